What follows belongs to an exercise in optimizing a design on an open flow for small area and a short achievable clock period; a production flow would make more cautious choices.
At most, simulation tests tie the RTL to the original design; equivalence was not proved.
Order is by start time. A run may have started before the one above it ended, and the first run may already hold edits.
Not every run is shown, and edits may drop behaviour that the tests do not exercise.
Function not checked in runs 2 and 5: the RTL went through the layout flow alone.
The clock port is modelled as an ideal driver; clocking choices that lean on that would not hold on a real chip.
Power figures rest on the tool's default switching activity, not on a simulated workload.

**flow/run.sh**
```bash
#!/bin/bash
# synth_recipe.tcl (not shown) runs the flow's synth.tcl, then flattens the netlist and writes it again
# the make line also repeats each setting of config.mk as NAME=value (left out here)
make -C /OpenROAD-flow-scripts/flow DESIGN_CONFIG=/design/flow/config.mk WORK_HOME=/design/flow/orfs CLKGATE_MAP_FILE= SYNTH_SCRIPT=/design/flow/synth_recipe.tcl finish
```
**flow/config.mk**
```make
export PLATFORM = sky130hd
export DESIGN_NAME = multiplier
export DESIGN_NICKNAME = multiplier
export VERILOG_FILES = /design/flow/design.v
export SDC_FILE = /design/flow/constraint.sdc
export NUM_CORES = 4
export LEC_CHECK = 0
export CAP_MARGIN = 20
export CORE_MARGIN = 2
export CORE_UTILIZATION = 40
export SLEW_MARGIN = 20
```
**flow/constraint.sdc**
```tcl
create_clock -name core_clock -period 6.0 [get_ports {clock}]
set_input_delay 1.2000 -clock core_clock [delete_from_list [all_inputs] [get_ports {clock}]]
set_output_delay 1.2000 -clock core_clock [all_outputs]
set_load 0.01 [all_outputs]
```
**flow/design.v**
```verilog
typedef union packed {
    logic [7:0][7:0] byte_level;
    logic [3:0][15:0] half_level;
    logic [1:0][31:0] word_level;
} EXAMPLE_CACHE_BLOCK;
typedef enum logic [3:0] {
	INST_ADDR_MISALIGN  = 4'h0,
	INST_ACCESS_FAULT   = 4'h1,
	ILLEGAL_INST        = 4'h2,
	BREAKPOINT          = 4'h3,
	LOAD_ADDR_MISALIGN  = 4'h4,
	LOAD_ACCESS_FAULT   = 4'h5,
	STORE_ADDR_MISALIGN = 4'h6,
	STORE_ACCESS_FAULT  = 4'h7,
	ECALL_U_MODE        = 4'h8,
	ECALL_S_MODE        = 4'h9,
	NO_ERROR            = 4'ha,  
	ECALL_M_MODE        = 4'hb,
	INST_PAGE_FAULT     = 4'hc,
	LOAD_PAGE_FAULT     = 4'hd,
	HALTED_ON_WFI       = 4'he,  
	STORE_PAGE_FAULT    = 4'hf
} EXCEPTION_CODE;
typedef enum logic [5:0] {
	ALU_ADD     = 6'h00,
	ALU_SUB     = 6'h01,
	ALU_SLT     = 6'h02,
	ALU_SLTU    = 6'h03,
	ALU_AND     = 6'h04,
	ALU_OR      = 6'h05,
	ALU_XOR     = 6'h06,
	ALU_SLL     = 6'h07,
	ALU_SRL     = 6'h08,
	ALU_SRA     = 6'h09,
	MULT_MUL     = 6'h0a,
	MULT_MULH    = 6'h0b,
	MULT_MULHSU  = 6'h0c,
	MULT_MULHU   = 6'h0d,
	BTU_BEQ		= 6'h0e,
	BTU_BNE 	= 6'h0f,
	BTU_BLT		= 6'h10,
	BTU_BGE		= 6'h11,
	BTU_BLTU	= 6'h12,
	BTU_BGEU	= 6'h13,
	BTU_JAL		= 6'h14,
	BTU_JALR	= 6'h15,
	LS_LOAD         = 6'h16,
	LS_LOADU        = 6'h17,
	LS_STORE        = 6'h18
} INSN_FUNC;
typedef enum logic [1:0] {
	FU_LSU    		= 2'b00,  
	FU_MULT     	= 2'b01,  
	FU_BTU     		= 2'b10,  
	FU_ALU     		= 2'b11  
} FUNC_UNIT;
typedef struct packed {
    logic unsigned [5-1:0] src1;
    logic unsigned [5-1:0] src2;
    logic unsigned [5-1:0] dest;
} ARCH_REG;
typedef union packed {
	logic [31:0] inst;
	struct packed {
		logic [6:0] funct7;
		logic [4:0] rs2;
		logic [4:0] rs1;
		logic [2:0] funct3;
		logic [4:0] rd;
		logic [6:0] opcode;
	} r;  
	struct packed {
		logic [11:0] imm;
		logic [4:0]  rs1;  
		logic [2:0]  funct3;
		logic [4:0]  rd;   
		logic [6:0]  opcode;
	} i;  
	struct packed {
		logic [6:0] off;  
		logic [4:0] rs2;  
		logic [4:0] rs1;  
		logic [2:0] funct3;
		logic [4:0] set;  
		logic [6:0] opcode;
	} s;  
	struct packed {
		logic       of;  
		logic [5:0] s;    
		logic [4:0] rs2; 
		logic [4:0] rs1; 
		logic [2:0] funct3;
		logic [3:0] et;  
		logic       f;   
		logic [6:0] opcode;
	} b;  
	struct packed {
		logic [19:0] imm;
		logic [4:0]  rd;
		logic [6:0]  opcode;
	} u;  
	struct packed {
		logic       of;  
		logic [9:0] et;  
		logic       s;   
		logic [7:0] f;	 
		logic [4:0] rd;  
		logic [6:0] opcode;
	} j;   
} INST;  
typedef enum logic [1:0] {
	BUS_NONE     = 2'h0,
	BUS_LOAD     = 2'h1,
	BUS_STORE    = 2'h2
} BUS_COMMAND;
`timescale 1ns/100ps
module multiplier #(
	parameter N = 8
) (
				input clock, reset,
				input unsigned [63:0] mcand, mplier,
				input [6-1:0] insn_tag_in,
				input [6-1:0] result_tag_in,
				input start,
				output [63:0] product,
				output [6-1:0] insn_tag,
				output [6-1:0] result_tag,
				output done
			);
  logic [63:0] mcand_out, mplier_out;
  logic [((N-1)*64)-1:0] internal_products, internal_mcands, internal_mpliers; 
  logic [((N-1)*6)-1:0] internal_insn_tags, internal_result_tags;
  logic [(N-2):0] internal_dones;
	mult_stage #(N) mstage [(N-1):0]  (
		.clock(clock),
		.reset(reset),
		.product_in({internal_products,64'h0}),
		.mplier_in({internal_mpliers,mplier}),
		.mcand_in({internal_mcands,mcand}),
		.insn_tag_in({internal_insn_tags, insn_tag_in}),
		.result_tag_in({internal_result_tags, result_tag_in}),
		.start({internal_dones,start}),
		.product_out({product,internal_products}),
		.mplier_out({mplier_out,internal_mpliers}),
		.mcand_out({mcand_out,internal_mcands}),
		.insn_tag_out({insn_tag, internal_insn_tags}),
		.result_tag_out({result_tag, internal_result_tags}),
		.done({done,internal_dones})
	);
endmodule
module mult_stage #(
	parameter N = 8
) (
					input clock, reset, start,
					input [63:0] product_in, mplier_in, mcand_in,
					input [6-1:0] insn_tag_in,
					input [6-1:0] result_tag_in,
					output logic done,
					output logic [63:0] product_out, mplier_out, mcand_out,
					output logic [6-1:0] insn_tag_out,
					output logic [6-1:0] result_tag_out
				);
	localparam M = 64 / N;
	logic [63:0] prod_in_reg, partial_prod_reg;
	logic [63:0] partial_product, next_mplier, next_mcand;
	assign product_out = prod_in_reg + partial_prod_reg;
	assign partial_product = mplier_in[M-1:0] * mcand_in;
	assign next_mplier = mplier_in >> M;
	assign next_mcand = mcand_in << M;
	always_ff @(posedge clock) begin
		prod_in_reg      <= product_in;
		partial_prod_reg <= partial_product;
		mplier_out       <= next_mplier;
		mcand_out        <= next_mcand;
		insn_tag_out	 <= insn_tag_in;
		result_tag_out	 <= result_tag_in;
	end
	always_ff @(posedge clock) begin
		if(reset)
			done <= 1'b0;
		else
			done <= start;
	end
endmodule
```
==> results of run 1 <==
synth_stat cells (65+ instances only):
cell	count	area share, %
a21o_1	248	1.9
o21a_1	73	0.57
nand2b_1	65	0.42
dfxtp_1	1288	27
fa_1	1447	30
nand2_1	801	3.1
o21ai_0	202	1.0
inv_1	1258	4.9
nor2_1	251	0.97
nand3_1	89	0.46
xor2_1	132	1.2
a21oi_1	384	2.0
and2_1	1506	9.7
nor3_1	80	0.41
xnor2_1	382	3.5
clkbuf_1	258	1.0
ha_1	569	7.3
worst max-delay path: stages:
cell       delay, ns
buf_6           0.12
buf_12          0.14
buf_6           0.14
and2_4          0.14
fa_1            0.51
fa_1            0.54
fa_1            0.53
inv_1           0.05
fa_1            0.50
inv_2           0.05
ha_4            0.26
buf_4           0.11
a21o_1          0.15
o21ai_2         0.07
a211oi_2        0.29
o31ai_4         0.16
a2111oi_4       0.35
buf_4           0.19
o31ai_4         0.06
buf_6           0.14
a211oi_4        0.25
o22ai_2         0.13
o211ai_1        0.20
o211ai_1        0.13
xnor2_1         0.14
cells by family after synthesis:
kind of cell             Yosys count  synth area share, %
buffers and inverters           1579                 6.34
adder cells (fa/ha/maj)         2016                 37.3
XOR/XNOR                         514                 4.65
AO/OA/AOI/OAI                   1247                 8.40
multiplexers                       5               0.0517
flip-flops                      1288                 26.6
AND/OR/NAND/NOR                 3024                 16.7
power breakdown:
| group | internal (mW) | switching [mW] | total [mW] |
|---|---|---|---|
| logic | 19.3 | 22.2 | 41.5 |
| clock network | 6.07 | 3.88 | 9.94 |
| registers | 11.9 | 1.41 | 13.3 |
| total | 37.2 | 27.5 | 64.7 |
metal layers:
metal / wire length (um) / global-route usage, %
met2: 117000 / 34.2
met4: 6750 / 5.69
met3: 10900 / 2.90
met5: 35 / 0
met1: 105000 / 25.5
per-stage QoR:
step / util, % / setup WS [ns] / hold slack, ns / cell area, sq um
after floorplan: - / -0.0136 / 0.310 / 96900
after global placement: 44.1 / -1.04 / 0.310 / 106000
after detailed placement: 44.1 / -1.19 / 0.312 / 106000
after CTS: 46.5 / -0.0245 / 0.289 / 112000
after global routing: 46.7 / -0.0547 / 0.309 / 112000
final: 46.7 / 0.106 / 0.301 / 112000
final cells by class:
class / count / share of cell area, %
clock inverters: 83 / 1.16
clock buffers: 193 / 3.72
well taps: 3185 / 3.55
repair buffers: 805 / 6.31
inverters: 1258 / 4.20
diodes: 7 / 0.0156
flip-flops and latches: 1288 / 22.9
multi-input cells: 6806 / 58.1
worst paths after layout:
check                            startpoint                              to  cells past startpoint
hold / removal    mstage[4].prod_in_reg[20]       mstage[5].prod_in_reg[20]                      0
setup reg to reg    mstage[1].mplier_out[2]  mstage[2].partial_prod_reg[62]                     21
hold reg to reg   mstage[4].prod_in_reg[20]       mstage[5].prod_in_reg[20]                      0
setup / recovery                  mplier[5]  mstage[0].partial_prod_reg[61]                     25
what timing repair did:
action,CTS,global route
gates cloned,6,1
gates resized for setup,51,119
setup endpoints to repair,16,30
buffers inserted,8,18
pin swaps,14,42
hold endpoints to repair,0,0
==> results.yml, run 1 <==
global_route:
  grt_pass1_vias: 73232
  grt_antenna_before_repair: 9
  overflow: 0
  grt_start_max_net_pins: 47
  grt_pass1_wl_mm: 389
  gr-usage-all-layers_pct: 19.7
clock_network:
  clk_latency_ns: 0.81
  root_buffer: "clkbuf_16"
  cts_tree: "yes"
  clock-sinks: 1288
  cts_buffers: 150
  path_clk_slew_ns: 0.06
  cts_hold_buf: 0
  clockBufferDepth: 3
  h-tree-depth: 4
floorplan:
  die_x_um: 496
  die_h_um: 496
  ios: 220
  dieArea_sq_mm: 0.246
  core_area_sq_mm: 0.241
  rows: 180
  initial_core_util_pct: 40.2
detailed_routing:
  wl_per_cell_um: 17.6
  num_vias: 67355
  drtAntennaViolNets: 0
  drc: 0
  totalWireLength_mm: 240
  via_per_inst: 4.94
  drt-initial-drc-count: 3331
  drt-pass1-iter-count: 5
sta:
  fin_setup_tns_ns: 0
  finalHoldViolations: 0
  slew_headroom_pct: 34.0
  setup_viol: 0
  rsz0062_at_grt: "true"
  fin_crit_sh_pct: 98.2
  fin_skew_ns: 0.0541
  post-route-min-period_ns: 5.89
  worst_pin_slew_ns: 0.965
  finalMaxSlewViolations: 0
  fmax_ghz: 0.170
power_and_ir_drop:
  p_total_mw: 64.7
  powerDensity_mw_per_mm2: 576
  leakage_nw: 52.4
  peakVddDrop_uv: 346
critical_path:
  path_class: "primary input to flop"
  r2r_slack_ns: 0.22
  worst_ep_required_time_ns: 6.68
  crit_fanout: 7
  critPathLaunchType: "primary input"
  cp_data_arrival_time_ns: 6.57
  end_kind: "flop"
synth:
  syn_area_per_cell_sq_um: 10.0
  ys_ff_latch: 1288
  synth_seq_area_share_pct: 26.6
  synthesis.area_sq_mm: 0.0969
  ys.flop_type: "dfxtp_1"
  synth_cell_types: 92
  ys_async_sr_fraction_pct: 0
  synthCells: 9673
  yosys_warnings: 1
  synth_enable_flop_cells: 0
layout:
  area_growth_pct: 16.0
  multiInputGateArea_sq_mm: 0.0653
  final_common_cell: "and2_1"
  finalNonFillerCells: 13625
  drive_gt1_share_pct: 9.31
  area.sequential_sq_mm: 0.0258
  fillCellCount: 22323
  layout.cells.most_common_list: "and2_1, fa_1, dfxtp_1"
  largest_reg_flops: 448
  final_nets: 12468
place:
  hpwlAfterDp_mm: 190
  io_buffers: 219
  place_inst: 13309
  routabilityCongestion: 0.914
run:
  max_cap_viol_count: 0
worst_hold_path:
  hold_path_class: "flop to flop"
outcome:
  status: "finished clean"
## Run 2: large edit since run 1, in outline
flow/design.v: 184 -> 7203 lines; modules unchanged: 0
  multiplier: edited, 34 -> 7087 lines, shown in part
  removed: mult_stage
==> module multiplier, changes in run 2, first 59 of 7121 lines <==
@@ -1,34 +1,7087 @@
-module multiplier #(
-	parameter N = 8
-) (
-				input clock, reset,
-				input unsigned [63:0] mcand, mplier,
-				input [6-1:0] insn_tag_in,
-				input [6-1:0] result_tag_in,
-				input start,
-				output [63:0] product,
-				output [6-1:0] insn_tag,
-				output [6-1:0] result_tag,
-				output done
-			);
-  logic [63:0] mcand_out, mplier_out;
-  logic [((N-1)*64)-1:0] internal_products, internal_mcands, internal_mpliers; 
-  logic [((N-1)*6)-1:0] internal_insn_tags, internal_result_tags;
-  logic [(N-2):0] internal_dones;
-	mult_stage #(N) mstage [(N-1):0]  (
-		.clock(clock),
-		.reset(reset),
-		.product_in({internal_products,64'h0}),
-		.mplier_in({internal_mpliers,mplier}),
-		.mcand_in({internal_mcands,mcand}),
-		.insn_tag_in({internal_insn_tags, insn_tag_in}),
-		.result_tag_in({internal_result_tags, result_tag_in}),
-		.start({internal_dones,start}),
-		.product_out({product,internal_products}),
-		.mplier_out({mplier_out,internal_mpliers}),
-		.mcand_out({mcand_out,internal_mcands}),
-		.insn_tag_out({insn_tag, internal_insn_tags}),
-		.result_tag_out({result_tag, internal_result_tags}),
-		.done({done,internal_dones})
-	);
+module multiplier (
+  input clock, reset,
+  input unsigned [63:0] mcand, mplier,
+  input [6-1:0] insn_tag_in,
+  input [6-1:0] result_tag_in,
+  input start,
+  output [63:0] product,
+  output [6-1:0] insn_tag,
+  output [6-1:0] result_tag,
+  output done
+);
+  reg [6-1:0] it_r [0:7];
+  reg [6-1:0] rt_r [0:7];
+  reg [7:0] dn_r;
+  integer k;
+  always @(posedge clock) begin
+    it_r[0] <= insn_tag_in;
+    rt_r[0] <= result_tag_in;
+    for (k = 1; k < 8; k = k + 1) begin
+      it_r[k] <= it_r[k-1];
+      rt_r[k] <= rt_r[k-1];
+    end
+  end
+  always @(posedge clock) begin
+    if (reset) dn_r <= 8'b0;
==> run 2 against run 1 <==
Effect of this change: global-route usage up 8.0 points; clock-buffer cell count fell by 57; worst setup slack improved by 1.6 ns; maximum frequency grew 37%; clock power down 24%; wire length down 1.8%; synthesized cell count shrank 37%; worst hold slack got worse by 0.0049 ns; largest power group unchanged.
==> results.yml, run 2 <==
layout:
  fillCellCount: 15313
  area_growth_pct: 11.9
  layout.cells.most_common_list: "a22oi_1, dfxtp_1, fa_1"
  final_nets: 7092
  postLayoutCellArea_sq_mm: 0.0742
  final_common_cell: "a22oi_1"
  multiInputGateArea_sq_mm: 0.0404
  drive_gt1_share_pct: 6.69
  largest_reg_flops: 320
  final_util_pct: 45.0
  area.sequential_sq_mm: 0.0214
sta:
  fin_setup_tns_ns: 0
  fin_skew_ns: 0.108
  finalHoldViolations: 0
  post-route-min-period_ns: 4.31
  slew_headroom_pct: 12.8
  worst_pin_slew_ns: 1.31
  finalMaxSlewViolations: 0
  rsz0062_at_grt: "false"
  setup_viol: 0
  fin_crit_sh_pct: 71.8
  fmax_ghz: 0.232
critical_path:
  path_cells: "ha_1 > ha_1 > nand3_2 > nor4_1 > o41ai_2 > buf_4 > o211ai_1 > nand3_1 > a211oi_2 > nor4_1 > a2111oi_0"
  crit_fanout: 5
  path_class: "flop to flop"
  slowest_stage: "o211ai_1"
  critPathLaunchType: "flop"
  end_kind: "flop"
  cp_data_arrival_time_ns: 4.98
  worst_ep_required_time_ns: 6.67
  critPathMaxStageDelay_ns: 0.70
synth:
  synth_top_area_share_pct: 31.9
  synthCells: 6094
  synth_seq_area_share_pct: 31.9
  yosys_warnings: 4
  syn_area_per_cell_sq_um: 10.9
  yosysMostFrequentCell: "dfxtp_1"
  ys_async_sr_fraction_pct: 0
  yosysTopAreaCell: "dfxtp_1"
  synthTopCellsByArea: "dfxtp_1, fa_1, a22oi_1"
  ys_ff_latch: 1059
  synth_enable_flop_cells: 0
  ys.flop_type: "dfxtp_1"
  ys_top_cells_by_count: "dfxtp_1, a22oi_1, fa_1"
  synth_cell_types: 73
  synthesis.area_sq_mm: 0.0664
outcome:
  status: "finished clean"
floorplan:
  dieArea_sq_mm: 0.169
  initial_core_util_pct: 40.3
  core_area_sq_mm: 0.165
  die_x_um: 411
  die_h_um: 411
  ios: 220
  rows: 149
global_route:
  grt_antenna_before_repair: 16
  overflow: 0
  grt_pass1_vias: 51188
  grt_start_max_net_pins: 63
  gr-usage-all-layers_pct: 27.7
  grt_pass1_wl_mm: 344
detailed_routing:
  wl_met2_mm: 101
  wl_per_cell_um: 28.6
  num_vias: 48313
  via_per_inst: 5.86
  drt-initial-drc-count: 6173
  drt-pass1-iter-count: 7
  totalWireLength_mm: 236
  wl_met3_mm: 30.6
  top_layer: "met5"
  drtAntennaViolNets: 0
  drc: 0
  met1_length_mm: 87.8
power_and_ir_drop:
  powerDensity_mw_per_mm2: 643
  peakVddDrop_uv: 761
  leakage_nw: 30.4
run:
  max_cap_viol_count: 0
place:
  placed_cell_area_sq_mm: 0.0701
  routabilityCongestion: 0.915
  io_buffers: 219
  hpwlAfterDp_mm: 148
clock_network:
  clockBufferDepth: 3
  cts_resized: 0
  cts_buffers: 115
  h-tree-depth: 3
  clock-sinks: 1059
  path_clk_slew_ns: 0.06
  clk_latency_ns: 0.83
  cts_setup_buffers: 0
  cts_hold_buf: 0
  cts_tree: "yes"
  root_buffer: "clkbuf_16"
worst_hold_path:
  hold_path_class: "flop to flop"
## run 2: cell count changes after synthesis, sizes merged, moves of 333 or more
cell / previous run / this run
inv: 1258 / 692
and2: 1506 / 3
a21oi: 384 / 51
fa: 1447 / 890
ha: 569 / 108
xor2: 132 / 510
a22oi: 1 / 1024
nand2: 801 / 146
## run 2: final timing paths
kind	from	end	slack [ns]	depth (start not counted)
min	p_r[1][35]	p_r[2][35]	0.30	0
max reg2reg	r2_2248	p_r[0][53]	1.69	11
max	r2_2248	p_r[0][53]	1.69	11
min reg2reg	p_r[1][35]	p_r[2][35]	0.30	0
## run 2: report_power, final
group / switching (mW) / internal, mW / total (mW)
Clock: 3.20 / 4.36 / 7.56
Combinational: 16.0 / 11.7 / 27.7
Sequential: 1.84 / 10.6 / 12.5
Total: 21.0 / 26.7 / 47.7
## run 2: area by class of cell
| cell class | instances | area share [%] |
|---|---|---|
| diodes | 4 | 0.0135 |
| clock buffers | 136 | 4.12 |
| clock inverters | 81 | 1.39 |
| inverters | 693 | 3.51 |
| multi-input cells | 3763 | 54.4 |
| flip-flops and latches | 1059 | 28.8 |
| well taps | 2189 | 3.69 |
| repair buffers | 319 | 4.06 |
## run 2: kinds of logic after synthesis
logic type,after synthesis,share of synthesized area (%)
AO/OA/AOI/OAI,1244,13.8
multiplexers,15,0.247
XOR/XNOR,1203,15.9
buffers and inverters,1272,7.20
adder cells (fa/ha/maj),998,28.9
flip-flops,1059,31.9
AND/OR/NAND/NOR,303,2.06
## run 2: worst max-delay path: cells and delay by family (launching register included)
family | cells | cell delay, ns
compound gates | 4 | 1.74
buf+inv | 1 | 0.20
simple gates | 4 | 1.27
fa+ha+maj | 2 | 0.65
flops | 1 | 0.30
## run 2: metal layers
metal  global-route usage [%]  vias to the layer above
li1                         -                    19476
met1                     34.5                    24022
met2                     41.5                     3706
met3                     9.52                     1091
met4                     16.3                       18
met5                     1.13                        -
## run 2: per-stage QoR
step | power, mW | instances | setup WS, ns | hold WS, ns
2_1_floorplan | 29.1 | 6094 | 2.74 | 0.310
4_1_cts | 47.9 | 8239 | 1.59 | 0.300
5_1_grt | 51.7 | 8242 | 1.26 | 0.309
3_5_place_dp | 40.2 | 8022 | 1.62 | 0.312
3_3_place_gp | 39.5 | 8022 | 1.61 | 0.310
6_report | 47.7 | 8244 | 1.69 | 0.297
## Run 3: large edit since run 2, in outline
flow/design.v: 7203 -> 6865 lines; modules unchanged: 0
  multiplier: edited, 7087 -> 6718 lines, shown in part
  bsel8: new, 3 lines
  mfa: new, 4 lines
  cpa_gp_a: new, 4 lines
  cpa_gp_o: new, 4 lines
  cpa_g_a: new, 3 lines
  cpa_g_o: new, 3 lines
  cpa_p_a: new, 3 lines
  cpa_p_o: new, 3 lines
  mha: new, 4 lines
==> module multiplier, changes in run 3, first 105 of 11495 lines <==
@@ -28,41 +28,8 @@
   assign insn_tag = it_r[7];
   assign result_tag = rt_r[7];
   assign done = dn_r[7];
-  reg [31:0] s_one, s_two, s_neg;
-  reg [63:0] s_a;
-  reg r1_1423;
-  reg r1_1424;
-  reg r1_1425;
-  reg r1_1426;
-  reg r1_1427;
-  reg r1_1428;
-  reg r1_1429;
-  reg r1_1430;
-  reg r1_1431;
-  reg r1_1432;
-  reg r1_1433;
-  reg r1_1434;
-  reg r1_1435;
-  reg r1_1436;
-  reg r1_1437;
-  reg r1_1438;
-  reg r1_1439;
-  reg r1_1440;
-  reg r1_1441;
-  reg r1_1442;
-  reg r1_1443;
-  reg r1_1444;
-  reg r1_1445;
-  reg r1_1446;
-  reg r1_1447;
-  reg r1_1448;
-  reg r1_1449;
-  reg r1_1450;
-  reg r1_1451;
-  reg r1_1452;
-  reg r1_1453;
-  reg r1_1454;
-  reg r1_1455;
+  reg [21:0] s_one, s_two, s_three, s_four, s_neg;
+  reg [63:0] s_a, s_a3;
   reg r1_1456;
   reg r1_1457;
   reg r1_1458;
@@ -385,37 +352,39 @@
   reg r1_1775;
   reg r1_1776;
   reg r1_1777;
-  reg r2_2232;
-  reg r2_2233;
-  reg r2_2234;
-  reg r2_2235;
-  reg r2_2236;
-  reg r2_2237;
-  reg r2_2238;
-  reg r2_2239;
-  reg r2_2240;
-  reg r2_2241;
-  reg r2_2242;
-  reg r2_2243;
-  reg r2_2244;
-  reg r2_2245;
-  reg r2_2246;
-  reg r2_2247;
-  reg r2_2248;
-  reg r2_2249;
-  reg r2_2250;
-  reg r2_2251;
-  reg r2_2252;
-  reg r2_2253;
-  reg r2_2254;
-  reg r2_2255;
-  reg r2_2256;
-  reg r2_2257;
-  reg r2_2258;
-  reg r2_2259;
-  reg r2_2260;
-  reg r2_2261;
-  reg r2_2262;
+  reg r1_1778;
+  reg r1_1779;
+  reg r1_1780;
+  reg r1_1781;
+  reg r1_1782;
+  reg r1_1783;
+  reg r1_1784;
+  reg r1_1785;
+  reg r1_1786;
+  reg r1_1787;
+  reg r1_1788;
+  reg r1_1789;
+  reg r1_1790;
+  reg r1_1791;
+  reg r1_1792;
+  reg r1_1793;
+  reg r1_1794;
+  reg r1_1795;
+  reg r1_1796;
+  reg r1_1797;
+  reg r1_1798;
+  reg r1_1799;
+  reg r1_1800;
+  reg r1_1801;
+  reg r1_1802;
+  reg r1_1803;
==> module bsel8 as of run 3 <==
module bsel8 (input one, two, three, four, neg, a1, a2, a3, a4, output pp);
  assign pp = ((one & a1) | (two & a2) | (three & a3) | (four & a4)) ^ neg;
endmodule
==> module mfa as of run 3 <==
module mfa (input a, b, c, output s, co);
  assign s = a ^ b ^ c;
  assign co = (a & b) | (a & c) | (b & c);
endmodule
==> module cpa_gp_a as of run 3 <==
module cpa_gp_a (input gh, ph, gl, pl, output g, p);
  assign g = ~(gh | (ph & gl));
  assign p = ~(ph & pl);
endmodule
==> module cpa_gp_o as of run 3 <==
module cpa_gp_o (input gh, ph, gl, pl, output g, p);
  assign g = ~(gh & (ph | gl));
  assign p = ~(ph | pl);
endmodule
==> module cpa_g_a as of run 3 <==
module cpa_g_a (input gh, ph, gl, output g);
  assign g = ~(gh | (ph & gl));
endmodule
==> module cpa_g_o as of run 3 <==
module cpa_g_o (input gh, ph, gl, output g);
  assign g = ~(gh & (ph | gl));
endmodule
==> module cpa_p_a as of run 3 <==
module cpa_p_a (input ph, pl, output p);
  assign p = ~(ph & pl);
endmodule
==> module cpa_p_o as of run 3 <==
module cpa_p_o (input ph, pl, output p);
  assign p = ~(ph | pl);
endmodule
==> module mha as of run 3 <==
module mha (input a, b, output s, co);
  assign s = a ^ b;
  assign co = a & b;
endmodule
--- a/flow/config.mk
+++ b/flow/config.mk
@@ -7,5 +7,7 @@
 export LEC_CHECK = 0
 export CAP_MARGIN = 20
 export CORE_MARGIN = 2
-export CORE_UTILIZATION = 40
+export CORE_UTILIZATION = 35
+export SETUP_SLACK_MARGIN = 3.4
 export SLEW_MARGIN = 20
+export SYNTH_HIERARCHICAL = 1
==> run 3 against run 2 <==
Effect of this change: still clean; flip-flop and latch count is 79 higher; largest cell class unchanged; critical endpoint is now r2_2348; clock skew decreased by 0.0089 ns; register-to-register slack better by 1.6 ns; first-iteration DRC count is 17% higher.
==> results.yml, run 3 <==
synth:
  syn_area_per_cell_sq_um: 12.6
  synthesis.area_sq_mm: 0.0696
  synthCells: 5532
  yosys_warnings: 10
detailed_routing:
  num_vias: 57273
  drt-pass1-iter-count: 6
  wl_met2_mm: 136
  wl_per_cell_um: 36.1
  totalWireLength_mm: 327
  met1_length_mm: 117
  wl_met3_mm: 44.6
  drc: 0
  via_per_inst: 6.32
  drt-initial-drc-count: 7197
  drtAntennaViolNets: 0
  top_layer: "met5"
clock_network:
  clockBufferDepth: 3
  cts_tree: "yes"
  root_buffer: "clkbuf_16"
  cts_buffers: 119
  path_clk_slew_ns: 0.07
  h-tree-depth: 3
  clk_latency_ns: 0.86
  clock-sinks: 1138
global_route:
  grt_pass1_wl_mm: 445
  gr-usage-all-layers_pct: 30.8
  overflow: 0
  grt_start_max_net_pins: 55
  grt_antenna_before_repair: 22
  grt_pass1_vias: 57424
floorplan:
  die_h_um: 450
  dieArea_sq_mm: 0.202
  initial_core_util_pct: 35.3
  ios: 220
  core_area_sq_mm: 0.197
  die_x_um: 450
  rows: 163
layout:
  multiInputGateArea_sq_mm: 0.0498
  layout.cells.most_common_list: "dfxtp_1, xnor2_1, a22o_1, a221oi_2, fa_1"
  area_growth_pct: 25.7
  drive_gt1_share_pct: 37.6
  final_nets: 7205
  fillCellCount: 18130
  area.sequential_sq_mm: 0.0233
  final_common_cell: "dfxtp_1"
  largest_reg_flops: 320
power_and_ir_drop:
  powerDensity_mw_per_mm2: 610
  p_total_mw: 53.4
  peakVddDrop_uv: 611
  leakage_nw: 31.4
place:
  io_buffers: 219
  routabilityCongestion: 1.00
  hpwlAfterDp_mm: 201
critical_path:
  end_kind: "flop"
  critPathMaxStageDelay_ns: 0.65
  crit_top_cell: "fa_2"
  worst_ep_required_time_ns: 6.73
  path_cells: "fa_2 > fa_2 > fa_2 > fa_2"
  rr_worst_depth: 4
  slowest_stage: "fa_2"
  critPathLaunchType: "flop"
  path_class: "flop to flop"
  cp_data_arrival_time_ns: 3.43
  crit_fanout: 2
run:
  max_cap_viol_count: 0
sta:
  worst_pin_slew_ns: 1.08
  slew_headroom_pct: 28.3
  rsz0062_at_grt: "true"
  fin_setup_tns_ns: 0
  fin_crit_sh_pct: 45.0
  setup_viol: 0
  finalHoldViolations: 0
  fmax_ghz: 0.370
  finalMaxSlewViolations: 0
  fin_skew_ns: 0.0992
  post-route-min-period_ns: 2.70
worst_hold_path:
  worstHoldPathCells: 0
  hold_path_class: "flop to flop"
outcome:
  status: "finished clean"
[run 3: power by group]
part           switching, mW  total [mW]  internal (mW)
registers               2.38        13.5           11.2
clock network           3.47        8.26           4.79
logic                   18.8        31.6           12.8
total                   24.6        53.4           28.8
[run 3: worst paths after layout]
kind / slack [ns] / end / from
worst min-delay path: 0.32 / p_r[1][18] / p_r[0][18]
worst max-delay path: 3.30 / r2_2348 / r1_1656
worst max register to register: 3.30 / r2_2348 / r1_1656
worst min register to register: 0.32 / p_r[1][18] / p_r[0][18]
[run 3: area by class of cell]
type	instances	share of cell area, %
antenna	21	0.0600
sequential	1138	26.6
inverter	39	0.167
multi-input combinational	4430	56.8
clock inverter	82	1.32
timing repair buffer	567	7.53
tap	2640	3.77
clock buffer	146	3.72
[run 3: stage by stage]
step           utilization [%]  std cells  instance area [sq um]  worst slack [ns]  hold slack [ns]
3_3_place_gp              39.0       8594                  77100              2.05            0.310
6_report                  44.3       9063                  87500              3.30            0.319
2_1_floorplan                -       5607                  70500              3.40            0.310
4_1_cts                   43.2       8946                  85200              3.27            0.323
5_1_grt                   44.3       9046                  87500              3.32            0.327
3_5_place_dp              39.0       8594                  77100              2.00            0.312
[run 3: metal layers]
metal | global-route usage, % | vias to the layer above
met1 | 35.0 | 28342
met3 | 14.5 | 1515
met2 | 45.4 | 4533
met5 | 1.52 | -
li1 | - | 22855
met4 | 21.5 | 28
[run 3: repair_timing]
action	in CTS	in global routing
gates resized for setup	665	353
hold buffers	0	0
setup buffers	124	96
pin swaps	34	75
endpoints found under the setup margin	459	191
gates cloned	0	0
[run 3: worst max-delay path, delay by kind of cell, from the launching register on]
kind	cells	cell delay, ns
adders and majority gates	4	2.25
DFF	1	0.32
==> run 4: changes to the inputs <==
==> flow/flow/run.sh (new file) <==
#!/bin/bash
# Standard layout, with one extra step after global placement: cells that synthesis sized up
# but that are off the critical paths are sized back down (OpenROAD power recovery, which
# keeps every path within the same setup margin the flow repairs to).
set -uo pipefail
R=orfs/results/$FLOW_PLATFORM/multiplier/base
bash standard.sh synth > log_synth.txt 2>&1 || exit 1
bash standard.sh place > log_place.txt 2>&1 || exit 1
openroad -no_init -exit flow/downsize.tcl > log_downsize.txt 2>&1 || exit 1
bash standard.sh > log_rest.txt 2>&1 || exit 1
==> flow/flow/downsize.tcl (new file) <==
# Size every combinational cell that synthesis sized up back to its smallest (_1) variant.
# The later repair steps of the standard flow size up again only what timing needs.
set R orfs/results/$::env(FLOW_PLATFORM)/multiplier/base
set P $::env(FLOW_HOME)/platforms/$::env(FLOW_PLATFORM)
read_db $R/3_place.odb
read_liberty $P/lib/sky130_fd_sc_hd__tt_025C_1v80.lib
read_sdc $R/3_place.sdc
source $P/setRC.tcl
estimate_parasitics -placement
puts "before: area [rsz::design_area] ws [worst_slack -max]"
set n 0
foreach inst [get_cells *] {
  set name [get_property $inst full_name]
  if {[string match input* $name] || [string match output* $name]} { continue }
  set lc [get_property $inst ref_name]
  if {[regexp {^(sky130_fd_sc_hd__[a-z0-9]+)_([0-9]+)$} $lc -> base drive] && $drive > 1} {
    if {[regexp {df|dl|sdf|edf|clk|conb|tap|fill|decap|diode|probe|lpflow} $base]} { continue }
    set new [get_lib_cells -quiet ${base}_1]
    if {[llength $new]} { replace_cell $inst $new; incr n }
  }
}
puts "downsized $n"
detailed_placement
estimate_parasitics -placement
puts "after: area [rsz::design_area] ws [worst_slack -max]"
write_db $R/3_place.odb
==> flow/standard.sh (new file) <==
#!/bin/bash
# synth_recipe.tcl (not shown) runs the flow's synth.tcl, then flattens the netlist and writes it again
# the make line also repeats each setting of config.mk as NAME=value (left out here)
make -C /OpenROAD-flow-scripts/flow DESIGN_CONFIG=/design/flow/config.mk WORK_HOME=/design/flow/orfs CLKGATE_MAP_FILE= SYNTH_SCRIPT=/design/flow/synth_recipe.tcl "${@:-finish}"
removed: flow/run.sh
==> run 4 against run 3 <==
Effect of this change: critical path depth did not move; non-clock buffer count fell by 32; global-route usage fell by 0.21 points; sequential share of layout area rose by 2.1 points; area after synthesis did not move; clock skew fell by 0.035 ns; largest power group unchanged; critical endpoint unchanged; combinational power fell by 6.3%; worst hold slack improved by 0.0041 ns; wire length fell by 0.88%; final cell count fell by 0.29%.
==> results.yml, run 4 <==
critical_path:
  critPathLaunchType: "flop"
  r2r_slack_ns: 3.33
  rr_worst_depth: 4
  worst_ep_required_time_ns: 6.74
  r2r_start: "r1_1650"
  end_kind: "flop"
  path_cells: "fa_1 > fa_2 > fa_1 > fa_2"
  cp_data_arrival_time_ns: 3.41
  critPathMaxStageDelay_ns: 0.62
  path_class: "flop to flop"
  slowest_stage: "fa_2"
  crit_fanout: 1
  rr_endpoint: "r2_2348"
place:
  hpwlAfterDp_mm: 201
  routabilityCongestion: 1.00
  placed_cell_area_sq_mm: 0.0771
  io_buffers: 219
  place_inst: 8594
clock_network:
  cts_tree: "yes"
  root_buffer: "clkbuf_16"
  cts_hold_buf: 0
  h-tree-depth: 3
  cts_buffers: 121
  clk_latency_ns: 0.85
  clock-sinks: 1138
  path_clk_slew_ns: 0.07
  clockBufferDepth: 3
sta:
  finalHoldViolations: 0
  fin_setup_tns_ns: 0
  finalMaxSlewViolations: 0
  fin_crit_sh_pct: 44.5
  setup_viol: 0
  fmax_ghz: 0.374
  slew_headroom_pct: 30.6
  post-route-min-period_ns: 2.67
  fin_skew_ns: 0.0642
  rsz0062_at_grt: "true"
  worst_pin_slew_ns: 1.04
floorplan:
  dieArea_sq_mm: 0.202
  rows: 163
  die_x_um: 450
  initial_core_util_pct: 35.3
  die_h_um: 450
  core_area_sq_mm: 0.197
  ios: 220
worst_hold_path:
  min_from: "p_r[0][56]"
  hold_path_class: "flop to flop"
  worstHoldPathCells: 0
  holdPathEnd: "p_r[1][56]"
detailed_routing:
  via_per_inst: 6.31
  num_vias: 57043
  wl_per_cell_um: 35.9
  drtAntennaViolNets: 0
  totalWireLength_mm: 324
  drc: 0
  drt-initial-drc-count: 7269
  drt-pass1-iter-count: 7
power_and_ir_drop:
  p_total_mw: 51.3
  powerDensity_mw_per_mm2: 632
  leakage_nw: 29.2
  peakVddDrop_uv: 572
layout:
  finalNonFillerCells: 9037
  final_nets: 7175
  area_growth_pct: 16.5
  largest_reg_flops: 320
  layout.cells.most_common_list: "dfxtp_1, xnor2_1, a22o_1"
  postLayoutCellArea_sq_mm: 0.0811
  final_util_pct: 41.1
  drive_gt1_share_pct: 21.4
  final_common_cell: "dfxtp_1"
global_route:
  grt_start_max_net_pins: 55
  grt_pass1_vias: 57176
  gr-usage-all-layers_pct: 30.6
  overflow: 0
  grt_antenna_before_repair: 25
  grt_pass1_wl_mm: 444
synth:
  syn_area_per_cell_sq_um: 12.6
  yosys_warnings: 10
  synthesis.area_sq_mm: 0.0696
  synthCells: 5532
outcome:
  status: "finished clean"
run:
  max_cap_viol_count: 0
==> run 4: worst max-delay path by stage <==
stage	start	slack, ns	endpoint	cells past startpoint
6_report	r1_1650	3.33	r2_2348	4
5_1_grt	mcand[60]	3.29	s_a3[63]	10
4_1_cts	mcand[12]	3.29	s_a3[63]	10
3_5_place_dp	mcand[27]	2.00	s_a3[53]	9
3_3_place_gp	mcand[7]	2.05	s_a3[30]	8
2_1_floorplan	mcand[35]	3.40	s_a3[63]	9
==> run 4: layout make-up <==
class / count / area (sq um)
Multi-Input combinational cell: 4430 / 43900
Sequential cell: 1138 / 23300
Fill cell: 19214 / 116000
Clock buffer: 160 / 3440
Clock inverter: 70 / 1000
Antenna cell: 25 / 62.6
Timing Repair Buffer: 535 / 6010
Inverter: 39 / 146
Tap cell: 2640 / 3300
==> run 4: critical path, delay by kind of cell (launching register included) <==
kind	cells	cell delay (ns)
adders and majority gates	4	2.15
DFF	1	0.41
==> run 4: where the power goes <==
| part | internal, mW | switching (mW) | total (mW) |
|---|---|---|---|
| Combinational | 12.0 | 17.6 | 29.6 |
| Clock | 4.75 | 3.47 | 8.21 |
| Sequential | 11.2 | 2.33 | 13.5 |
| Total | 27.9 | 23.4 | 51.3 |
==> run 4: timing repair <==
item / in CTS / in global routing
cloned: 1 / 0
gates resized for setup: 1457 / 500
setup buffers: 106 / 81
endpoints found under the setup margin: 539 / 276
pin swaps: 49 / 89
==> run 4: stage by stage <==
stage	hold slack, ns	setup slack, ns
after CTS	0.318	3.29
after global placement	0.310	2.05
after detailed placement	0.312	2.00
final	0.324	3.33
after floorplan	0.310	3.40
after global routing	0.328	3.29
==> run 4: layer usage <==
metal,GRT usage [%],up-vias,share of wire (%)
met4,20.6,32,8.6
met2,45.5,4590,42
met5,0.568,-,0.21
met1,35.3,28195,36
li1,-,22667,-
met3,13.6,1559,14
==> run 5: too many edits to list; what changed since run 4 <==
flow/design.v: 6865 -> 6488 lines; modules unchanged: 9
  multiplier: edited, 6718 -> 6341 lines, shown in part
==> module multiplier, changes in run 5, first 108 of 8968 lines <==
@@ -30,6 +30,259 @@
   assign done = dn_r[7];
   reg [21:0] s_one, s_two, s_three, s_four, s_neg;
   reg [63:0] s_a, s_a3;
+  reg r1_1203;
+  reg r1_1204;
+  reg r1_1205;
+  reg r1_1206;
+  reg r1_1207;
+  reg r1_1208;
+  reg r1_1209;
+  reg r1_1210;
+  reg r1_1211;
+  reg r1_1212;
+  reg r1_1213;
+  reg r1_1214;
+  reg r1_1215;
+  reg r1_1216;
+  reg r1_1217;
+  reg r1_1218;
+  reg r1_1219;
+  reg r1_1220;
+  reg r1_1221;
+  reg r1_1222;
+  reg r1_1223;
+  reg r1_1224;
+  reg r1_1225;
+  reg r1_1226;
+  reg r1_1227;
+  reg r1_1228;
+  reg r1_1229;
+  reg r1_1230;
+  reg r1_1231;
+  reg r1_1232;
+  reg r1_1233;
+  reg r1_1234;
+  reg r1_1235;
+  reg r1_1236;
+  reg r1_1237;
+  reg r1_1238;
+  reg r1_1239;
+  reg r1_1240;
+  reg r1_1241;
+  reg r1_1242;
+  reg r1_1243;
+  reg r1_1244;
+  reg r1_1245;
+  reg r1_1246;
+  reg r1_1247;
+  reg r1_1248;
+  reg r1_1249;
+  reg r1_1250;
+  reg r1_1251;
+  reg r1_1252;
+  reg r1_1253;
+  reg r1_1254;
+  reg r1_1255;
+  reg r1_1256;
+  reg r1_1257;
+  reg r1_1258;
+  reg r1_1259;
+  reg r1_1260;
+  reg r1_1261;
+  reg r1_1262;
+  reg r1_1263;
+  reg r1_1264;
+  reg r1_1265;
+  reg r1_1266;
+  reg r1_1267;
+  reg r1_1268;
+  reg r1_1269;
+  reg r1_1270;
+  reg r1_1271;
+  reg r1_1272;
+  reg r1_1273;
+  reg r1_1274;
+  reg r1_1275;
+  reg r1_1276;
+  reg r1_1277;
+  reg r1_1278;
+  reg r1_1279;
+  reg r1_1280;
+  reg r1_1281;
+  reg r1_1282;
+  reg r1_1283;
+  reg r1_1284;
+  reg r1_1285;
+  reg r1_1286;
+  reg r1_1287;
+  reg r1_1288;
+  reg r1_1289;
+  reg r1_1290;
+  reg r1_1291;
+  reg r1_1292;
+  reg r1_1293;
+  reg r1_1294;
+  reg r1_1295;
+  reg r1_1296;
+  reg r1_1297;
+  reg r1_1298;
+  reg r1_1299;
+  reg r1_1300;
+  reg r1_1301;
+  reg r1_1302;
+  reg r1_1303;
+  reg r1_1304;
+  reg r1_1305;
+  reg r1_1306;
==> flow/flow/run.sh (replaced) <==
#!/bin/bash
# Standard layout with two changes, both after synthesis:
#  - after global placement, combinational cells that synthesis sized up are set back to their
#    smallest size and the port buffers to plain buffers (flow/downsize.tcl); the flow's own
#    timing repair then sizes up only what the setup margin needs;
#  - clock tree synthesis without dummy loads, with larger sink clusters (fewer leaf buffers).
# Each tool's output goes to a log file of its own in this folder.
set -uo pipefail
export CTS_ARGS="-sink_clustering_enable -repair_clock_nets -dont_use_dummy_load -sink_clustering_size 20 -sink_clustering_max_diameter 150"
bash standard.sh synth > log_1_synth.txt 2>&1 || exit 1
bash standard.sh place > log_2_floorplan_place.txt 2>&1 || exit 1
openroad -no_init -exit flow/downsize.tcl > log_3_downsize.txt 2>&1 || exit 1
bash standard.sh > log_4_cts_route_finish.txt 2>&1 || exit 1
==> flow/flow/downsize.tcl (replaced) <==
# Set every combinational cell that synthesis sized up back to its smallest (_1) variant, and
# the port buffers to plain buffers. The later repair steps of the standard flow size up again
# only what the setup margin needs.
set R orfs/results/$::env(FLOW_PLATFORM)/multiplier/base
set P $::env(FLOW_HOME)/platforms/$::env(FLOW_PLATFORM)
read_db $R/3_place.odb
read_liberty $P/lib/sky130_fd_sc_hd__tt_025C_1v80.lib
read_sdc $R/3_place.sdc
source $P/setRC.tcl
estimate_parasitics -placement
puts "before: area [rsz::design_area] ws [worst_slack -max]"
set n 0
set nport 0
set ibuf [get_lib_cells sky130_fd_sc_hd__buf_1]
set obuf [get_lib_cells sky130_fd_sc_hd__buf_2]
foreach inst [get_cells *] {
  set name [get_property $inst full_name]
  set lc [get_property $inst ref_name]
  if {[string match input* $name]} {
    if {[string match *clkdlybuf* $lc]} { replace_cell $inst $ibuf; incr nport }
    continue
  }
  if {[string match output* $name]} {
    if {[string match *clkdlybuf* $lc]} { replace_cell $inst $obuf; incr nport }
    continue
  }
  if {[regexp {^(sky130_fd_sc_hd__[a-z0-9]+)_([0-9]+)$} $lc -> base drive] && $drive > 1} {
    if {[regexp {df|dl|sdf|edf|clk|conb|tap|fill|decap|diode|probe|lpflow} $base]} { continue }
    set new [get_lib_cells -quiet ${base}_1]
    if {[llength $new]} { replace_cell $inst $new; incr n }
  }
}
puts "downsized $n, port buffers replaced $nport"
detailed_placement
estimate_parasitics -placement
puts "after: area [rsz::design_area] ws [worst_slack -max]"
write_db $R/3_place.odb
--- a/flow/config.mk
+++ b/flow/config.mk
@@ -8,6 +8,7 @@
 export CAP_MARGIN = 20
 export CORE_MARGIN = 2
 export CORE_UTILIZATION = 35
+export PLACE_DENSITY = 0.7
 export SETUP_SLACK_MARGIN = 3.4
 export SLEW_MARGIN = 20
 export SYNTH_HIERARCHICAL = 1
==> run 5 against run 4 <==
Effect of this change: sequential share of layout area is 3.0 points higher; final cell count is 6.7% lower; synthesized cell count is 4.5% lower; combinational power is 4% lower; utilization is 3.1 points lower; area after synthesis is 2.1% lower; via count is 5.5% lower; non-clock buffer count is 67 lower; power is 9.6% lower; wire length is 12% lower; register-to-register slack hardly changed; critical endpoint is now r1_1549; largest power group unchanged.
==> results.yml, run 5 <==
sta:
  fin_crit_sh_pct: 44.6
  finalMaxSlewViolations: 0
  fin_skew_ns: 0.0859
  slew_headroom_pct: 33.0
  rsz0062_at_grt: "true"
  worst_pin_slew_ns: 1.01
  fmax_ghz: 0.374
  setup_viol: 0
  fin_setup_tns_ns: 0
  finalHoldViolations: 0
  post-route-min-period_ns: 2.67
synth:
  yosys_warnings: 10
  synthesis.area_sq_mm: 0.0681
  synth_top_area_share_pct: 33.4
  ys_top_cells_by_count: "dfxtp_1, xnor2_1, a221oi_2, a22o_1, fa_1"
  synth_cell_types: 25
  synthTopCellsByArea: "dfxtp_1, fa_1, a221oi_2"
  ys.flop_type: "dfxtp_1"
  syn_area_per_cell_sq_um: 12.9
  yosysMostFrequentCell: "dfxtp_1"
  synth_enable_flop_cells: 0
  synth_seq_area_share_pct: 33.4
  ys_async_sr_fraction_pct: 0
  ys_ff_latch: 1138
  synthCells: 5284
  yosysTopAreaCell: "dfxtp_1"
worst_hold_path:
  hold_path_class: "flop to flop"
detailed_routing:
  num_vias: 53924
  drt-initial-drc-count: 7475
  drc: 0
  via_per_inst: 6.40
  drt-pass1-iter-count: 9
  drtAntennaViolNets: 0
  totalWireLength_mm: 286
  wl_per_cell_um: 33.9
layout:
  multiInputGateArea_sq_mm: 0.0410
  drive_gt1_share_pct: 15.6
  final_util_pct: 38.0
  postLayoutCellArea_sq_mm: 0.0733
  area_growth_pct: 7.62
  final_common_cell: "dfxtp_1"
  layout.cells.most_common_list: "dfxtp_1, xnor2_1, a22o_1"
  largest_reg_flops: 320
  finalNonFillerCells: 8430
  area.sequential_sq_mm: 0.0232
  fillCellCount: 19105
  final_nets: 6805
global_route:
  grt_antenna_before_repair: 19
  grt_pass1_vias: 54115
  grt_start_max_net_pins: 56
  overflow: 0
  gr-usage-all-layers_pct: 27.2
  grt_pass1_wl_mm: 393
power_and_ir_drop:
  leakage_nw: 26.3
  powerDensity_mw_per_mm2: 633
  p_total_mw: 46.4
  peakVddDrop_uv: 608
floorplan:
  die_h_um: 445
  initial_core_util_pct: 35.3
  dieArea_sq_mm: 0.198
  core_area_sq_mm: 0.193
  die_x_um: 445
  rows: 161
  ios: 220
critical_path:
  worst_ep_required_time_ns: 6.66
  crit_fanout: 28
  critPathLaunchType: "flop"
  end_kind: "flop"
  path_class: "flop to flop"
  cp_data_arrival_time_ns: 3.33
place:
  place_inst: 8232
  placed_cell_area_sq_mm: 0.0754
  routabilityCongestion: 1.00
  io_buffers: 219
  hpwlAfterDp_mm: 180
outcome:
  status: "finished clean"
clock_network:
  clk_latency_ns: 0.76
  cts_buffers: 66
  h-tree-depth: 3
  root_buffer: "clkbuf_16"
  clockBufferDepth: 3
  cts_tree: "yes"
  cts_hold_buf: 0
  path_clk_slew_ns: 0.11
  clock-sinks: 1138
run:
  max_cap_viol_count: 0
run 5: where the power goes:
part / internal (mW) / leakage (nW) / switching [mW] / total, mW
sequential: 11.1 / 9.63 / 2.27 / 13.4
combinational: 11.4 / 15.8 / 17.0 / 28.5
clock: 1.96 / 0.813 / 2.54 / 4.51
run 5: worst paths after layout:
check,start,to,slack (ns),cells past startpoint
min reg2reg,it_r[1][4],it_r[2][4],0.30,0
max,s_neg[9],r1_1549,3.33,4
min,it_r[1][4],it_r[2][4],0.30,0
max reg2reg,s_neg[9],r1_1549,3.33,4
run 5: Yosys stat by module (local to each module, per instance), excerpt:
module | cells inside | flip-flops and latches | area [sq um] | times used
cpa_p_a | 1 | 0 | 3.75 | 15
cpa_gp_a | 2 | 0 | 12.5 | 204
cpa_g_o | 1 | 0 | 5.00 | 61
bsel8 | 3 | 0 | 32.5 | 715
multiplier | 1636 | 1138 | 26900 | 1
mha | 1 | 0 | 12.5 | 54
cpa_g_a | 1 | 0 | 8.76 | 62
run 5: stage by stage:
stage / worst slack, ns / hold slack, ns
6_report: 3.33 / 0.296
5_1_grt: 3.32 / 0.309
4_1_cts: 3.32 / 0.309
3_5_place_dp: 2.03 / 0.312
3_3_place_gp: 2.02 / 0.311
2_1_floorplan: 3.24 / 0.310
run 5: layout make-up:
class / instances / share of cell area, %
antenna: 11 / 0.0375
clock buffer: 66 / 2.25
inverter: 39 / 0.200
multi-input combinational: 4182 / 56.0
sequential: 1138 / 31.7
tap: 2526 / 4.31
timing repair buffer: 468 / 5.58
run 5: per-layer routing:
metal	share of wire, %	track usage (%)
met1	35	31.3
met2	41	40.3
met3	15	12.6
met4	8.9	17.7
met5	0.37	3.47
run 5: worst max-delay path, cell delays in order (launching register included):
cell and delay (ns):
dfxtp_2 0.68, buf_6 0.44, xnor2_1 0.19, fa_1 0.55
fa_2 0.74
run 5: repair_timing:
action / 4_1_cts / 5_1_grt
setup buffers: 64 / 56
endpoints found under the setup margin: 436 / 228
gates resized for setup: 995 / 316
pin swaps: 26 / 71
cloned: 1 / 0
run 5: logic make-up after synthesis:
| group | after synthesis | share of synthesized area (%) |
|---|---|---|
| simple gates | 490 | 2.98 |
| compound gates | 1945 | 31.0 |
| fa+ha+maj | 767 | 20.7 |
| mux | 19 | 0.279 |
| flops | 1138 | 33.4 |
| xor+xnor | 884 | 11.4 |
| other cells | 2 | 0.0110 |
| buf+inv | 39 | 0.215 |
==> run 6: changes to the inputs <==
==> flow/design.v: back to that of run 3 <==
--- a/flow/flow/downsize.tcl
+++ b/flow/flow/downsize.tcl
@@ -11,17 +11,12 @@
 puts "before: area [rsz::design_area] ws [worst_slack -max]"
 set n 0
 set nport 0
-set ibuf [get_lib_cells sky130_fd_sc_hd__buf_1]
-set obuf [get_lib_cells sky130_fd_sc_hd__buf_2]
+set pbuf [get_lib_cells sky130_fd_sc_hd__buf_2]
 foreach inst [get_cells *] {
   set name [get_property $inst full_name]
   set lc [get_property $inst ref_name]
-  if {[string match input* $name]} {
-    if {[string match *clkdlybuf* $lc]} { replace_cell $inst $ibuf; incr nport }
-    continue
-  }
-  if {[string match output* $name]} {
-    if {[string match *clkdlybuf* $lc]} { replace_cell $inst $obuf; incr nport }
+  if {[string match input* $name] || [string match output* $name]} {
+    if {[string match *clkdlybuf* $lc]} { replace_cell $inst $pbuf; incr nport }
     continue
   }
   if {[regexp {^(sky130_fd_sc_hd__[a-z0-9]+)_([0-9]+)$} $lc -> base drive] && $drive > 1} {
--- a/flow/config.mk
+++ b/flow/config.mk
@@ -8,7 +8,6 @@
 export CAP_MARGIN = 20
 export CORE_MARGIN = 2
 export CORE_UTILIZATION = 35
-export PLACE_DENSITY = 0.7
 export SETUP_SLACK_MARGIN = 3.4
 export SLEW_MARGIN = 20
 export SYNTH_HIERARCHICAL = 1
==> run 6 against run 5 <==
Effect of this change: clock-buffer cell count grew 2; register-to-register slack lost 0.02 ns; global-route usage rose by 3.3 points; clock power increased by 2%.
==> results.yml, run 6 <==
floorplan:
  initial_core_util_pct: 35.3
  rows: 163
  die_h_um: 450
  die_x_um: 450
  dieArea_sq_mm: 0.202
  ios: 220
  core_area_sq_mm: 0.197
critical_path:
  rr_endpoint: "r2_2344"
  rr_worst_depth: 4
  crit_fanout: 1
  crit_end: "r2_2344"
  worst_ep_required_time_ns: 6.61
  crit_start: "r1_1637"
  critPathLaunchType: "flop"
  cp_data_arrival_time_ns: 3.30
  end_kind: "flop"
  r2r_start: "r1_1637"
  path_class: "flop to flop"
  r2r_slack_ns: 3.31
power_and_ir_drop:
  peakVddDrop_uv: 611
  power_frac_clock_pct: 9.7
  leakage_nw: 27.6
  p_total_mw: 47.7
  switching_share_pct: 47.3
  p_int_mw: 25.1
  combPwrFrac_pct: 62.1
  pwr-share-seq_pct: 28.2
  powerDensity_mw_per_mm2: 624
  p_switching_mw: 22.5
sta:
  fmax_ghz: 0.371
  finalMaxSlewViolations: 0
  slew_headroom_pct: 31.3
  setup_viol: 0
  finalHoldViolations: 0
  fin_setup_tns_ns: 0
  post-route-min-period_ns: 2.69
  worst_pin_slew_ns: 1.03
  worst_slack_ns: 3.31
  fin_crit_sh_pct: 44.9
  fin_skew_ns: 0.0499
  rsz0062_at_grt: "true"
clock_network:
  clk_latency_ns: 0.73
  h-tree-depth: 3
  cts_hold_buf: 0
  root_buffer: "clkbuf_16"
  clockBufferDepth: 3
  cts_tree: "yes"
  path_clk_slew_ns: 0.10
  clock-sinks: 1138
  cts_buffers: 68
layout:
  multiInputGateArea_sq_mm: 0.0427
  largest_reg_flops: 320
  final_util_pct: 38.7
  area_growth_pct: 9.69
  final_common_cell: "dfxtp_1"
  fillCellCount: 19779
  final_nets: 7131
  postLayoutCellArea_sq_mm: 0.0764
  layout.cells.most_common_list: "dfxtp_1, xnor2_1, a22o_1"
  drive_gt1_share_pct: 19.7
  area.sequential_sq_mm: 0.0233
place:
  io_buffers: 219
  place_ws_ns: 2.00
  routabilityCongestion: 1.00
  hpwlAfterDp_mm: 201
  placed_cell_area_sq_mm: 0.0771
detailed_routing:
  drtAntennaViolNets: 0
  drt-pass1-iter-count: 7
  drt-initial-drc-count: 7122
  via_per_inst: 6.35
  wl_per_cell_um: 36.3
  num_vias: 56336
  drc: 0
  totalWireLength_mm: 322
global_route:
  grt_pass1_vias: 56858
  gr-usage-all-layers_pct: 30.6
  grt_pass1_wl_mm: 443
  grt_antenna_before_repair: 27
  grt_start_max_net_pins: 55
  overflow: 0
synth:
  syn_area_per_cell_sq_um: 12.6
  synthesis.area_sq_mm: 0.0696
  synthCells: 5532
  yosys_warnings: 10
worst_hold_path:
  hold_path_class: "flop to flop"
run:
  max_cap_viol_count: 0
outcome:
  status: "finished clean"
[run 6: layout make-up]
class / instances / share of cell area [%]
multi-input cells: 4430 / 55.9
flip-flops and latches: 1138 / 30.5
well taps: 2640 / 4.33
clock buffers: 68 / 2.23
diodes: 18 / 0.0590
inverters: 39 / 0.192
repair buffers: 544 / 6.81
[run 6: how the worst min path moves through the flow]
stage	from	to	slack (ns)	cells after the start
2_1_floorplan	it_r[0][0]	it_r[1][0]	0.31	0
3_3_place_gp	rt_r[6][5]	rt_r[7][5]	0.31	0
3_5_place_dp	it_r[4][0]	it_r[5][0]	0.31	0
4_1_cts	rt_r[4][1]	rt_r[5][1]	0.29	0
5_1_grt	rt_r[4][1]	rt_r[5][1]	0.30	0
6_report	rt_r[4][1]	rt_r[5][1]	0.29	0
[run 6: metal layers]
metal  GRT usage [%]  up-vias  wire length [um]
met5               0        -               454
met4            20.4       36             28800
met3            13.9     1504             44200
met2            45.2     4462            133000
met1            35.4    27896            115000
li1                -    22438                 -
[run 6: per-stage QoR]
stage	instances	hold slack, ns
2_1_floorplan	5607	0.310
3_3_place_gp	8594	0.310
3_5_place_dp	8594	0.312
4_1_cts	8775	0.291
5_1_grt	8860	0.296
6_report	8877	0.292
[run 6: power groups by stage]
stage | Combinational, mW | Sequential, mW | Clock (mW)
2_1_floorplan | 16.4 | 13.1 | 0
3_3_place_gp | 27.5 | 13.9 | 0
3_5_place_dp | 27.8 | 13.9 | 0
4_1_cts | 27.4 | 13.4 | 4.74
5_1_grt | 31.7 | 13.6 | 4.99
6_report | 29.6 | 13.4 | 4.62
[run 6: timing repair]
item	in CTS	in global routing
pin swaps	39	79
resized for setup	1092	341
buffers inserted	112	84
setup endpoints to repair	447	218
hold endpoints to repair	0	0
gates cloned	1	0
[run 6: worst max-delay path, stage by stage, from the launching register on]
cell and delay, ns:
dfxtp_2 0.34, fa_1 0.51, fa_1 0.59, fa_1 0.44, fa_2 0.70
--- run 7: outline of the changes from run 6 ---
flow/design.v: 6865 -> 6865 lines; modules unchanged: 9
  multiplier: edited, 6718 -> 6718 lines, shown in part
==> module multiplier, changes in run 7, first 8 of 1582 lines <==
@@ -4398,8 +4398,8 @@
   cpa_g_o u_gg_714 (.gh(gg_673), .ph(pp_674), .gl(gg_611), .g(gg_714));
   cpa_g_o u_gg_715 (.gh(gg_675), .ph(pp_676), .gl(gg_612), .g(gg_715));
   wire [63:0] e_a3 = {(p126 ^ gg_714), (p124 ^ gg_713), (p122 ^ gg_712), (p120 ^ gg_711), (p118 ^ gg_710), (p116 ^ gg_709), (p114 ^ gg_708), (p112 ^ gg_707), (p110 ^ gg_706), (p108 ^ gg_705), (p106 ^ gg_704), (p104 ^ gg_703), (p102 ^ gg_702), (p100 ^ gg_701), (p98 ^ gg_700), (p96 ^ gg_698), (p94 ^ gg_696), (p92 ^ gg_694), (p90 ^ gg_692), (p88 ^ gg_690), (p86 ^ gg_688), (p84 ^ gg_686), (p82 ^ gg_684), (p80 ^ gg_683), (p78 ^ gg_682), (p76 ^ gg_681), (p74 ^ gg_680), (p72 ^ gg_679), (p70 ^ gg_678), (p68 ^ gg_677), ~(p66 ^ gg_613), ~(p64 ^ gg_612), ~(p62 ^ gg_611), ~(p60 ^ gg_610), ~(p58 ^ gg_609), ~(p56 ^ gg_608), ~(p54 ^ gg_607), ~(p52 ^ gg_606), ~(p50 ^ gg_605), ~(p48 ^ gg_603), ~(p46 ^ gg_601), ~(p44 ^ gg_599), ~(p42 ^ gg_597), ~(p40 ^ gg_596), ~(p38 ^ gg_595), ~(p36 ^ gg_594), (p34 ^ gg_498), (p32 ^ gg_497), (p30 ^ gg_496), (p28 ^ gg_495), (p26 ^ gg_494), (p24 ^ gg_492), (p22 ^ gg_490), (p20 ^ gg_489), ~(p18 ^ gg_377), ~(p16 ^ gg_376), ~(p14 ^ gg_375), ~(p12 ^ gg_373), (p10 ^ gg_253), (p8 ^ gg_252), ~(p6 ^ gg_127), (p4 ^ g1), p2, mcand[0]};
-  bsel8 u_pp0_0 (.one(s_one[0]), .two(s_two[0]), .three(s_three[0]), .four(s_four[0]), .neg(s_neg[0]), .a1(s_a[0]), .a2(1'b0), .a3(s_a3[0]), .a4(1'b0), .pp(pp0_0));
-  bsel8 u_pp0_1 (.one(s_one[0]), .two(s_two[0]), .three(s_three[0]), .four(s_four[0]), .neg(s_neg[0]), .a1(s_a[1]), .a2(s_a[0]), .a3(s_a3[1]), .a4(1'b0), .pp(pp0_1));
+  assign pp0_0 = ((s_one[0] & s_a[0]) | (s_two[0] & 1'b0) | (s_three[0] & s_a3[0]) | (s_four[0] & 1'b0)) ^ s_neg[0];
+  assign pp0_1 = ((s_one[0] & s_a[1]) | (s_two[0] & s_a[0]) | (s_three[0] & s_a3[1]) | (s_four[0] & 1'b0)) ^ s_neg[0];
--- a/flow/flow/downsize.tcl
+++ b/flow/flow/downsize.tcl
@@ -11,12 +11,17 @@
 puts "before: area [rsz::design_area] ws [worst_slack -max]"
 set n 0
 set nport 0
-set pbuf [get_lib_cells sky130_fd_sc_hd__buf_2]
+set ibuf [get_lib_cells sky130_fd_sc_hd__buf_1]
+set obuf [get_lib_cells sky130_fd_sc_hd__buf_1]
 foreach inst [get_cells *] {
   set name [get_property $inst full_name]
   set lc [get_property $inst ref_name]
-  if {[string match input* $name] || [string match output* $name]} {
-    if {[string match *clkdlybuf* $lc]} { replace_cell $inst $pbuf; incr nport }
+  if {[string match input* $name]} {
+    if {[string match *clkdlybuf* $lc]} { replace_cell $inst $ibuf; incr nport }
+    continue
+  }
+  if {[string match output* $name]} {
+    if {[string match *clkdlybuf* $lc]} { replace_cell $inst $obuf; incr nport }
     continue
   }
   if {[regexp {^(sky130_fd_sc_hd__[a-z0-9]+)_([0-9]+)$} $lc -> base drive] && $drive > 1} {
--- a/flow/config.mk
+++ b/flow/config.mk
@@ -5,9 +5,11 @@
 export SDC_FILE = /design/flow/constraint.sdc
 export NUM_CORES = 4
 export LEC_CHECK = 0
-export CAP_MARGIN = 20
+export CAP_MARGIN = 10
 export CORE_MARGIN = 2
 export CORE_UTILIZATION = 35
+export PLACE_DENSITY = 0.7
 export SETUP_SLACK_MARGIN = 3.4
-export SLEW_MARGIN = 20
+export SLEW_MARGIN = 10
 export SYNTH_HIERARCHICAL = 1
+export TNS_END_PERCENT = 10
==> run 7 against run 6 <==
Effect of this change: still clean on timing, DRC and antenna; maximum frequency decreased by 4.0%; first-iteration DRC count up 20%; die area down 0.95%; highest routed layer unchanged.
==> results.yml, run 7 <==
detailed_routing:
  num_vias: 56296
  drt-initial-drc-count: 8551
  drc: 0
  totalWireLength_mm: 311
  drt-pass1-iter-count: 13
  drtAntennaViolNets: 0
  via_per_inst: 6.51
  wl_per_cell_um: 35.9
clock_network:
  path_clk_slew_ns: 0.09
  clockBufferDepth: 3
  cts_buffers: 67
  clock-sinks: 1138
  h-tree-depth: 3
  cts_tree: "yes"
  root_buffer: "clkbuf_16"
  cts_hold_buf: 0
  clk_latency_ns: 0.73
critical_path:
  crit_start: "s_a[8]"
  cp_data_arrival_time_ns: 3.39
  rr_worst_depth: 6
  crit_fanout: 24
  worst_ep_required_time_ns: 6.59
  end_kind: "flop"
  r2r_start: "s_a[8]"
  path_class: "flop to flop"
  critPathLaunchType: "flop"
layout:
  final_common_cell: "dfxtp_1"
  finalNonFillerCells: 8652
  area.sequential_sq_mm: 0.0232
  largest_reg_flops: 320
  drive_gt1_share_pct: 11.8
  fillCellCount: 19665
  layout.cells.most_common_list: "dfxtp_1, xnor2_1, a22o_1"
  final_nets: 6917
  multiInputGateArea_sq_mm: 0.0412
  area_growth_pct: 6.18
place:
  place_inst: 8453
  io_buffers: 219
  routabilityCongestion: 0.996
  hpwlAfterDp_mm: 195
worst_hold_path:
  hold_path_class: "flop to flop"
  worstHoldPathCells: 0
  min_from: "p_r[3][50]"
floorplan:
  ios: 220
  rows: 162
  die_x_um: 448
  dieArea_sq_mm: 0.201
  core_area_sq_mm: 0.195
  die_h_um: 448
  initial_core_util_pct: 35.3
sta:
  setup_viol: 0
  worst_pin_slew_ns: 1.15
  post-route-min-period_ns: 2.81
  fmax_ghz: 0.356
  fin_crit_sh_pct: 46.8
  slew_headroom_pct: 23.6
  finalHoldViolations: 0
  rsz0062_at_grt: "true"
  finalMaxSlewViolations: 0
  fin_skew_ns: 0.0757
  fin_setup_tns_ns: 0
global_route:
  gr-usage-all-layers_pct: 29.9
  grt_pass1_wl_mm: 426
  grt_pass1_vias: 56187
  overflow: 0
  grt_start_max_net_pins: 53
  grt_antenna_before_repair: 51
power_and_ir_drop:
  p_int_mw: 23.9
  leakage_nw: 25.8
  combPwrFrac_pct: 60.5
  powerDensity_mw_per_mm2: 629
  power_frac_clock_pct: 9.9
  switching_share_pct: 48.0
  peakVddDrop_uv: 618
  pwr-share-seq_pct: 29.6
  p_switching_mw: 22.1
outcome:
  status: "finished clean"
run:
  max_cap_viol_count: 0
synth:
  syn_area_per_cell_sq_um: 12.5
  synthesis.area_sq_mm: 0.0689
  yosys_warnings: 10
  synthCells: 5496
[run 7: cell count changes in the layout (fill, tap and decap cells not counted), sizes merged, moves of 4 or more]
cell	change
a21oi	-4
conb	-77
a222oi	+21
o21ai	+15
buf	-99
a221oi	-43
a22o	-43
nand2	+6
diode	+5
nor2	+4
[run 7: critical path: stages (launching register included)]
cell and delay (ns):
dfxtp_4 0.73, buf_6 0.35, a22o_1 0.19, a221oi_1 0.06
xnor2_1 0.46, fa_2 0.40, fa_1 0.44
[run 7: final cells by class]
type | count | share of cell area, %
Multi-Input combinational cell | 4310 | 56.3
Sequential cell | 1138 | 31.7
Antenna cell | 23 | 0.0786
Inverter | 39 | 0.200
Timing Repair Buffer | 451 | 4.92
Tap cell | 2624 | 4.48
Clock buffer | 67 | 2.29
[run 7: power by group through the flow]
stage | logic, mW | registers (mW) | clock network [mW]
floorplan | 15.2 | 13.1 | 0
global placement | 26.3 | 13.8 | 0
detailed placement | 26.7 | 13.9 | 0
CTS | 25.6 | 13.5 | 4.68
global route | 29.2 | 13.7 | 4.91
finish | 27.8 | 13.6 | 4.57
[run 7: metal layers]
metal / vias up / global-route usage [%] / share of wire, %
li1: 21920 / - / -
met3: 1890 / 14.5 / 15
met1: 27442 / 33.7 / 35
met2: 4955 / 43.3 / 40
met5: - / 3.00 / 0.45
met4: 89 / 22.0 / 10
[run 7: path summary, 6_finish.rpt]
check                    end  slack (ns)
setup / recovery     r1_1629        3.19
hold / removal    p_r[4][50]        0.27
setup reg to reg     r1_1629        3.19
hold reg to reg   p_r[4][50]        0.27
[run 7: timing repair]
action	4_1_cts	5_1_grt
gates cloned	3	0
gates resized for setup	886	230
pin swaps	15	22
setup buffers	66	40
setup endpoints to repair	437	264
[run 7: stage by stage]
stage                     hold WS [ns]  utilization (%)  setup slack [ns]  cell area (sq um)  power (mW)
after CTS                        0.264             36.8              3.30              71800        43.7
after detailed placement         0.312             38.8              1.96              75800        40.6
after global routing             0.279             37.5              3.26              73200        47.8
after floorplan                  0.310                -              3.35              69300        28.3
final                            0.269             37.5              3.19              73200        46.0
after global placement           0.310             38.8              1.98              75800        40.1
--- run 8: outline of the changes from run 7 ---
flow/design.v: 6865 -> 6488 lines; modules unchanged: 9
  multiplier: edited, 6718 -> 6341 lines, shown in part
==> module multiplier, changes in run 8, first 108 of 8968 lines <==
@@ -30,6 +30,259 @@
   assign done = dn_r[7];
   reg [21:0] s_one, s_two, s_three, s_four, s_neg;
   reg [63:0] s_a, s_a3;
+  reg r1_1203;
+  reg r1_1204;
+  reg r1_1205;
+  reg r1_1206;
+  reg r1_1207;
+  reg r1_1208;
+  reg r1_1209;
+  reg r1_1210;
+  reg r1_1211;
+  reg r1_1212;
+  reg r1_1213;
+  reg r1_1214;
+  reg r1_1215;
+  reg r1_1216;
+  reg r1_1217;
+  reg r1_1218;
+  reg r1_1219;
+  reg r1_1220;
+  reg r1_1221;
+  reg r1_1222;
+  reg r1_1223;
+  reg r1_1224;
+  reg r1_1225;
+  reg r1_1226;
+  reg r1_1227;
+  reg r1_1228;
+  reg r1_1229;
+  reg r1_1230;
+  reg r1_1231;
+  reg r1_1232;
+  reg r1_1233;
+  reg r1_1234;
+  reg r1_1235;
+  reg r1_1236;
+  reg r1_1237;
+  reg r1_1238;
+  reg r1_1239;
+  reg r1_1240;
+  reg r1_1241;
+  reg r1_1242;
+  reg r1_1243;
+  reg r1_1244;
+  reg r1_1245;
+  reg r1_1246;
+  reg r1_1247;
+  reg r1_1248;
+  reg r1_1249;
+  reg r1_1250;
+  reg r1_1251;
+  reg r1_1252;
+  reg r1_1253;
+  reg r1_1254;
+  reg r1_1255;
+  reg r1_1256;
+  reg r1_1257;
+  reg r1_1258;
+  reg r1_1259;
+  reg r1_1260;
+  reg r1_1261;
+  reg r1_1262;
+  reg r1_1263;
+  reg r1_1264;
+  reg r1_1265;
+  reg r1_1266;
+  reg r1_1267;
+  reg r1_1268;
+  reg r1_1269;
+  reg r1_1270;
+  reg r1_1271;
+  reg r1_1272;
+  reg r1_1273;
+  reg r1_1274;
+  reg r1_1275;
+  reg r1_1276;
+  reg r1_1277;
+  reg r1_1278;
+  reg r1_1279;
+  reg r1_1280;
+  reg r1_1281;
+  reg r1_1282;
+  reg r1_1283;
+  reg r1_1284;
+  reg r1_1285;
+  reg r1_1286;
+  reg r1_1287;
+  reg r1_1288;
+  reg r1_1289;
+  reg r1_1290;
+  reg r1_1291;
+  reg r1_1292;
+  reg r1_1293;
+  reg r1_1294;
+  reg r1_1295;
+  reg r1_1296;
+  reg r1_1297;
+  reg r1_1298;
+  reg r1_1299;
+  reg r1_1300;
+  reg r1_1301;
+  reg r1_1302;
+  reg r1_1303;
+  reg r1_1304;
+  reg r1_1305;
+  reg r1_1306;
==> run 8 against run 7 <==
Effect of this change: die area fell by 2.1%; critical path depth fell by 1; clock power barely moved; worst hold slack improved by 0.044 ns; via count fell by 5.2%; highest routed layer unchanged; register-to-register slack improved by 0.05 ns; area after synthesis fell by 2.2%; wire length fell by 9.7%; utilization fell by 0.23 points; critical path type unchanged; worst setup slack improved by 0.049 ns; global-route usage fell by 2.9 points.
==> results.yml, run 8 <==
critical_path:
  worst_ep_required_time_ns: 6.58
  cp_top_family: "adder cells"
  path_cells: "a22o_1 > a221oi_2 > xnor2_1 > fa_1 > fa_1"
  slowest_stage: "dfxtp_2"
  path_class: "flop to flop"
  r2r_start: "s_a3[21]"
  critPathLaunchType: "flop"
  path_buf_inv: 0
  critPathMaxStageDelay_ns: 0.93
  crit_top_cell: "fa_1"
  end_kind: "flop"
  r2r_slack_ns: 3.24
  rr_worst_depth: 5
  cp_data_arrival_time_ns: 3.34
  rr_endpoint: "r1_1552"
  crit_fanout: 15
synth:
  synth-simple-area-share_pct: 3.04
  ys.flop_type: "dfxtp_1"
  yosys-mux-area-fraction_pct: 0.297
  synth_cell_types: 25
  yosysMostFrequentCell: "dfxtp_1"
  synthTopCellsByArea: "dfxtp_1, fa_1, a221oi_2"
  synth_enable_flop_cells: 0
  yosys_warnings: 10
  yosysTopAreaCell: "dfxtp_1"
  ys_async_sr_fraction_pct: 0
  synth_top_area_share_pct: 33.8
  synth_seq_area_share_pct: 33.8
  synth-adder-area-share_pct: 20.9
  synthCells: 5248
  ys_top_cells_by_count: "dfxtp_1, xnor2_1, a221oi_2, a22o_1, fa_1"
  synth_top_family_by_area: "compound AO/OA/AOI/OAI gates"
  syn_area_per_cell_sq_um: 12.9
  ys_ff_latch: 1138
  synthesis.area_sq_mm: 0.0675
  synth_compound_area_share_pct: 30.2
  synth_xor_area_share_pct: 11.5
place:
  hpwlAfterDp_mm: 176
  io_buffers: 219
  place_inst: 8101
  routabilityCongestion: 0.985
power_and_ir_drop:
  peakVddDrop_uv: 617
  powerDensity_mw_per_mm2: 630
  combPwrFrac_pct: 59.7
  p_total_mw: 45.0
  p_switching_mw: 21.4
  power_frac_clock_pct: 10.1
  pwr-share-seq_pct: 30.1
  p_int_mw: 23.6
  leakage_nw: 25.3
  switching_share_pct: 47.5
global_route:
  grt_pass1_wl_mm: 389
  gr-usage-all-layers_pct: 27.0
  overflow: 0
  grt_start_max_net_pins: 56
  grt_antenna_before_repair: 13
  grt_pass1_vias: 53084
layout:
  area_growth_pct: 5.95
  layout.cells.most_common_list: "dfxtp_1, xnor2_1, a22o_1"
  largest_reg_flops: 320
  final_common_cell: "dfxtp_1"
  finalNonFillerCells: 8282
  drive_gt1_share_pct: 11.8
  final_nets: 6651
run:
  max_cap_viol_count: 0
sta:
  fmax_ghz: 0.363
  slew_headroom_pct: 29.2
  rsz0062_at_grt: "true"
  finalHoldViolations: 0
  fin_crit_sh_pct: 46.0
  fin_setup_tns_ns: 0
  finalMaxSlewViolations: 0
  post-route-min-period_ns: 2.76
  setup_viol: 0
  fin_skew_ns: 0.0587
  worst_pin_slew_ns: 1.06
clock_network:
  clk_latency_ns: 0.72
  root_buffer: "clkbuf_16"
  cts_hold_buf: 0
  path_clk_slew_ns: 0.09
  cts_buffers: 67
  clockBufferDepth: 3
  cts_tree: "yes"
  h-tree-depth: 3
  clock-sinks: 1138
worst_hold_path:
  worstHoldPathCells: 0
  holdPathEnd: "it_r[6][1]"
  min_from: "it_r[5][1]"
  hold_path_class: "flop to flop"
outcome:
  status: "finished clean"
floorplan:
  initial_core_util_pct: 35.1
  core_area_sq_mm: 0.192
  die_x_um: 443
  die_h_um: 443
  rows: 161
  dieArea_sq_mm: 0.196
  ios: 220
detailed_routing:
  num_vias: 53358
  wl_per_cell_um: 33.9
  drtAntennaViolNets: 0
  totalWireLength_mm: 281
  drt-pass1-iter-count: 12
  via_per_inst: 6.44
  drc: 0
  drt-initial-drc-count: 8108
==> run 8: logic make-up after synthesis <==
family / count (synthesis)
buf+inv: 48
flops: 1138
compound gates: 1892
mux: 20
fa+ha+maj: 767
xor+xnor: 884
simple gates: 499
==> run 8: per-layer routing <==
| layer | track usage [%] | vias up | wire [um] |
|---|---|---|---|
| li1 | - | 20976 | - |
| met1 | 32.0 | 26076 | 101000 |
| met2 | 39.3 | 4691 | 113000 |
| met3 | 12.3 | 1591 | 40000 |
| met4 | 17.5 | 24 | 26400 |
| met5 | 1.03 | - | 456 |
==> run 8: worst register-to-register path, stage by stage, from the launching register on <==
cell	delay, ns
dfxtp_2	0.93
a22o_1	0.31
a221oi_2	0.06
xnor2_1	0.20
fa_1	0.65
fa_1	0.48
==> run 8: worst max path at each step <==
stage | start | to | slack [ns] | depth (start not counted)
floorplan | mcand[2] | s_a3[63] | 3.24 | 10
global placement | mcand[1] | s_a3[61] | 1.83 | 10
detailed placement | mcand[1] | s_a3[61] | 1.84 | 10
CTS | s_four[13] | r1_1541 | 3.25 | 5
global route | s_three[3] | r1_1407 | 3.29 | 6
finish | s_a3[21] | r1_1552 | 3.24 | 5
==> run 8: cell type report <==
type,count,area (sq um)
tap,2526,3160
sequential,1138,23200
clock buffer,67,1680
multi-input combinational,4062,39900
timing repair buffer,433,3360
antenna,17,42.5
inverter,39,146
fill,19195,121000
==> run 8: stage by stage <==
step           hold WS (ns)  worst slack (ns)  util (%)  area, sq um
6_report              0.312              3.24      37.2        71500
4_1_cts               0.305              3.25      36.3        69600
3_5_place_dp          0.312              1.84      38.7        74200
5_1_grt               0.315              3.29      37.2        71500
2_1_floorplan         0.310              3.24         -        68000
3_3_place_gp          0.310              1.83      38.7        74200
==> run 8: power by group through the flow <==
stage / Sequential [mW] / Combinational, mW / Clock, mW
2_1_floorplan: 13.1 / 15.1 / 0
3_3_place_gp: 13.7 / 26.0 / 0
3_5_place_dp: 13.8 / 26.4 / 0
4_1_cts: 13.4 / 24.5 / 4.63
5_1_grt: 13.7 / 28.3 / 4.88
6_report: 13.6 / 26.9 / 4.55
==> run 8: timing repair <==
item	in CTS	in global routing
endpoints found under the hold margin	0	0
gates resized for setup	763	349
cloned	1	0
pin swaps	1	25
buffers inserted	37	59
endpoints found under the setup margin	427	283
==> run 8: Yosys stat by module (local to each module, per instance), excerpt <==
module,area [sq um],copies in the design
cpa_g_a,8.76,57
cpa_g_o,5.00,57
cpa_gp_a,12.5,204
cpa_gp_o,12.5,148
cpa_p_a,3.75,20
mfa,20.0,597
mha,12.5,54
multiplier,27700,1
==> run 9: changes to the inputs <==
==> flow/flow/run.sh (replaced) <==
#!/bin/bash
# Standard layout with three changes, all after synthesis:
#  - after global placement, combinational cells that synthesis sized up are set back to their
#    smallest size and the port buffers to plain buffers (flow/downsize.tcl); the flow's own
#    timing repair then sizes up only what the setup margin needs;
#  - clock tree synthesis without dummy loads, with larger sink clusters (fewer leaf buffers);
#  - after clock tree synthesis and its timing repair, cells whose paths keep ample slack are
#    sized back down (flow/recover.tcl), checking the worst slack after every change.
# Each tool's output goes to a log file of its own in this folder.
set -uo pipefail
export CTS_ARGS="-sink_clustering_enable -repair_clock_nets -dont_use_dummy_load -sink_clustering_size 20 -sink_clustering_max_diameter 150"
bash standard.sh synth > log_1_synth.txt 2>&1 || exit 1
bash standard.sh place > log_2_floorplan_place.txt 2>&1 || exit 1
openroad -no_init -exit flow/downsize.tcl > log_3_downsize.txt 2>&1 || exit 1
bash standard.sh cts > log_4_cts.txt 2>&1 || exit 1
openroad -no_init -exit flow/recover.tcl > log_5_recover.txt 2>&1 || exit 1
bash standard.sh > log_6_route_finish.txt 2>&1 || exit 1
==> flow/flow/recover.tcl (new file) <==
# Area recovery after clock tree synthesis: size down cells whose paths keep ample slack.
# A cell is set to a smaller drive of the same type only if the slack through its output
# stays at least GUARD above the design's worst slack; otherwise it is put back.
set R orfs/results/$::env(FLOW_PLATFORM)/multiplier/base
set P $::env(FLOW_HOME)/platforms/$::env(FLOW_PLATFORM)
read_db $R/4_cts.odb
read_liberty $P/lib/sky130_fd_sc_hd__tt_025C_1v80.lib
read_sdc $R/4_cts.sdc
source $P/setRC.tcl
set_propagated_clock [all_clocks]
estimate_parasitics -placement
set ws [worst_slack -max]
set guard 0.12
puts "before: area [rsz::design_area] ws $ws"
set cands {}
foreach inst [get_cells *] {
  set lc [get_property $inst ref_name]
  if {![regexp {^(sky130_fd_sc_hd__[a-z0-9]+)_([0-9]+)$} $lc -> base drive] || $drive < 2} { continue }
  if {[regexp {df|dl|sdf|edf|clk|conb|tap|fill|decap|diode|probe|lpflow} $base]} { continue }
  set opin ""
  foreach p [get_pins -of_objects $inst] {
    if {[get_property $p direction] eq "output"} { set opin $p; break }
  }
  if {$opin eq ""} { continue }
  set s [get_property $opin slack_max]
  if {$s eq "INF" || $s < $ws + 2*$guard} { continue }
  lappend cands [list $inst $base $drive $opin $s]
}
set cands [lsort -real -decreasing -index 4 $cands]
set n 0
foreach c $cands {
  lassign $c inst base drive opin s0
  set orig [get_lib_cells ${base}_$drive]
  foreach d {1 2 4} {
    if {$d >= $drive} { break }
    set new [get_lib_cells -quiet ${base}_$d]
    if {![llength $new]} { continue }
    replace_cell $inst $new
    estimate_parasitics -placement
    set s [get_property $opin slack_max]
    if {$s ne "INF" && $s >= $ws + $guard && [worst_slack -max] >= $ws - 0.002} { incr n; break }
    replace_cell $inst $orig
    estimate_parasitics -placement
  }
}
puts "downsized $n of [llength $cands]"
detailed_placement
estimate_parasitics -placement
puts "after: area [rsz::design_area] ws [worst_slack -max]"
write_db $R/4_cts.odb
==> run 9 against run 8 <==
Effect of this change: critical path type unchanged; critical endpoint is now r1_1295; largest power group unchanged; non-clock buffer count is 1 higher; die area stayed put; via count hardly changed.
==> results.yml, run 9 <==
outcome:
  status: "finished clean"
detailed_routing:
  drt-initial-drc-count: 8048
  drt-pass1-iter-count: 11
  totalWireLength_mm: 281
  drc: 0
  num_vias: 53337
  drtAntennaViolNets: 0
  via_per_inst: 6.44
  wl_per_cell_um: 33.9
global_route:
  grt_start_max_net_pins: 56
  gr-usage-all-layers_pct: 27.0
  overflow: 0
  grt_antenna_before_repair: 15
  grt_pass1_vias: 53108
  grt_pass1_wl_mm: 389
power_and_ir_drop:
  p_total_mw: 45.0
  combPwrFrac_pct: 59.8
  p_switching_mw: 21.4
  pwr-share-seq_pct: 30.1
  power_frac_clock_pct: 10.1
  leakage_nw: 25.2
  switching_share_pct: 47.5
  peakVddDrop_uv: 634
  p_int_mw: 23.6
  powerDensity_mw_per_mm2: 631
layout:
  fillCellCount: 19230
  layout.cells.most_common_list: "dfxtp_1, xnor2_1, a22o_1"
  area_growth_pct: 5.67
  largest_reg_flops: 320
  final_common_cell: "dfxtp_1"
  final_nets: 6652
  drive_gt1_share_pct: 11.8
place:
  io_buffers: 219
  routabilityCongestion: 0.985
  hpwlAfterDp_mm: 176
sta:
  finalHoldViolations: 0
  fmax_ghz: 0.362
  finalMaxSlewViolations: 0
  post-route-min-period_ns: 2.76
  rsz0062_at_grt: "true"
  slew_headroom_pct: 26.6
  fin_crit_sh_pct: 46.0
  fin_skew_ns: 0.0563
  worst_pin_slew_ns: 1.10
  fin_setup_tns_ns: 0
  setup_viol: 0
critical_path:
  crit_fanout: 16
  path_class: "flop to flop"
  cp_data_arrival_time_ns: 3.33
  worst_ep_required_time_ns: 6.57
  end_kind: "flop"
  critPathLaunchType: "flop"
run:
  max_cap_viol_count: 0
clock_network:
  clockBufferDepth: 3
  path_clk_slew_ns: 0.10
  clock-sinks: 1138
  h-tree-depth: 3
  cts_buffers: 67
  clk_latency_ns: 0.71
  root_buffer: "clkbuf_16"
  cts_tree: "yes"
synth:
  synthesis.area_sq_mm: 0.0675
  synth_enable_flop_cells: 0
  synthTopCellsByArea: "dfxtp_1, fa_1, a221oi_2"
  synth_seq_area_share_pct: 33.8
  ys_async_sr_fraction_pct: 0
  syn_area_per_cell_sq_um: 12.9
  yosysTopAreaCell: "dfxtp_1"
  ys.flop_type: "dfxtp_1"
  synthCells: 5248
  synth_cell_types: 25
  ys_top_cells_by_count: "dfxtp_1, xnor2_1, a221oi_2, a22o_1, fa_1"
  synth_top_area_share_pct: 33.8
  yosys_warnings: 10
  ys_ff_latch: 1138
  yosysMostFrequentCell: "dfxtp_1"
floorplan:
  initial_core_util_pct: 35.1
  ios: 220
  die_h_um: 443
  die_x_um: 443
  dieArea_sq_mm: 0.196
  core_area_sq_mm: 0.192
  rows: 161
worst_hold_path:
  hold_path_class: "flop to flop"
run 9: cell counts after synthesis:
Identical to the previous run, type by type.
run 9: modules after synthesis (local to each module, per instance), a selection:
module | flip-flops and latches | area, sq um | cells | copies in the design
bsel8 | 0 | 32.5 | 3 | 672
cpa_g_o | 0 | 5.00 | 1 | 57
cpa_gp_a | 0 | 12.5 | 2 | 204
cpa_gp_o | 0 | 12.5 | 2 | 148
cpa_p_a | 0 | 3.75 | 1 | 20
cpa_p_o | 0 | 3.75 | 1 | 14
mfa | 0 | 20.0 | 1 | 597
mha | 0 | 12.5 | 1 | 54
multiplier | 1138 | 27700 | 1729 | 1
run 9: layout make-up:
type                    instances  area [sq um]  area share [%]
clock buffers                  67          1680            2.35
inverters                      39           146           0.205
diodes                         17          42.5          0.0597
well taps                    2526          3160            4.43
repair buffers                434          3160            4.44
multi-input cells            4062         39900            56.0
flip-flops and latches       1138         23200            32.5
run 9: power by group through the flow:
stage | logic (mW) | clock network (mW) | registers [mW]
after global routing | 28.3 | 4.87 | 13.7
after global placement | 26.0 | 0 | 13.7
final | 26.9 | 4.55 | 13.6
after floorplan | 15.1 | 0 | 13.1
after CTS | 24.5 | 4.63 | 13.4
after detailed placement | 26.4 | 0 | 13.8
run 9: worst paths after layout:
path,startpoint,end,slack [ns],depth (start not counted)
worst max-delay path,s_a[23],r1_1295,3.24,6
worst min-delay path,it_r[5][1],it_r[6][1],0.31,0
worst max register to register,s_a[23],r1_1295,3.24,6
worst min register to register,it_r[5][1],it_r[6][1],0.31,0
run 9: cells by family (layout without fill, tap and decap cells):
family / Yosys count / count (layout) / synth area share, %
compound gates: 1892 / 1892 / 30.2
xor+xnor: 884 / 884 / 11.5
fa+ha+maj: 767 / 767 / 20.9
buf+inv: 48 / 540 / 0.330
flops: 1138 / 1138 / 33.8
mux: 20 / 20 / 0.297
other cells: 0 / 17 / 0
simple gates: 499 / 499 / 3.04
run 9: metal layers:
metal / global-route usage [%] / part of all wire [%] / up-vias
met2: 39.3 / 40 / 4728
met1: 32.0 / 36 / 26014
met5: 1.66 / 0.20 / -
met3: 12.2 / 15 / 1593
met4: 17.4 / 9.1 / 26
li1: - / - / 20976
run 9: metrics by stage:
| step | hold WS, ns | utilization, % | worst slack, ns | instance area (sq um) | cells |
|---|---|---|---|---|---|
| after floorplan | 0.310 | - | 3.24 | 68000 | 5248 |
| after detailed placement | 0.312 | 38.7 | 1.84 | 74200 | 8101 |
| final | 0.313 | 37.1 | 3.24 | 71300 | 8283 |
| after global placement | 0.310 | 38.7 | 1.83 | 74200 | 8101 |
| after global routing | 0.315 | 37.1 | 3.30 | 71300 | 8275 |
| after CTS | 0.305 | 36.3 | 3.25 | 69600 | 8206 |
run 9: what timing repair did:
item | CTS | global route
pin swaps | 1 | 25
hold buffers | 0 | 0
setup endpoints to repair | 427 | 301
gates resized for setup | 763 | 365
setup buffers | 37 | 60
cloned | 1 | 0
run 9: worst max-delay path, stage by stage (launching register included):
cell and delay [ns]:
dfxtp_4 0.66, buf_2 0.42, a22o_1 0.19, a221oi_1 0.06
xnor2_1 0.32, fa_1 0.47, fa_1 0.50

==> afterwards: timing with drivers on the ports <==
Ports are ideal in the flow. The routed layouts listed here were re-timed in OpenROAD.
Step 1 (the two cells are an assumption about what drives the block):
set clk [get_ports {clock}]
set_driving_cell -lib_cell sky130_fd_sc_hd__clkbuf_16 $clk
set_driving_cell -lib_cell sky130_fd_sc_hd__buf_2 [delete_from_list [all_inputs] $clk]
Step 2 also shifts input and output timing later by t, the mid clock arrival at the registers, as if the neighbouring blocks saw the same clock.
Slacks: no drivers / after step 1 / after step 2; pairs: no drivers / after step 1.
run	t, ns	setup WS [ns]	worst hold slack (ns)	worst setup path after step 2	worst slew at a driven data input, ns
run 1	0.875	0.106 / 0.162 / -0.714	0.301 / 0.301 / 0.301	input to register	0.17
run 2	0.860	1.689 / 1.689 / 1.689	0.297 / 0.297 / 0.297	register to register	0.07
run 3	0.899	3.298 / 3.298 / 2.615	0.319 / 0.319 / 0.319	input to register	0.10
run 4	0.898	3.329 / 3.329 / 2.501	0.324 / 0.324 / 0.324	input to register	0.10
run 5	0.796	3.326 / 3.326 / 2.668	0.296 / 0.296 / 0.296	input to register	0.07
run 6	0.792	3.306 / 3.306 / 2.691	0.292 / 0.292 / 0.292	input to register	0.09
run 7	0.785	3.194 / 3.194 / 2.566	0.269 / 0.269 / 0.269	input to register	0.09
run 8	0.781	3.243 / 3.243 / 2.652	0.312 / 0.312 / 0.312	input to register	0.08
run 9	0.774	3.238 / 3.238 / 2.662	0.313 / 0.313 / 0.313	input to register	0.08
Met with ideal ports but missed after step 2: setup timing in run 1. For run 4, which loses most, drivers alone change the setup slack by 0.000 ns; drivers and shift together by -0.828 ns.
